What follows belongs to an exercise in optimizing a design on an open flow for small area; a production flow would make more cautious choices. At most, simulation tests tie the RTL to the original design; equivalence was not proved. The runs stand in the order in which they began. Some may have run side by side, so a run need not build on the results above it, and the first need not be the original design. Some runs may be left out. An edit can pass the tests and still lose a function that they never use. The RTL of run 1 was laid out without a check of its function. Power and IR drop assume default switching activity.

==> flow/design.v <==
module n_shift_register
#(parameter n=1)
(
	out,
	clk,
	rst,
	in
);
output [16:0] out;
input clk;
input rst;
input [16:0] in;
reg [16:0] registers [0:n-1];
assign out = registers[n-1];
integer i;
always@(posedge clk or posedge rst) begin
	if(rst) begin
		for(i=0; i<n; i=i+1) begin
			registers[i] <= 0;
		end
	end
	else begin
		for(i=1; i<n; i=i+1) begin
			registers[i] <= registers[i-1];
		end
		registers[0] <= in;
	end
end
endmodule
module pipeline_unit(
	y_out,
	clk,
	rst,
	x_in,
	y_in,
	w_in
);
output reg [16:0] y_out;
input clk;
input rst;
input [16:0] x_in;
input [16:0] y_in;
input [16:0] w_in;
wire [33:0] x_in_ext;
assign x_in_ext = x_in[16] ? {17'h1ffff, x_in} : x_in;
wire [33:0] y_in_ext;
assign y_in_ext = y_in[16] ? {17'h1ffff, y_in} : y_in;
wire [33:0] w_in_ext;
assign w_in_ext = w_in[16] ? {17'h1ffff, w_in} : w_in;
wire [33:0] y_out_ext;
assign y_out_ext = y_in_ext + x_in_ext*w_in_ext;
always@(posedge clk or posedge rst) begin
	if(rst) begin
		y_out <= 0;
	end
	else begin
		y_out <= $signed(y_out_ext) > $signed(34'h00000ffff) ? 17'h0ffff :
				$signed(y_out_ext) < $signed(34'h3ffff0000) ? 17'h10000 : y_out_ext[16:0];
	end
end
endmodule
module convolution_pipeline(
	y_out,
	y_valid,
	clk,
	rst,
	x_in,
	w0,
	w1,
	w2,
	w3,
	w4,
	w5,
	w6,
	w7,
	w8
);
parameter length = 32;
output [15:0] y_out;
output reg y_valid;
input clk;
input rst;
input [15:0] x_in;
input [16:0] w0;
input [16:0] w1;
input [16:0] w2;
input [16:0] w3;
input [16:0] w4;
input [16:0] w5;
input [16:0] w6;
input [16:0] w7;
input [16:0] w8;
wire [16:0] x_in_ext;
assign x_in_ext = {1'b0, x_in};
wire [16:0] y0_out;
wire [16:0] y1_out;
wire [16:0] y2_out;
wire [16:0] y3_out;
wire [16:0] y4_out;
wire [16:0] y5_out;
wire [16:0] y6_out;
wire [16:0] y7_out;
wire [16:0] y8_out;
assign y_out = $signed(y8_out) < $signed(17'h0) ? 16'h0 : y8_out[15:0];
always@(posedge clk or posedge rst) begin
	if(rst) begin
		y_valid <= 1'b0;
	end
	else begin
		y_valid <= 1'b1;
	end
end
wire [16:0] r0_out;
wire [16:0] r1_out;
pipeline_unit p0(
	.y_out(y0_out),
	.clk(clk),
	.rst(rst),
	.x_in(x_in_ext),
	.y_in(17'h0),
	.w_in(w0)
);
pipeline_unit p1(
	.y_out(y1_out),
	.clk(clk),
	.rst(rst),
	.x_in(x_in_ext),
	.y_in(y0_out),
	.w_in(w1)
);
pipeline_unit p2(
	.y_out(y2_out),
	.clk(clk),
	.rst(rst),
	.x_in(x_in_ext),
	.y_in(y1_out),
	.w_in(w2)
);
n_shift_register #(length-3) r0(
	.out(r0_out),
	.clk(clk),
	.rst(rst),
	.in(y2_out)
);
pipeline_unit p3(
	.y_out(y3_out),
	.clk(clk),
	.rst(rst),
	.x_in(x_in_ext),
	.y_in(r0_out),
	.w_in(w3)
);
pipeline_unit p4(
	.y_out(y4_out),
	.clk(clk),
	.rst(rst),
	.x_in(x_in_ext),
	.y_in(y3_out),
	.w_in(w4)
);
pipeline_unit p5(
	.y_out(y5_out),
	.clk(clk),
	.rst(rst),
	.x_in(x_in_ext),
	.y_in(y4_out),
	.w_in(w5)
);
n_shift_register #(length-3) r1(
	.out(r1_out),
	.clk(clk),
	.rst(rst),
	.in(y5_out)
);
pipeline_unit p6(
	.y_out(y6_out),
	.clk(clk),
	.rst(rst),
	.x_in(x_in_ext),
	.y_in(r1_out),
	.w_in(w6)
);
pipeline_unit p7(
	.y_out(y7_out),
	.clk(clk),
	.rst(rst),
	.x_in(x_in_ext),
	.y_in(y6_out),
	.w_in(w7)
);
pipeline_unit p8(
	.y_out(y8_out),
	.clk(clk),
	.rst(rst),
	.x_in(x_in_ext),
	.y_in(y7_out),
	.w_in(w8)
);
endmodule
==> flow/run.sh <==
#!/bin/bash
# synth_recipe.tcl (not shown) runs the flow's synth.tcl, then flattens the netlist and writes it again
# the make line also repeats each setting of config.mk as NAME=value (left out here)
make -C /OpenROAD-flow-scripts/flow DESIGN_CONFIG=/design/flow/config.mk WORK_HOME=/design/flow/orfs CLKGATE_MAP_FILE= SYNTH_SCRIPT=/design/flow/synth_recipe.tcl finish
==> flow/config.mk <==
export PLATFORM = sky130hd
export DESIGN_NAME = convolution_pipeline
export DESIGN_NICKNAME = convolution_pipeline
export VERILOG_FILES = /design/flow/design.v
export SDC_FILE = /design/flow/constraint.sdc
export NUM_CORES = 4
export LEC_CHECK = 0
export CAP_MARGIN = 20
export CORE_MARGIN = 2
export CORE_UTILIZATION = 40
export SLEW_MARGIN = 20
==> flow/constraint.sdc <==
create_clock -name core_clock -period 8.5 [get_ports {clk}]
set_input_delay 1.7000 -clock core_clock [delete_from_list [all_inputs] [get_ports {clk}]]
set_output_delay 1.7000 -clock core_clock [all_outputs]
set_load 0.01 [all_outputs]
==> results of run 1 <==
## state kept, by name, indices dropped and copies added (netlist names)
signal and cells:
p6.y_out 17, p8.y_out 17, p3.y_out 17, r0.registers 493, p2.y_out 17, y_valid 1
p7.y_out 17, p4.y_out 17, p0.y_out 17, r1.registers 493, p5.y_out 17, p1.y_out 17
## final timing paths
check                               startpoint                  end  slack (ns)
min reg2reg                r1.registers[27][1]  r1.registers[28][1]        0.24
min                        r1.registers[27][1]  r1.registers[28][1]        0.24
max                                    x_in[5]          p6.y_out[5]        0.22
max reg2reg                        p7.y_out[9]          p8.y_out[7]        2.14
min in group asynchronous                  rst   r0.registers[1][0]        1.52
max in group asynchronous                  rst  r0.registers[28][9]        5.15
## cell families (layout without fill, tap and decap cells)
logic type | after synthesis | count (layout) | synth area share (%)
buffers and inverters | 3411 | 4798 | 10.0
adder cells (fa/ha/maj) | 3325 | 3325 | 48.3
AND/OR/NAND/NOR | 3135 | 3135 | 12.2
flip-flops | 1140 | 1140 | 22.3
AO/OA/AOI/OAI | 981 | 982 | 4.97
XOR/XNOR | 316 | 316 | 2.16
multiplexers | 10 | 10 | 0.0781
other | 1 | 14 | 0.00293
## layout make-up
cell class / count / area, µm²
fill: 29500 / 168000
multi-input combinational: 7769 / 87000
sequential: 1140 / 28500
timing repair buffer: 1673 / 15100
inverter: 2915 / 10900
tap: 4180 / 5230
clock buffer: 149 / 3110
clock inverter: 61 / 823
antenna: 13 / 32.5
## repair_timing
item / 4_1_cts / 5_1_grt
setup buffers: 0 / 3
setup endpoints to repair: 3 / 141
pin swaps: 0 / 9
resized for setup: 1 / 67
gates cloned: 0 / 3
## per-stage QoR
stage,cells,TNS [ns]
6_report,17900,0
4_1_cts,17900,0
5_1_grt,17900,-0.0133
2_1_floorplan,12300,-
3_3_place_gp,17700,-57.09
3_5_place_dp,17700,-60.79
## synthesized netlist by cell type, types with 142 or more instances
cell type	n	area, µm²
ha_1	627	7850
a21oi_1	272	1360
clkbuf_1	474	1780
nor2_1	142	533
dfrtp_1	1140	28500
a21o_1	147	1100
xnor2_1	205	1800
nand2_1	1445	5420
and2_1	1190	7440
fa_1	2698	54000
inv_1	2915	10900
o21ai_0	222	1110
## metal layers
metal	share of wire (%)	routed length, µm
met3	4.0	12500
met2	49	154000
met4	2.6	8130
met1	44	139000
met5	0	0
==> metrics.csv, run 1 <==
stage,metric,value,unit
run_status,status,timing/DRC/antenna clean,
logic_synthesis,synth_cell_types,96,
setup_path,start_kind,primary input,
logic_synthesis,synthCells,12300,
global_route,antenna_found_initial,22,
finish,fin_nets,17100,
drt,drtIter0Drc,4814,
clock_network,cts_sinks,1140,
placement,place_ws,-0.704,ns
timing,finClkSkew,0.135,ns
drt,vias_per_cell,4.71,
logic_synthesis,async_flop_share,100,%
die,die_h,570,µm
logic_synthesis,synth-edff-count,0,
global_route,use_met2,34.6,%
drt,routed_wl,314000,µm
timing,whs,0.243,ns
global_route,met3_usage,1.80,%
timing,min_period_over_period,97.5,%
global_route,grt_pass1_wl,522000,µm
setup_path,critPathRequiredTime,9.03,ns
timing,worst_slack,0.216,ns
timing,fin_crit,8.28,ns
drt,detail_route.first_pass.iterations,6,
timing,fmax,121,MHz
setup_path,cp-end-kind,flop,
die,core-area,0.318,mm²
logic_synthesis,syn_avg_cell_area,10.4,µm²
finish,synthToLayoutAreaGrowth,17.6,%
die,die_w,570,µm
timing,finalHoldViolations,0,
setup_path,crit_path_frequent_cell,fa_1,
setup_path,reg2regPathDepth,23,
drt,avgRoutedWirePerCell,17.5,µm
global_route,globalRouteTotalUtil,20.3,%
logic_synthesis,synth_flop_cell,dfrtp_1,
placement,dpl.hpwl,259000,µm
job,cap_violations,0,
global_route,grt_use_met1,28.1,%
placement,port_buffers,187,
drt,ant_nets,0,
clock_network,cts-root-buf,clkbuf_16,
clock_network,cts_hold_buf,0,
setup_path,cp_top_family,adder cells,
global_route,grt.busiest_layer,met2,
timing,tightestPinTransition,0.872,ns
finish,drive_gt1_share,13.0,%
timing,slew_viol_final,0,
clock_network,insertion_delay,0.78,ns
clock_network,clockBufferDepth,3,
logic_synthesis,yosysSeqAreaShare,22.3,%
die,dieArea,0.325,mm²
finish,final_common_cell,inv_1,
global_route,gr-total-overflow,0,
setup_path,slowest_stage,fa_1,
finish,stdcell_area,0.151,mm²
finish,fin_util,47.4,%
clock_network,numCtsBuffers,112,
die,rows,207,
clock_network,htreeDepth,3,
placement,place.gp.congestion,0.872,
placement,place_area,0.146,mm²
logic_synthesis,ys_warn_count,4,
finish,final_cell_mix,"inv_1 (2909), fa_1 (2698), nand2_1 (1443), buf_4 (1328), and2_1 (1190)",
global_route,grt_pass1_vias,94400,
die,ios,188,
min_path,whs_path_depth,0,
logic_synthesis,synth-seq-cells,1140,
logic_synthesis,syn_area,0.128,mm²
setup_path,crit_cells,28,
drt,via_count,84400,
min_path,hp-class,flop to flop,
die,initial_core_util,40.3,%
setup_path,cpPeakStageDelay,0.54,ns
timing,slew_headroom,41.8,%
setup_path,path_buf_inv,9,
drt,drc,0,
timing,finalSetupViolCount,0,
setup_path,path_max_fanout,17,
global_route,grt_max_degree,195,
clock_network,cts_tree,yes,
clock_network,clk_pin_slew_worst_paths,0.06,ns
setup_path,crit_arrival,8.82,ns
setup_path,critical_path_class,primary input to flop,
Power of run 1 is not shown: default switching activity piles up to over one toggle a cycle in this logic, so the estimate is an artifact.
--- run 2: outline of the changes from run 1 ---
flow/design.v: 199 -> 2257 lines; modules unchanged: 0
  fa_bit: new, 4 lines
  ha_bit: new, 4 lines
  pp_seln: new, 3 lines
  pp_sel13n: new, 3 lines
  pp_sel23n: new, 3 lines
  pp_sel: new, 3 lines
  pp_sel13: new, 3 lines
  pp_sel23: new, 3 lines
  mac_first: new, 421 lines, not shown
  mac_mid: new, 463 lines, shown in part
  mac_mid_u: new, 462 lines, not shown
  mac_last_u: new, 462 lines, not shown
  mac_row_first: new, 116 lines
  mac_row_mid: new, 117 lines
  mac_row_last: new, 116 lines
  convolution_pipeline: edited, 138 -> 74 lines
  removed: n_shift_register, pipeline_unit
==> module fa_bit as of run 2 <==
module fa_bit(input a, input b, input c, output s, output co);
assign s = a ^ b ^ c;
assign co = (a & b) | (a & c) | (b & c);
endmodule
==> module ha_bit as of run 2 <==
module ha_bit(input a, input b, output s, output co);
assign s = a ^ b;
assign co = a & b;
endmodule
==> module pp_seln as of run 2 <==
module pp_seln(input one, input two, input three, input a, input b, input c, output p);
assign p = ~((one & a) | (two & b) | (three & c));
endmodule
==> module pp_sel13n as of run 2 <==
module pp_sel13n(input one, input three, input a, input c, output p);
assign p = ~((one & a) | (three & c));
endmodule
==> module pp_sel23n as of run 2 <==
module pp_sel23n(input two, input three, input b, input c, output p);
assign p = ~((two & b) | (three & c));
endmodule
==> module pp_sel as of run 2 <==
module pp_sel(input one, input two, input three, input a, input b, input c, output p);
assign p = (one & a) | (two & b) | (three & c);
endmodule
==> module pp_sel13 as of run 2 <==
module pp_sel13(input one, input three, input a, input c, output p);
assign p = (one & a) | (three & c);
endmodule
==> module pp_sel23 as of run 2 <==
module pp_sel23(input two, input three, input b, input c, output p);
assign p = (two & b) | (three & c);
endmodule
==> module mac_mid as of run 2, first 45 of 463 lines <==
module mac_mid(
	input clk,
	input rst,
	input v,
	input [15:0] x,
	input [17:0] x3,
	input [15:0] xp,
	input [16:0] y_in,
	input [16:0] w_in,
	output reg [16:0] y_out
);
wire s = w_in[16];
wire [17:0] wx = {s, w_in};
wire [8:0] one, two, three;
genvar g;
generate for(g=0; g<9; g=g+1) begin : dig
	assign one[g] = v & (wx[2*g +: 2] == 2'd1);
	assign two[g] = v & (wx[2*g +: 2] == 2'd2);
	assign three[g] = v & (wx[2*g +: 2] == 2'd3);
end endgenerate
wire pp1;
pp_sel13 u_pp2(.one(one[0]), .three(three[0]), .a(x[0]), .c(x3[0]), .p(pp1));
wire pp3;
pp_sel u_pp4(.one(one[0]), .two(two[0]), .three(three[0]), .a(x[1]), .b(x[0]), .c(x3[1]), .p(pp3));
wire pp5;
pp_sel u_pp6(.one(one[0]), .two(two[0]), .three(three[0]), .a(x[2]), .b(x[1]), .c(x3[2]), .p(pp5));
wire pp7;
pp_sel u_pp8(.one(one[0]), .two(two[0]), .three(three[0]), .a(x[3]), .b(x[2]), .c(x3[3]), .p(pp7));
wire pp9;
pp_sel u_pp10(.one(one[0]), .two(two[0]), .three(three[0]), .a(x[4]), .b(x[3]), .c(x3[4]), .p(pp9));
wire pp11;
pp_sel u_pp12(.one(one[0]), .two(two[0]), .three(three[0]), .a(x[5]), .b(x[4]), .c(x3[5]), .p(pp11));
wire pp13;
pp_sel u_pp14(.one(one[0]), .two(two[0]), .three(three[0]), .a(x[6]), .b(x[5]), .c(x3[6]), .p(pp13));
wire pp15;
pp_sel u_pp16(.one(one[0]), .two(two[0]), .three(three[0]), .a(x[7]), .b(x[6]), .c(x3[7]), .p(pp15));
wire pp17;
pp_sel u_pp18(.one(one[0]), .two(two[0]), .three(three[0]), .a(x[8]), .b(x[7]), .c(x3[8]), .p(pp17));
wire pp19;
pp_sel u_pp20(.one(one[0]), .two(two[0]), .three(three[0]), .a(x[9]), .b(x[8]), .c(x3[9]), .p(pp19));
wire pp21;
pp_sel u_pp22(.one(one[0]), .two(two[0]), .three(three[0]), .a(x[10]), .b(x[9]), .c(x3[10]), .p(pp21));
wire pp23;
pp_sel u_pp24(.one(one[0]), .two(two[0]), .three(three[0]), .a(x[11]), .b(x[10]), .c(x3[11]), .p(pp23));
wire pp25;
==> module mac_row_first as of run 2 <==
module mac_row_first(
	input clk,
	input rst,
	input v,
	input [15:0] x,
	input [16:0] wa,
	input [16:0] wb,
	input [16:0] wc,
	output [16:0] y_out
);
wire [17:0] x3;
wire s1, c2;
ha_bit u_ha3(.a(x[1]), .b(x[0]), .s(s1), .co(c2));
wire s4, c5;
ha_bit u_ha6(.a(x[2]), .b(x[1]), .s(s4), .co(c5));
wire s7, c8;
ha_bit u_ha9(.a(x[3]), .b(x[2]), .s(s7), .co(c8));
wire s10, c11;
ha_bit u_ha12(.a(x[4]), .b(x[3]), .s(s10), .co(c11));
wire s13, c14;
ha_bit u_ha15(.a(x[5]), .b(x[4]), .s(s13), .co(c14));
wire s16, c17;
ha_bit u_ha18(.a(x[6]), .b(x[5]), .s(s16), .co(c17));
wire s19, c20;
ha_bit u_ha21(.a(x[7]), .b(x[6]), .s(s19), .co(c20));
wire s22, c23;
ha_bit u_ha24(.a(x[8]), .b(x[7]), .s(s22), .co(c23));
wire s25, c26;
ha_bit u_ha27(.a(x[9]), .b(x[8]), .s(s25), .co(c26));
wire s28, c29;
ha_bit u_ha30(.a(x[10]), .b(x[9]), .s(s28), .co(c29));
wire s31, c32;
ha_bit u_ha33(.a(x[11]), .b(x[10]), .s(s31), .co(c32));
wire s34, c35;
ha_bit u_ha36(.a(x[12]), .b(x[11]), .s(s34), .co(c35));
wire s37, c38;
ha_bit u_ha39(.a(x[13]), .b(x[12]), .s(s37), .co(c38));
wire s40, c41;
ha_bit u_ha42(.a(x[14]), .b(x[13]), .s(s40), .co(c41));
wire s43, c44;
ha_bit u_ha45(.a(x[15]), .b(x[14]), .s(s43), .co(c44));
wire g46 = c5 | (s4 & c2);
wire g47 = c11 | (s10 & c8);
wire p48 = s10 & s7;
wire g49 = c17 | (s16 & c14);
wire p50 = s16 & s13;
wire g51 = c23 | (s22 & c20);
wire p52 = s22 & s19;
wire g53 = c29 | (s28 & c26);
wire p54 = s28 & s25;
wire g55 = c35 | (s34 & c32);
wire p56 = s34 & s31;
wire g57 = c41 | (s40 & c38);
wire p58 = s40 & s37;
wire g59 = x[15] & c44;
wire p60 = x[15] & s43;
wire g61 = c8 | (s7 & g46);
wire g62 = g47 | (p48 & g46);
wire g63 = c20 | (s19 & g49);
wire p64 = s19 & p50;
wire g65 = g51 | (p52 & g49);
wire p66 = p52 & p50;
wire g67 = c32 | (s31 & g53);
wire p68 = s31 & p54;
wire g69 = g55 | (p56 & g53);
wire p70 = p56 & p54;
wire g71 = c44 | (s43 & g57);
wire p72 = s43 & p58;
wire g73 = g59 | (p60 & g57);
wire p74 = p60 & p58;
wire g75 = c14 | (s13 & g62);
wire g76 = g49 | (p50 & g62);
wire g77 = g63 | (p64 & g62);
wire g78 = g65 | (p66 & g62);
wire g79 = c38 | (s37 & g69);
wire p80 = s37 & p70;
wire g81 = g57 | (p58 & g69);
wire p82 = p58 & p70;
wire g83 = g71 | (p72 & g69);
wire p84 = p72 & p70;
wire g85 = g73 | (p74 & g69);
wire p86 = p74 & p70;
wire g87 = c26 | (s25 & g78);
wire g88 = g53 | (p54 & g78);
wire g89 = g67 | (p68 & g78);
wire g90 = g69 | (p70 & g78);
wire g91 = g79 | (p80 & g78);
wire g92 = g81 | (p82 & g78);
wire g93 = g83 | (p84 & g78);
wire g94 = g85 | (p86 & g78);
wire s95 = s4 ^ c2;
wire s96 = s7 ^ g46;
wire s97 = s10 ^ g61;
wire s98 = s13 ^ g62;
wire s99 = s16 ^ g75;
wire s100 = s19 ^ g76;
wire s101 = s22 ^ g77;
wire s102 = s25 ^ g78;
wire s103 = s28 ^ g87;
wire s104 = s31 ^ g88;
wire s105 = s34 ^ g89;
wire s106 = s37 ^ g90;
wire s107 = s40 ^ g91;
wire s108 = s43 ^ g92;
wire s109 = x[15] ^ g93;
assign x3 = {g94, s109, s108, s107, s106, s105, s104, s103, s102, s101, s100, s99, s98, s97, s96, s95, s1, x[0]};
wire [15:0] xp;
genvar g;
generate for(g=0; g<16; g=g+1) begin : pre
	assign xp[g] = |x[15:g];
end endgenerate
wire [16:0] ya, yb;
mac_first sa(.clk(clk), .rst(rst), .v(v), .x(x), .x3(x3), .xp(xp), .w_in(wa), .y_out(ya));
mac_mid sb(.clk(clk), .rst(rst), .v(v), .x(x), .x3(x3), .xp(xp), .y_in(ya), .w_in(wb), .y_out(yb));
mac_mid sc(.clk(clk), .rst(rst), .v(v), .x(x), .x3(x3), .xp(xp), .y_in(yb), .w_in(wc), .y_out(y_out));
endmodule
==> module mac_row_mid as of run 2 <==
module mac_row_mid(
	input clk,
	input rst,
	input v,
	input [15:0] x,
	input [16:0] y_in,
	input [16:0] wa,
	input [16:0] wb,
	input [16:0] wc,
	output [16:0] y_out
);
wire [17:0] x3;
wire s1, c2;
ha_bit u_ha3(.a(x[1]), .b(x[0]), .s(s1), .co(c2));
wire s4, c5;
ha_bit u_ha6(.a(x[2]), .b(x[1]), .s(s4), .co(c5));
wire s7, c8;
ha_bit u_ha9(.a(x[3]), .b(x[2]), .s(s7), .co(c8));
wire s10, c11;
ha_bit u_ha12(.a(x[4]), .b(x[3]), .s(s10), .co(c11));
wire s13, c14;
ha_bit u_ha15(.a(x[5]), .b(x[4]), .s(s13), .co(c14));
wire s16, c17;
ha_bit u_ha18(.a(x[6]), .b(x[5]), .s(s16), .co(c17));
wire s19, c20;
ha_bit u_ha21(.a(x[7]), .b(x[6]), .s(s19), .co(c20));
wire s22, c23;
ha_bit u_ha24(.a(x[8]), .b(x[7]), .s(s22), .co(c23));
wire s25, c26;
ha_bit u_ha27(.a(x[9]), .b(x[8]), .s(s25), .co(c26));
wire s28, c29;
ha_bit u_ha30(.a(x[10]), .b(x[9]), .s(s28), .co(c29));
wire s31, c32;
ha_bit u_ha33(.a(x[11]), .b(x[10]), .s(s31), .co(c32));
wire s34, c35;
ha_bit u_ha36(.a(x[12]), .b(x[11]), .s(s34), .co(c35));
wire s37, c38;
ha_bit u_ha39(.a(x[13]), .b(x[12]), .s(s37), .co(c38));
wire s40, c41;
ha_bit u_ha42(.a(x[14]), .b(x[13]), .s(s40), .co(c41));
wire s43, c44;
ha_bit u_ha45(.a(x[15]), .b(x[14]), .s(s43), .co(c44));
wire g46 = c5 | (s4 & c2);
wire g47 = c11 | (s10 & c8);
wire p48 = s10 & s7;
wire g49 = c17 | (s16 & c14);
wire p50 = s16 & s13;
wire g51 = c23 | (s22 & c20);
wire p52 = s22 & s19;
wire g53 = c29 | (s28 & c26);
wire p54 = s28 & s25;
wire g55 = c35 | (s34 & c32);
wire p56 = s34 & s31;
wire g57 = c41 | (s40 & c38);
wire p58 = s40 & s37;
wire g59 = x[15] & c44;
wire p60 = x[15] & s43;
wire g61 = c8 | (s7 & g46);
wire g62 = g47 | (p48 & g46);
wire g63 = c20 | (s19 & g49);
wire p64 = s19 & p50;
wire g65 = g51 | (p52 & g49);
wire p66 = p52 & p50;
wire g67 = c32 | (s31 & g53);
wire p68 = s31 & p54;
wire g69 = g55 | (p56 & g53);
wire p70 = p56 & p54;
wire g71 = c44 | (s43 & g57);
wire p72 = s43 & p58;
wire g73 = g59 | (p60 & g57);
wire p74 = p60 & p58;
wire g75 = c14 | (s13 & g62);
wire g76 = g49 | (p50 & g62);
wire g77 = g63 | (p64 & g62);
wire g78 = g65 | (p66 & g62);
wire g79 = c38 | (s37 & g69);
wire p80 = s37 & p70;
wire g81 = g57 | (p58 & g69);
wire p82 = p58 & p70;
wire g83 = g71 | (p72 & g69);
wire p84 = p72 & p70;
wire g85 = g73 | (p74 & g69);
wire p86 = p74 & p70;
wire g87 = c26 | (s25 & g78);
wire g88 = g53 | (p54 & g78);
wire g89 = g67 | (p68 & g78);
wire g90 = g69 | (p70 & g78);
wire g91 = g79 | (p80 & g78);
wire g92 = g81 | (p82 & g78);
wire g93 = g83 | (p84 & g78);
wire g94 = g85 | (p86 & g78);
wire s95 = s4 ^ c2;
wire s96 = s7 ^ g46;
wire s97 = s10 ^ g61;
wire s98 = s13 ^ g62;
wire s99 = s16 ^ g75;
wire s100 = s19 ^ g76;
wire s101 = s22 ^ g77;
wire s102 = s25 ^ g78;
wire s103 = s28 ^ g87;
wire s104 = s31 ^ g88;
wire s105 = s34 ^ g89;
wire s106 = s37 ^ g90;
wire s107 = s40 ^ g91;
wire s108 = s43 ^ g92;
wire s109 = x[15] ^ g93;
assign x3 = {g94, s109, s108, s107, s106, s105, s104, s103, s102, s101, s100, s99, s98, s97, s96, s95, s1, x[0]};
wire [15:0] xp;
genvar g;
generate for(g=0; g<16; g=g+1) begin : pre
	assign xp[g] = |x[15:g];
end endgenerate
wire [16:0] ya, yb;
mac_mid sa(.clk(clk), .rst(rst), .v(v), .x(x), .x3(x3), .xp(xp), .y_in(y_in), .w_in(wa), .y_out(ya));
mac_mid sb(.clk(clk), .rst(rst), .v(v), .x(x), .x3(x3), .xp(xp), .y_in(ya), .w_in(wb), .y_out(yb));
mac_mid sc(.clk(clk), .rst(rst), .v(v), .x(x), .x3(x3), .xp(xp), .y_in(yb), .w_in(wc), .y_out(y_out));
endmodule
==> module mac_row_last as of run 2 <==
module mac_row_last(
	input clk,
	input rst,
	input [15:0] x,
	input [16:0] y_in,
	input [16:0] wa,
	input [16:0] wb,
	input [16:0] wc,
	output [15:0] y_out
);
wire [17:0] x3;
wire s1, c2;
ha_bit u_ha3(.a(x[1]), .b(x[0]), .s(s1), .co(c2));
wire s4, c5;
ha_bit u_ha6(.a(x[2]), .b(x[1]), .s(s4), .co(c5));
wire s7, c8;
ha_bit u_ha9(.a(x[3]), .b(x[2]), .s(s7), .co(c8));
wire s10, c11;
ha_bit u_ha12(.a(x[4]), .b(x[3]), .s(s10), .co(c11));
wire s13, c14;
ha_bit u_ha15(.a(x[5]), .b(x[4]), .s(s13), .co(c14));
wire s16, c17;
ha_bit u_ha18(.a(x[6]), .b(x[5]), .s(s16), .co(c17));
wire s19, c20;
ha_bit u_ha21(.a(x[7]), .b(x[6]), .s(s19), .co(c20));
wire s22, c23;
ha_bit u_ha24(.a(x[8]), .b(x[7]), .s(s22), .co(c23));
wire s25, c26;
ha_bit u_ha27(.a(x[9]), .b(x[8]), .s(s25), .co(c26));
wire s28, c29;
ha_bit u_ha30(.a(x[10]), .b(x[9]), .s(s28), .co(c29));
wire s31, c32;
ha_bit u_ha33(.a(x[11]), .b(x[10]), .s(s31), .co(c32));
wire s34, c35;
ha_bit u_ha36(.a(x[12]), .b(x[11]), .s(s34), .co(c35));
wire s37, c38;
ha_bit u_ha39(.a(x[13]), .b(x[12]), .s(s37), .co(c38));
wire s40, c41;
ha_bit u_ha42(.a(x[14]), .b(x[13]), .s(s40), .co(c41));
wire s43, c44;
ha_bit u_ha45(.a(x[15]), .b(x[14]), .s(s43), .co(c44));
wire g46 = c5 | (s4 & c2);
wire g47 = c11 | (s10 & c8);
wire p48 = s10 & s7;
wire g49 = c17 | (s16 & c14);
wire p50 = s16 & s13;
wire g51 = c23 | (s22 & c20);
wire p52 = s22 & s19;
wire g53 = c29 | (s28 & c26);
wire p54 = s28 & s25;
wire g55 = c35 | (s34 & c32);
wire p56 = s34 & s31;
wire g57 = c41 | (s40 & c38);
wire p58 = s40 & s37;
wire g59 = x[15] & c44;
wire p60 = x[15] & s43;
wire g61 = c8 | (s7 & g46);
wire g62 = g47 | (p48 & g46);
wire g63 = c20 | (s19 & g49);
wire p64 = s19 & p50;
wire g65 = g51 | (p52 & g49);
wire p66 = p52 & p50;
wire g67 = c32 | (s31 & g53);
wire p68 = s31 & p54;
wire g69 = g55 | (p56 & g53);
wire p70 = p56 & p54;
wire g71 = c44 | (s43 & g57);
wire p72 = s43 & p58;
wire g73 = g59 | (p60 & g57);
wire p74 = p60 & p58;
wire g75 = c14 | (s13 & g62);
wire g76 = g49 | (p50 & g62);
wire g77 = g63 | (p64 & g62);
wire g78 = g65 | (p66 & g62);
wire g79 = c38 | (s37 & g69);
wire p80 = s37 & p70;
wire g81 = g57 | (p58 & g69);
wire p82 = p58 & p70;
wire g83 = g71 | (p72 & g69);
wire p84 = p72 & p70;
wire g85 = g73 | (p74 & g69);
wire p86 = p74 & p70;
wire g87 = c26 | (s25 & g78);
wire g88 = g53 | (p54 & g78);
wire g89 = g67 | (p68 & g78);
wire g90 = g69 | (p70 & g78);
wire g91 = g79 | (p80 & g78);
wire g92 = g81 | (p82 & g78);
wire g93 = g83 | (p84 & g78);
wire g94 = g85 | (p86 & g78);
wire s95 = s4 ^ c2;
wire s96 = s7 ^ g46;
wire s97 = s10 ^ g61;
wire s98 = s13 ^ g62;
wire s99 = s16 ^ g75;
wire s100 = s19 ^ g76;
wire s101 = s22 ^ g77;
wire s102 = s25 ^ g78;
wire s103 = s28 ^ g87;
wire s104 = s31 ^ g88;
wire s105 = s34 ^ g89;
wire s106 = s37 ^ g90;
wire s107 = s40 ^ g91;
wire s108 = s43 ^ g92;
wire s109 = x[15] ^ g93;
assign x3 = {g94, s109, s108, s107, s106, s105, s104, s103, s102, s101, s100, s99, s98, s97, s96, s95, s1, x[0]};
wire [15:0] xp;
genvar g;
generate for(g=0; g<16; g=g+1) begin : pre
	assign xp[g] = |x[15:g];
end endgenerate
wire [16:0] ya, yb;
mac_mid_u sa(.clk(clk), .rst(rst), .x(x), .x3(x3), .xp(xp), .y_in(y_in), .w_in(wa), .y_out(ya));
mac_mid_u sb(.clk(clk), .rst(rst), .x(x), .x3(x3), .xp(xp), .y_in(ya), .w_in(wb), .y_out(yb));
mac_last_u sc(.clk(clk), .rst(rst), .x(x), .x3(x3), .xp(xp), .y_in(yb), .w_in(wc), .y_out(y_out));
endmodule
==> module convolution_pipeline as of run 2 <==
module convolution_pipeline(
	y_out,
	y_valid,
	clk,
	rst,
	x_in,
	w0,
	w1,
	w2,
	w3,
	w4,
	w5,
	w6,
	w7,
	w8
);
parameter length = 32;
output [15:0] y_out;
output reg y_valid;
input clk;
input rst;
input [15:0] x_in;
input [16:0] w0;
input [16:0] w1;
input [16:0] w2;
input [16:0] w3;
input [16:0] w4;
input [16:0] w5;
input [16:0] w6;
input [16:0] w7;
input [16:0] w8;
localparam DL = length - 3;
reg [15:0] line0;
reg [15:0] line [1:2*DL];
integer i;
always @(posedge clk or posedge rst) begin
	if(rst)
		line0 <= 16'h0;
	else
		line0 <= x_in;
end
always @(posedge clk) begin
	line[1] <= line0;
	for(i=2; i<=2*DL; i=i+1)
		line[i] <= line[i-1];
end
reg [5:0] fill;
reg v0, v1;
always @(posedge clk or posedge rst) begin
	if(rst) begin
		fill <= 0;
		v0 <= 1'b0;
		v1 <= 1'b0;
	end
	else begin
		if(!v0)
			fill <= fill + 1'b1;
		if(fill == DL)
			v1 <= 1'b1;
		if(fill == 2*DL)
			v0 <= 1'b1;
	end
end
always @(posedge clk or posedge rst) begin
	if(rst)
		y_valid <= 1'b0;
	else
		y_valid <= fill != 0;
end
wire [16:0] a2, a5;
mac_row_first r0(.clk(clk), .rst(rst), .v(v0), .x(line[2*DL]), .wa(w0), .wb(w1), .wc(w2), .y_out(a2));
mac_row_mid r1(.clk(clk), .rst(rst), .v(v1), .x(line[DL]), .y_in(a2), .wa(w3), .wb(w4), .wc(w5), .y_out(a5));
mac_row_last r2(.clk(clk), .rst(rst), .x(line0), .y_in(a5), .wa(w6), .wb(w7), .wc(w8), .y_out(y_out));
endmodule
--- a/flow/config.mk
+++ b/flow/config.mk
@@ -5,7 +5,11 @@
 export SDC_FILE = /design/flow/constraint.sdc
 export NUM_CORES = 4
 export LEC_CHECK = 0
+export ABC_AREA = 1
 export CAP_MARGIN = 20
 export CORE_MARGIN = 2
-export CORE_UTILIZATION = 40
+export CORE_UTILIZATION = 65
+export CTS_BUF_LIST = sky130_fd_sc_hd__clkbuf_2 sky130_fd_sc_hd__clkbuf_4 sky130_fd_sc_hd__clkbuf_8
+export CTS_CLUSTER_SIZE = 30
 export SLEW_MARGIN = 20
+export SYNTH_HIERARCHICAL = 1
==> run 2 against run 1 <==
  * Die area shrank 68%
  * Hold slack is essentially flat
  * Non-clock buffer count shrank 1233
  * Critical path depth is the same
  * Via count shrank 30%
  * Cell count shrank 44%
  * Register-to-register slack lost 1.3 ns
  * First-iteration DRC count grew 58%
  * Sequential share of layout area grew 12 points
  * Flip-flop and latch count shrank 35
  * Synthesized cell count shrank 35%
  * Area after synthesis shrank 49%
  * Largest cell class unchanged
==> metrics.csv, run 2 <==
stage,metric,value,unit
finish,n_fill_cell,7221,
placement,place.gp.congestion,1.01,
pwr,p_total,22.0,mW
timing,rsz0062_at_grt,false,
die,die_w,321,µm
clock_network,cts_resized,0,
die,die_h,321,µm
drt,via_count,59200,
placement,place_ws,0.256,ns
job,cap_violations,0,
clock_network,clockBufferDepth,3,
clock_network,cts_hold_buf,0,
min_path,whs_path_depth,0,
setup_path,worstReg2RegStart,v0,
min_path,hp-class,flop to flop,
logic_synthesis,ys_warn_count,13,
min_path,min_from,line[54][15],
finish,fin_nets,9595,
die,initial_core_util,65.5,%
pwr,ir_drop,0.000877,V
setup_path,crit_arrival,8.36,ns
setup_path,start_kind,flop,
placement,dpl.hpwl,150000,µm
setup_path,reg2regPathDepth,28,
drt,drc,0,
setup_path,cp-end-kind,flop,
setup_path,critical_path_class,flop to flop,
setup_path,reg2reg_slack,0.79,ns
timing,tightestPinTransition,1.22,ns
logic_synthesis,syn_area,0.0654,mm²
timing,finClkSkew,0.111,ns
global_route,grt_pass1_wl,336000,µm
pwr,p_switching,9.85,mW
pwr,clkPwrFrac,21.2,%
finish,regMostFlops,line,
placement,place_inst,9665,
finish,final_common_cell,nand2_1,
setup_path,slowest_stage,nor3_2,
finish,final_cell_count_no_fill,9951,
clock_network,cts_tree,yes,
die,core-area,0.0999,mm²
pwr,p_leak,37.1,nW
clock_network,numCtsBuffers,157,
pwr,p_int,12.1,mW
timing,fmax,130,MHz
pwr,combPwrFrac,53.5,%
timing,fin_crit,7.71,ns
timing,slew_headroom,18.5,%
die,ios,188,
logic_synthesis,synthCells,7946,
setup_path,cpPeakStageDelay,1.04,ns
min_path,hold_path_end,line[55][15],
finish,largest_reg_flops,928,
finish,final_cell_mix,"nand2_1 (3571), dfxtp_1 (918), nand3_1 (897), fa_1 (631), inv_1 (467)",
pwr,switching_share,44.9,%
finish,synthToLayoutAreaGrowth,13.6,%
drt,ant_nets,0,
finish,drive_gt1_share,9.67,%
timing,slew_viol_final,0,
pwr,seq_power_share,25.3,%
drt,routed_wl,219000,µm
setup_path,path_max_fanout,24,
logic_synthesis,syn_avg_cell_area,8.23,µm²
setup_path,critPathRequiredTime,9.15,ns
drt,drtIter0Drc,7587,
drt,detail_route.first_pass.iterations,10,
run_status,status,timing/DRC/antenna clean,
clock_network,insertion_delay,0.88,ns
clock_network,htreeDepth,4,
drt,vias_per_cell,5.95,
global_route,grt_max_degree,56,
timing,finalSetupViolCount,0,
timing,tns,0,ns
global_route,gr-total-overflow,0,
clock_network,cts_sinks,1105,
global_route,globalRouteTotalUtil,42.8,%
timing,worst_slack,0.791,ns
clock_network,cts-root-buf,clkbuf_8,
placement,port_buffers,187,
setup_path,crit_path_frequent_cell,fa_1,
global_route,grt_pass1_vias,59000,
die,rows,116,
clock_network,clk_pin_slew_worst_paths,0.08,ns
timing,min_period_over_period,90.7,%
die,dieArea,0.103,mm²
timing,finalHoldViolations,0,
drt,avgRoutedWirePerCell,22.0,µm
pwr,p_per_area,296,mW/mm²
clock_network,cts_setup_buffers,0,
setup_path,timing.rr.end,r0.sb.y_out[7],
global_route,antenna_found_initial,8,
[run 2: metrics by stage]
stage / instance area, µm² / hold WS [ns] / utilization (%)
2_1_floorplan: 65500 / 0.310 / -
3_3_place_gp: 70600 / 0.310 / 70.7
3_5_place_dp: 70600 / 0.312 / 70.7
4_1_cts: 74200 / 0.247 / 74.3
5_1_grt: 74200 / 0.246 / 74.3
6_report: 74200 / 0.243 / 74.3
[run 2: area by class of cell]
class,instances,area [µm²],share of cell area (%)
well taps,1298,1620,2.19
inverters,481,1870,2.52
repair buffers,440,3800,5.11
clock inverters,38,598,0.806
diodes,6,15.0,0.0202
multi-input cells,6341,40300,54.3
flip-flops and latches,1105,23000,31.0
clock buffers,242,3030,4.08
[run 2: worst max path at each step]
stage | from | slack [ns] | endpoint | depth (start not counted)
2_1_floorplan | line[29][0] | 0.90 | r1.sa.y_out[10] | 33
3_5_place_dp | w2[0] | 0.26 | r0.sc.y_out[13] | 29
6_report | v0 | 0.79 | r0.sb.y_out[7] | 28
3_3_place_gp | w1[0] | 0.41 | r0.sb.y_out[4] | 29
4_1_cts | v0 | 0.95 | r0.sb.y_out[7] | 28
5_1_grt | v0 | 0.41 | r0.sc.y_out[14] | 28
[run 2: critical path: cells and delay by family (launching register included)]
kind / cells / cell delay, ns
xor+xnor: 1 / 0.13
buf+inv: 4 / 0.77
simple gates: 14 / 2.50
flops: 1 / 0.87
fa+ha+maj: 9 / 3.23
[run 2: power by group through the flow]
| stage | sequential, mW | clock, mW | combinational [mW] |
|---|---|---|---|
| finish | 5.56 | 4.66 | 11.7 |
| global route | 5.58 | 4.93 | 13.0 |
| CTS | 5.56 | 4.72 | 11.4 |
| detailed placement | 5.66 | 0 | 11.3 |
| global placement | 5.65 | 0 | 11.0 |
| floorplan | 5.65 | 0 | 8.67 |
[run 2: routing by layer]
metal | share of wire [%] | track usage (%) | vias to the layer above
li1 | - | - | 26200
met1 | 35 | 52.5 | 27400
met2 | 44 | 64.9 | 4316
met3 | 13 | 13.2 | 1229
met4 | 8.1 | 29.6 | 4
met5 | 0.016 | 0 | -
==> run 3: changes to the inputs <==
--- a/flow/config.mk
+++ b/flow/config.mk
@@ -9,7 +9,5 @@
 export CAP_MARGIN = 20
 export CORE_MARGIN = 2
 export CORE_UTILIZATION = 65
-export CTS_BUF_LIST = sky130_fd_sc_hd__clkbuf_2 sky130_fd_sc_hd__clkbuf_4 sky130_fd_sc_hd__clkbuf_8
-export CTS_CLUSTER_SIZE = 30
 export SLEW_MARGIN = 20
 export SYNTH_HIERARCHICAL = 1
==> run 3 against run 2 <==
  * Worst setup slack lost 0.054 ns
  * Hold slack gained 0.058 ns
  * Cell count shrank 1.0%
  * Flip-flop and latch count is the same
  * Critical path depth grew 1
  * Area after synthesis is the same
  * First-iteration DRC count grew 6.5%
  * Largest cell class unchanged
  * Highest routed layer unchanged
==> metrics.csv, run 3 <==
stage,metric,value,unit
run_status,status,timing/DRC/antenna clean,
drt,avgRoutedWirePerCell,22.6,µm
setup_path,crit_path_frequent_cell,fa_1,
clock_network,numCtsBuffers,97,
logic_synthesis,syn_area,0.0654,mm²
clock_network,cts_setup_buffers,0,
timing,min_period_over_period,91.3,%
die,die_w,321,µm
clock_network,htreeDepth,3,
die,dieArea,0.103,mm²
finish,fin_util,74.0,%
finish,final_common_cell,nand2_1,
finish,final_cell_count_no_fill,9851,
logic_synthesis,syn_avg_cell_area,8.23,µm²
setup_path,critPathRequiredTime,9.03,ns
setup_path,reg2reg_slack,0.85,ns
finish,drive_gt1_share,8.34,%
timing,rsz0062_at_grt,false,
setup_path,reg2regPathDepth,28,
setup_path,critical_path_class,primary input to flop,
setup_path,cp-end-kind,flop,
timing,finalSetupViolCount,0,
clock_network,clockBufferDepth,3,
timing,tns,0,ns
setup_path,cpPeakStageDelay,0.85,ns
setup_path,crit_start,w2[0],
placement,port_buffers,187,
timing,tightestPinTransition,1.28,ns
timing,slew_viol_final,0,
min_path,hold_path_end,line[55][1],
clock_network,cts_tree,yes,
clock_network,cts_resized,0,
global_route,grt_pass1_wl,340000,µm
logic_synthesis,synthCells,7946,
die,initial_core_util,65.5,%
setup_path,worstReg2RegStart,v0,
timing,fmax,129,MHz
job,cap_violations,0,
drt,vias_per_cell,6.00,
setup_path,start_kind,primary input,
setup_path,slowest_stage,nor3_2,
placement,place_area,0.0706,mm²
pwr,p_leak,36.8,nW
finish,fin_nets,9535,
clock_network,insertion_delay,0.71,ns
drt,ant_nets,0,
pwr,p_total,21.9,mW
drt,drc,0,
min_path,whs_path_depth,0,
global_route,grt_max_degree,56,
finish,regMostFlops,line,
clock_network,cts_hold_buf,0,
global_route,globalRouteTotalUtil,43.4,%
die,ios,188,
min_path,min_from,line[54][1],
die,core-area,0.0999,mm²
clock_network,cts-root-buf,clkbuf_16,
clock_network,cts_sinks,1105,
timing,whs,0.301,ns
timing,worst_slack,0.738,ns
global_route,grt_pass1_vias,59000,
finish,final_cell_mix,"nand2_1 (3571), dfxtp_1 (918), nand3_1 (897), fa_1 (631), inv_1 (467)",
global_route,gr-total-overflow,0,
die,die_h,321,µm
die,rows,116,
placement,dpl.hpwl,150000,µm
drt,via_count,59100,
drt,drtIter0Drc,8077,
clock_network,clk_pin_slew_worst_paths,0.06,ns
timing,slew_headroom,14.6,%
timing,finClkSkew,0.0662,ns
finish,stdcell_area,0.0739,mm²
logic_synthesis,ys_warn_count,13,
placement,place.gp.congestion,1.01,
pwr,p_per_area,296,mW/mm²
drt,routed_wl,222000,µm
setup_path,timing.rr.end,r0.sb.y_out[1],
setup_path,path_max_fanout,18,
finish,largest_reg_flops,928,
timing,fin_crit,7.76,ns
pwr,ir_drop,0.000886,V
timing,finalHoldViolations,0,
placement,place_ws,0.256,ns
min_path,hp-class,flop to flop,
global_route,antenna_found_initial,7,
setup_path,crit_arrival,8.29,ns
finish,synthToLayoutAreaGrowth,13.0,%
drt,detail_route.first_pass.iterations,7,
placement,place_inst,9665,
-- run 3: worst max-delay path by stage --
stage                     slack [ns]               to
after detailed placement        0.26  r0.sc.y_out[13]
after global routing            0.32   r0.sc.y_out[7]
final                           0.74   r0.sc.y_out[7]
after CTS                       0.87   r0.sc.y_out[7]
after global placement          0.41   r0.sb.y_out[4]
after floorplan                 0.90  r1.sa.y_out[10]
-- run 3: cell type report --
| cell class | instances | area [µm²] |
|---|---|---|
| tap | 1298 | 1620 |
| antenna | 6 | 15.0 |
| multi-input combinational | 6341 | 40300 |
| clock inverter | 45 | 557 |
| inverter | 481 | 1870 |
| timing repair buffer | 440 | 3800 |
| fill | 7252 | 26000 |
| sequential | 1105 | 23000 |
| clock buffer | 135 | 2720 |
-- run 3: layer usage --
metal  track usage, %  part of all wire (%)  vias up
met5                0                0.0072        -
met4             29.8                   8.4        2
met3             13.7                    13     1313
met2             66.5                    44     4424
met1             52.5                    35    27200
li1                 -                     -    26100
-- run 3: critical path, delay by kind of cell --
kind          cells  cell delay (ns)
xor+xnor          1             0.15
fa+ha+maj         9             3.23
buf+inv           5             0.91
simple gates     14             2.28
-- run 3: where the power goes --
group	total, mW	internal, mW	switching (mW)
combinational	11.8	4.22	7.62
clock	4.48	2.42	2.06
sequential	5.57	5.43	0.138
==> run 4: too many edits to list; what changed since run 3 <==
flow/design.v: 2257 -> 2429 lines; modules unchanged: 9
  mac_first: edited, 421 -> 467 lines
  mac_mid: edited, 463 -> 505 lines, shown in part
  mac_mid_u: edited, 462 -> 504 lines, not shown
  mac_last_u: edited, 462 -> 504 lines, not shown
  mac_row_first: edited, 116 -> 116 lines
  mac_row_mid: edited, 117 -> 117 lines
  mac_row_last: edited, 116 -> 116 lines
==> module mac_first as of run 4 <==
module mac_first #(parameter RST = 1) (
	input clk,
	input rst,
	input v,
	input [15:0] x,
	input [17:0] x3,
	input [15:0] xp,
	input [16:0] w_in,
	output reg [16:0] y_out
);
wire s = w_in[16];
wire [17:0] wx = {s, w_in};
wire [8:0] one, two, three;
genvar g;
generate for(g=0; g<9; g=g+1) begin : dig
	assign one[g] = v & (wx[2*g +: 2] == 2'd1);
	assign two[g] = v & (wx[2*g +: 2] == 2'd2);
	assign three[g] = v & (wx[2*g +: 2] == 2'd3);
end endgenerate
wire pp1;
pp_sel13n u_pp2(.one(one[0]), .three(three[0]), .a(x[0]), .c(x3[0]), .p(pp1));
wire pp3;
pp_seln u_pp4(.one(one[0]), .two(two[0]), .three(three[0]), .a(x[1]), .b(x[0]), .c(x3[1]), .p(pp3));
wire pp5;
pp_seln u_pp6(.one(one[0]), .two(two[0]), .three(three[0]), .a(x[2]), .b(x[1]), .c(x3[2]), .p(pp5));
wire pp7;
pp_seln u_pp8(.one(one[0]), .two(two[0]), .three(three[0]), .a(x[3]), .b(x[2]), .c(x3[3]), .p(pp7));
wire pp9;
pp_seln u_pp10(.one(one[0]), .two(two[0]), .three(three[0]), .a(x[4]), .b(x[3]), .c(x3[4]), .p(pp9));
wire pp11;
pp_seln u_pp12(.one(one[0]), .two(two[0]), .three(three[0]), .a(x[5]), .b(x[4]), .c(x3[5]), .p(pp11));
wire pp13;
pp_seln u_pp14(.one(one[0]), .two(two[0]), .three(three[0]), .a(x[6]), .b(x[5]), .c(x3[6]), .p(pp13));
wire pp15;
pp_seln u_pp16(.one(one[0]), .two(two[0]), .three(three[0]), .a(x[7]), .b(x[6]), .c(x3[7]), .p(pp15));
wire pp17;
pp_seln u_pp18(.one(one[0]), .two(two[0]), .three(three[0]), .a(x[8]), .b(x[7]), .c(x3[8]), .p(pp17));
wire pp19;
pp_seln u_pp20(.one(one[0]), .two(two[0]), .three(three[0]), .a(x[9]), .b(x[8]), .c(x3[9]), .p(pp19));
wire pp21;
pp_seln u_pp22(.one(one[0]), .two(two[0]), .three(three[0]), .a(x[10]), .b(x[9]), .c(x3[10]), .p(pp21));
wire pp23;
pp_seln u_pp24(.one(one[0]), .two(two[0]), .three(three[0]), .a(x[11]), .b(x[10]), .c(x3[11]), .p(pp23));
wire pp25;
pp_seln u_pp26(.one(one[0]), .two(two[0]), .three(three[0]), .a(x[12]), .b(x[11]), .c(x3[12]), .p(pp25));
wire pp27;
pp_seln u_pp28(.one(one[0]), .two(two[0]), .three(three[0]), .a(x[13]), .b(x[12]), .c(x3[13]), .p(pp27));
wire pp29;
pp_seln u_pp30(.one(one[0]), .two(two[0]), .three(three[0]), .a(x[14]), .b(x[13]), .c(x3[14]), .p(pp29));
wire pp31;
pp_seln u_pp32(.one(one[0]), .two(two[0]), .three(three[0]), .a(x[15]), .b(x[14]), .c(x3[15]), .p(pp31));
wire pp33;
pp_sel23n u_pp34(.two(two[0]), .three(three[0]), .b(x[15]), .c(x3[16]), .p(pp33));
wire pp35;
assign pp35 = ~(three[0] & x3[17]);
wire pp37;
pp_sel13n u_pp38(.one(one[1]), .three(three[1]), .a(x[0]), .c(x3[0]), .p(pp37));
wire pp39;
pp_seln u_pp40(.one(one[1]), .two(two[1]), .three(three[1]), .a(x[1]), .b(x[0]), .c(x3[1]), .p(pp39));
wire pp41;
pp_seln u_pp42(.one(one[1]), .two(two[1]), .three(three[1]), .a(x[2]), .b(x[1]), .c(x3[2]), .p(pp41));
wire pp43;
pp_seln u_pp44(.one(one[1]), .two(two[1]), .three(three[1]), .a(x[3]), .b(x[2]), .c(x3[3]), .p(pp43));
wire pp45;
pp_seln u_pp46(.one(one[1]), .two(two[1]), .three(three[1]), .a(x[4]), .b(x[3]), .c(x3[4]), .p(pp45));
wire pp47;
pp_seln u_pp48(.one(one[1]), .two(two[1]), .three(three[1]), .a(x[5]), .b(x[4]), .c(x3[5]), .p(pp47));
wire pp49;
pp_seln u_pp50(.one(one[1]), .two(two[1]), .three(three[1]), .a(x[6]), .b(x[5]), .c(x3[6]), .p(pp49));
wire pp51;
pp_seln u_pp52(.one(one[1]), .two(two[1]), .three(three[1]), .a(x[7]), .b(x[6]), .c(x3[7]), .p(pp51));
wire pp53;
pp_seln u_pp54(.one(one[1]), .two(two[1]), .three(three[1]), .a(x[8]), .b(x[7]), .c(x3[8]), .p(pp53));
wire pp55;
pp_seln u_pp56(.one(one[1]), .two(two[1]), .three(three[1]), .a(x[9]), .b(x[8]), .c(x3[9]), .p(pp55));
wire pp57;
pp_seln u_pp58(.one(one[1]), .two(two[1]), .three(three[1]), .a(x[10]), .b(x[9]), .c(x3[10]), .p(pp57));
wire pp59;
pp_seln u_pp60(.one(one[1]), .two(two[1]), .three(three[1]), .a(x[11]), .b(x[10]), .c(x3[11]), .p(pp59));
wire pp61;
pp_seln u_pp62(.one(one[1]), .two(two[1]), .three(three[1]), .a(x[12]), .b(x[11]), .c(x3[12]), .p(pp61));
wire pp63;
pp_seln u_pp64(.one(one[1]), .two(two[1]), .three(three[1]), .a(x[13]), .b(x[12]), .c(x3[13]), .p(pp63));
wire pp65;
pp_seln u_pp66(.one(one[1]), .two(two[1]), .three(three[1]), .a(x[14]), .b(x[13]), .c(x3[14]), .p(pp65));
wire pp67;
pp_seln u_pp68(.one(one[1]), .two(two[1]), .three(three[1]), .a(x[15]), .b(x[14]), .c(x3[15]), .p(pp67));
wire pp69;
pp_sel23n u_pp70(.two(two[1]), .three(three[1]), .b(x[15]), .c(x3[16]), .p(pp69));
wire pp71;
pp_sel13n u_pp72(.one(one[2]), .three(three[2]), .a(x[0]), .c(x3[0]), .p(pp71));
wire pp73;
pp_seln u_pp74(.one(one[2]), .two(two[2]), .three(three[2]), .a(x[1]), .b(x[0]), .c(x3[1]), .p(pp73));
wire pp75;
pp_seln u_pp76(.one(one[2]), .two(two[2]), .three(three[2]), .a(x[2]), .b(x[1]), .c(x3[2]), .p(pp75));
wire pp77;
pp_seln u_pp78(.one(one[2]), .two(two[2]), .three(three[2]), .a(x[3]), .b(x[2]), .c(x3[3]), .p(pp77));
wire pp79;
pp_seln u_pp80(.one(one[2]), .two(two[2]), .three(three[2]), .a(x[4]), .b(x[3]), .c(x3[4]), .p(pp79));
wire pp81;
pp_seln u_pp82(.one(one[2]), .two(two[2]), .three(three[2]), .a(x[5]), .b(x[4]), .c(x3[5]), .p(pp81));
wire pp83;
pp_seln u_pp84(.one(one[2]), .two(two[2]), .three(three[2]), .a(x[6]), .b(x[5]), .c(x3[6]), .p(pp83));
wire pp85;
pp_seln u_pp86(.one(one[2]), .two(two[2]), .three(three[2]), .a(x[7]), .b(x[6]), .c(x3[7]), .p(pp85));
wire pp87;
pp_seln u_pp88(.one(one[2]), .two(two[2]), .three(three[2]), .a(x[8]), .b(x[7]), .c(x3[8]), .p(pp87));
wire pp89;
pp_seln u_pp90(.one(one[2]), .two(two[2]), .three(three[2]), .a(x[9]), .b(x[8]), .c(x3[9]), .p(pp89));
wire pp91;
pp_seln u_pp92(.one(one[2]), .two(two[2]), .three(three[2]), .a(x[10]), .b(x[9]), .c(x3[10]), .p(pp91));
wire pp93;
pp_seln u_pp94(.one(one[2]), .two(two[2]), .three(three[2]), .a(x[11]), .b(x[10]), .c(x3[11]), .p(pp93));
wire pp95;
pp_seln u_pp96(.one(one[2]), .two(two[2]), .three(three[2]), .a(x[12]), .b(x[11]), .c(x3[12]), .p(pp95));
wire pp97;
pp_seln u_pp98(.one(one[2]), .two(two[2]), .three(three[2]), .a(x[13]), .b(x[12]), .c(x3[13]), .p(pp97));
wire pp99;
pp_seln u_pp100(.one(one[2]), .two(two[2]), .three(three[2]), .a(x[14]), .b(x[13]), .c(x3[14]), .p(pp99));
wire pp101;
pp_sel13n u_pp102(.one(one[3]), .three(three[3]), .a(x[0]), .c(x3[0]), .p(pp101));
wire pp103;
pp_seln u_pp104(.one(one[3]), .two(two[3]), .three(three[3]), .a(x[1]), .b(x[0]), .c(x3[1]), .p(pp103));
wire pp105;
pp_seln u_pp106(.one(one[3]), .two(two[3]), .three(three[3]), .a(x[2]), .b(x[1]), .c(x3[2]), .p(pp105));
wire pp107;
pp_seln u_pp108(.one(one[3]), .two(two[3]), .three(three[3]), .a(x[3]), .b(x[2]), .c(x3[3]), .p(pp107));
wire pp109;
pp_seln u_pp110(.one(one[3]), .two(two[3]), .three(three[3]), .a(x[4]), .b(x[3]), .c(x3[4]), .p(pp109));
wire pp111;
pp_seln u_pp112(.one(one[3]), .two(two[3]), .three(three[3]), .a(x[5]), .b(x[4]), .c(x3[5]), .p(pp111));
wire pp113;
pp_seln u_pp114(.one(one[3]), .two(two[3]), .three(three[3]), .a(x[6]), .b(x[5]), .c(x3[6]), .p(pp113));
wire pp115;
pp_seln u_pp116(.one(one[3]), .two(two[3]), .three(three[3]), .a(x[7]), .b(x[6]), .c(x3[7]), .p(pp115));
wire pp117;
pp_seln u_pp118(.one(one[3]), .two(two[3]), .three(three[3]), .a(x[8]), .b(x[7]), .c(x3[8]), .p(pp117));
wire pp119;
pp_seln u_pp120(.one(one[3]), .two(two[3]), .three(three[3]), .a(x[9]), .b(x[8]), .c(x3[9]), .p(pp119));
wire pp121;
pp_seln u_pp122(.one(one[3]), .two(two[3]), .three(three[3]), .a(x[10]), .b(x[9]), .c(x3[10]), .p(pp121));
wire pp123;
pp_seln u_pp124(.one(one[3]), .two(two[3]), .three(three[3]), .a(x[11]), .b(x[10]), .c(x3[11]), .p(pp123));
wire pp125;
pp_seln u_pp126(.one(one[3]), .two(two[3]), .three(three[3]), .a(x[12]), .b(x[11]), .c(x3[12]), .p(pp125));
wire pp127;
pp_sel13n u_pp128(.one(one[4]), .three(three[4]), .a(x[0]), .c(x3[0]), .p(pp127));
wire pp129;
pp_seln u_pp130(.one(one[4]), .two(two[4]), .three(three[4]), .a(x[1]), .b(x[0]), .c(x3[1]), .p(pp129));
wire pp131;
pp_seln u_pp132(.one(one[4]), .two(two[4]), .three(three[4]), .a(x[2]), .b(x[1]), .c(x3[2]), .p(pp131));
wire pp133;
pp_seln u_pp134(.one(one[4]), .two(two[4]), .three(three[4]), .a(x[3]), .b(x[2]), .c(x3[3]), .p(pp133));
wire pp135;
pp_seln u_pp136(.one(one[4]), .two(two[4]), .three(three[4]), .a(x[4]), .b(x[3]), .c(x3[4]), .p(pp135));
wire pp137;
pp_seln u_pp138(.one(one[4]), .two(two[4]), .three(three[4]), .a(x[5]), .b(x[4]), .c(x3[5]), .p(pp137));
wire pp139;
pp_seln u_pp140(.one(one[4]), .two(two[4]), .three(three[4]), .a(x[6]), .b(x[5]), .c(x3[6]), .p(pp139));
wire pp141;
pp_seln u_pp142(.one(one[4]), .two(two[4]), .three(three[4]), .a(x[7]), .b(x[6]), .c(x3[7]), .p(pp141));
wire pp143;
pp_seln u_pp144(.one(one[4]), .two(two[4]), .three(three[4]), .a(x[8]), .b(x[7]), .c(x3[8]), .p(pp143));
wire pp145;
pp_seln u_pp146(.one(one[4]), .two(two[4]), .three(three[4]), .a(x[9]), .b(x[8]), .c(x3[9]), .p(pp145));
wire pp147;
pp_seln u_pp148(.one(one[4]), .two(two[4]), .three(three[4]), .a(x[10]), .b(x[9]), .c(x3[10]), .p(pp147));
wire pp149;
pp_sel13n u_pp150(.one(one[5]), .three(three[5]), .a(x[0]), .c(x3[0]), .p(pp149));
wire pp151;
pp_seln u_pp152(.one(one[5]), .two(two[5]), .three(three[5]), .a(x[1]), .b(x[0]), .c(x3[1]), .p(pp151));
wire pp153;
pp_seln u_pp154(.one(one[5]), .two(two[5]), .three(three[5]), .a(x[2]), .b(x[1]), .c(x3[2]), .p(pp153));
wire pp155;
pp_seln u_pp156(.one(one[5]), .two(two[5]), .three(three[5]), .a(x[3]), .b(x[2]), .c(x3[3]), .p(pp155));
wire pp157;
pp_seln u_pp158(.one(one[5]), .two(two[5]), .three(three[5]), .a(x[4]), .b(x[3]), .c(x3[4]), .p(pp157));
wire pp159;
pp_seln u_pp160(.one(one[5]), .two(two[5]), .three(three[5]), .a(x[5]), .b(x[4]), .c(x3[5]), .p(pp159));
wire pp161;
pp_seln u_pp162(.one(one[5]), .two(two[5]), .three(three[5]), .a(x[6]), .b(x[5]), .c(x3[6]), .p(pp161));
wire pp163;
pp_seln u_pp164(.one(one[5]), .two(two[5]), .three(three[5]), .a(x[7]), .b(x[6]), .c(x3[7]), .p(pp163));
wire pp165;
pp_seln u_pp166(.one(one[5]), .two(two[5]), .three(three[5]), .a(x[8]), .b(x[7]), .c(x3[8]), .p(pp165));
wire pp167;
pp_sel13n u_pp168(.one(one[6]), .three(three[6]), .a(x[0]), .c(x3[0]), .p(pp167));
wire pp169;
pp_seln u_pp170(.one(one[6]), .two(two[6]), .three(three[6]), .a(x[1]), .b(x[0]), .c(x3[1]), .p(pp169));
wire pp171;
pp_seln u_pp172(.one(one[6]), .two(two[6]), .three(three[6]), .a(x[2]), .b(x[1]), .c(x3[2]), .p(pp171));
wire pp173;
pp_seln u_pp174(.one(one[6]), .two(two[6]), .three(three[6]), .a(x[3]), .b(x[2]), .c(x3[3]), .p(pp173));
wire pp175;
pp_seln u_pp176(.one(one[6]), .two(two[6]), .three(three[6]), .a(x[4]), .b(x[3]), .c(x3[4]), .p(pp175));
wire pp177;
pp_seln u_pp178(.one(one[6]), .two(two[6]), .three(three[6]), .a(x[5]), .b(x[4]), .c(x3[5]), .p(pp177));
wire pp179;
pp_seln u_pp180(.one(one[6]), .two(two[6]), .three(three[6]), .a(x[6]), .b(x[5]), .c(x3[6]), .p(pp179));
wire pp181;
pp_sel13n u_pp182(.one(one[7]), .three(three[7]), .a(x[0]), .c(x3[0]), .p(pp181));
wire pp183;
pp_seln u_pp184(.one(one[7]), .two(two[7]), .three(three[7]), .a(x[1]), .b(x[0]), .c(x3[1]), .p(pp183));
wire pp185;
pp_seln u_pp186(.one(one[7]), .two(two[7]), .three(three[7]), .a(x[2]), .b(x[1]), .c(x3[2]), .p(pp185));
wire pp187;
pp_seln u_pp188(.one(one[7]), .two(two[7]), .three(three[7]), .a(x[3]), .b(x[2]), .c(x3[3]), .p(pp187));
wire pp189;
pp_seln u_pp190(.one(one[7]), .two(two[7]), .three(three[7]), .a(x[4]), .b(x[3]), .c(x3[4]), .p(pp189));
wire pp191;
pp_sel13n u_pp192(.one(one[8]), .three(three[8]), .a(x[0]), .c(x3[0]), .p(pp191));
wire pp193;
pp_seln u_pp194(.one(one[8]), .two(two[8]), .three(three[8]), .a(x[1]), .b(x[0]), .c(x3[1]), .p(pp193));
wire pp195;
pp_seln u_pp196(.one(one[8]), .two(two[8]), .three(three[8]), .a(x[2]), .b(x[1]), .c(x3[2]), .p(pp195));
wire pp197 = ~(s & x[0] & v);
wire i198 = ~pp37;
wire i199 = ~pp71;
wire i200 = ~pp101;
wire i201 = ~pp127;
wire i202 = ~pp149;
wire i203 = ~pp167;
wire i204 = ~pp181;
wire i205 = ~pp191;
wire s206, c207;
ha_bit u_ha208(.a(pp191), .b(pp193), .s(s206), .co(c207));
wire s209 = pp197 ^ pp195;
wire s210, c211;
ha_bit u_ha212(.a(pp149), .b(pp151), .s(s210), .co(c211));
wire s213, c214;
fa_bit u_fa215(.a(i203), .b(pp153), .c(pp135), .s(s213), .co(c214));
wire s216, c217;
fa_bit u_fa218(.a(pp167), .b(pp169), .c(pp155), .s(s216), .co(c217));
wire s219, c220;
ha_bit u_ha221(.a(pp137), .b(pp115), .s(s219), .co(c220));
wire s222, c223;
fa_bit u_fa224(.a(i204), .b(pp171), .c(pp157), .s(s222), .co(c223));
wire s225, c226;
fa_bit u_fa227(.a(pp139), .b(pp117), .c(pp91), .s(s225), .co(c226));
wire s228, c229;
fa_bit u_fa230(.a(pp181), .b(pp183), .c(pp173), .s(s228), .co(c229));
wire s231, c232;
fa_bit u_fa233(.a(pp159), .b(pp141), .c(pp119), .s(s231), .co(c232));
wire s234, c235;
ha_bit u_ha236(.a(pp93), .b(pp63), .s(s234), .co(c235));
wire s237, c238;
fa_bit u_fa239(.a(i205), .b(pp185), .c(pp175), .s(s237), .co(c238));
wire s240, c241;
fa_bit u_fa242(.a(pp161), .b(pp143), .c(pp121), .s(s240), .co(c241));
wire s243, c244;
fa_bit u_fa245(.a(pp95), .b(pp65), .c(pp33), .s(s243), .co(c244));
wire s246, c247;
fa_bit u_fa248(.a(pp187), .b(s206), .c(pp177), .s(s246), .co(c247));
wire s249, c250;
fa_bit u_fa251(.a(pp163), .b(pp145), .c(pp123), .s(s249), .co(c250));
wire s252, c253;
fa_bit u_fa254(.a(pp97), .b(pp67), .c(pp35), .s(s252), .co(c253));
wire s255 = c207 ^ pp189 ^ s209;
wire s256 = pp179 ^ pp165 ^ pp147;
wire s257 = pp125 ^ pp99 ^ pp69;
wire s258, c259;
ha_bit u_ha260(.a(pp101), .b(pp103), .s(s258), .co(c259));
wire s261, c262;
fa_bit u_fa263(.a(i201), .b(pp105), .c(pp79), .s(s261), .co(c262));
wire s264, c265;
fa_bit u_fa266(.a(pp127), .b(pp129), .c(pp107), .s(s264), .co(c265));
wire s267, c268;
ha_bit u_ha269(.a(pp81), .b(pp51), .s(s267), .co(c268));
wire s270, c271;
fa_bit u_fa272(.a(i202), .b(pp131), .c(pp109), .s(s270), .co(c271));
wire s273, c274;
fa_bit u_fa275(.a(pp83), .b(pp53), .c(pp21), .s(s273), .co(c274));
wire s276, c277;
fa_bit u_fa278(.a(pp133), .b(s210), .c(pp111), .s(s276), .co(c277));
wire s279, c280;
fa_bit u_fa281(.a(pp85), .b(pp55), .c(pp23), .s(s279), .co(c280));
wire s282, c283;
fa_bit u_fa284(.a(c211), .b(pp113), .c(pp87), .s(s282), .co(c283));
wire s285, c286;
fa_bit u_fa287(.a(s213), .b(pp57), .c(pp25), .s(s285), .co(c286));
wire s288, c289;
fa_bit u_fa290(.a(c214), .b(s216), .c(pp89), .s(s288), .co(c289));
wire s291, c292;
fa_bit u_fa293(.a(s219), .b(pp59), .c(pp27), .s(s291), .co(c292));
wire s294, c295;
fa_bit u_fa296(.a(c217), .b(s222), .c(c220), .s(s294), .co(c295));
wire s297, c298;
fa_bit u_fa299(.a(pp61), .b(pp29), .c(s225), .s(s297), .co(c298));
wire s300, c301;
fa_bit u_fa302(.a(c223), .b(s228), .c(c226), .s(s300), .co(c301));
wire s303, c304;
fa_bit u_fa305(.a(s231), .b(pp31), .c(s234), .s(s303), .co(c304));
wire s306, c307;
fa_bit u_fa308(.a(c229), .b(s237), .c(c232), .s(s306), .co(c307));
wire s309, c310;
fa_bit u_fa311(.a(s240), .b(c235), .c(s243), .s(s309), .co(c310));
wire s312, c313;
fa_bit u_fa314(.a(c238), .b(s246), .c(c241), .s(s312), .co(c313));
wire s315, c316;
fa_bit u_fa317(.a(s249), .b(c244), .c(s252), .s(s315), .co(c316));
wire s318 = c247 ^ s255 ^ c250;
wire s319 = s256 ^ c253 ^ s257;
wire s320, c321;
ha_bit u_ha322(.a(pp71), .b(pp73), .s(s320), .co(c321));
wire s323, c324;
fa_bit u_fa325(.a(i200), .b(pp75), .c(pp45), .s(s323), .co(c324));
wire s326, c327;
fa_bit u_fa328(.a(pp77), .b(s258), .c(pp47), .s(s326), .co(c327));
wire s329, c330;
fa_bit u_fa331(.a(c259), .b(pp49), .c(pp17), .s(s329), .co(c330));
wire s332, c333;
fa_bit u_fa334(.a(c262), .b(s264), .c(pp19), .s(s332), .co(c333));
wire s335, c336;
fa_bit u_fa337(.a(c265), .b(s270), .c(c268), .s(s335), .co(c336));
wire s338, c339;
fa_bit u_fa340(.a(c271), .b(s276), .c(c274), .s(s338), .co(c339));
wire s341, c342;
fa_bit u_fa343(.a(c277), .b(s282), .c(c280), .s(s341), .co(c342));
wire s344, c345;
fa_bit u_fa346(.a(c283), .b(s288), .c(c286), .s(s344), .co(c345));
wire s347, c348;
fa_bit u_fa349(.a(c289), .b(s294), .c(c292), .s(s347), .co(c348));
wire s350, c351;
fa_bit u_fa352(.a(c295), .b(c298), .c(s300), .s(s350), .co(c351));
wire s353, c354;
fa_bit u_fa355(.a(c301), .b(s306), .c(c304), .s(s353), .co(c354));
wire s356, c357;
fa_bit u_fa358(.a(c307), .b(s312), .c(c310), .s(s356), .co(c357));
wire s359 = c313 ^ s318 ^ c316;
wire s360, c361;
ha_bit u_ha362(.a(pp37), .b(pp39), .s(s360), .co(c361));
wire s363, c364;
fa_bit u_fa365(.a(i199), .b(pp41), .c(pp9), .s(s363), .co(c364));
wire s366, c367;
fa_bit u_fa368(.a(pp43), .b(s320), .c(pp11), .s(s366), .co(c367));
wire s369, c370;
fa_bit u_fa371(.a(c321), .b(pp13), .c(s323), .s(s369), .co(c370));
wire s372, c373;
fa_bit u_fa374(.a(pp15), .b(c324), .c(s326), .s(s372), .co(c373));
wire s375, c376;
fa_bit u_fa377(.a(s261), .b(c327), .c(s329), .s(s375), .co(c376));
wire s378, c379;
fa_bit u_fa380(.a(s267), .b(c330), .c(s332), .s(s378), .co(c379));
wire s381, c382;
fa_bit u_fa383(.a(c333), .b(s335), .c(s273), .s(s381), .co(c382));
wire s384, c385;
fa_bit u_fa386(.a(c336), .b(s279), .c(s338), .s(s384), .co(c385));
wire s387, c388;
fa_bit u_fa389(.a(s285), .b(c339), .c(s341), .s(s387), .co(c388));
wire s390, c391;
fa_bit u_fa392(.a(s291), .b(c342), .c(s344), .s(s390), .co(c391));
wire s393, c394;
fa_bit u_fa395(.a(s297), .b(c345), .c(s347), .s(s393), .co(c394));
wire s396, c397;
fa_bit u_fa398(.a(s303), .b(c348), .c(s350), .s(s396), .co(c397));
wire s399, c400;
fa_bit u_fa401(.a(c351), .b(s353), .c(s309), .s(s399), .co(c400));
wire s402, c403;
fa_bit u_fa404(.a(c354), .b(s315), .c(s356), .s(s402), .co(c403));
wire s405 = s319 ^ c357 ^ s359;
wire s406, c407;
ha_bit u_ha408(.a(i198), .b(pp5), .s(s406), .co(c407));
wire s409, c410;
fa_bit u_fa411(.a(pp7), .b(s360), .c(c407), .s(s409), .co(c410));
wire s412, c413;
fa_bit u_fa414(.a(c361), .b(s363), .c(c410), .s(s412), .co(c413));
wire s415, c416;
fa_bit u_fa417(.a(c364), .b(s366), .c(c413), .s(s415), .co(c416));
wire s418, c419;
ha_bit u_ha420(.a(c367), .b(s369), .s(s418), .co(c419));
wire s421, c422;
ha_bit u_ha423(.a(c370), .b(s372), .s(s421), .co(c422));
wire s424, c425;
ha_bit u_ha426(.a(c373), .b(s375), .s(s424), .co(c425));
wire s427, c428;
ha_bit u_ha429(.a(c376), .b(s378), .s(s427), .co(c428));
wire s430, c431;
ha_bit u_ha432(.a(c379), .b(s381), .s(s430), .co(c431));
wire s433, c434;
ha_bit u_ha435(.a(c382), .b(s384), .s(s433), .co(c434));
wire s436, c437;
ha_bit u_ha438(.a(c385), .b(s387), .s(s436), .co(c437));
wire s439, c440;
ha_bit u_ha441(.a(c388), .b(s390), .s(s439), .co(c440));
wire s442, c443;
ha_bit u_ha444(.a(c391), .b(s393), .s(s442), .co(c443));
wire s445, c446;
ha_bit u_ha447(.a(c394), .b(s396), .s(s445), .co(c446));
wire s448, c449;
ha_bit u_ha450(.a(c397), .b(s399), .s(s448), .co(c449));
wire s451, c452;
ha_bit u_ha453(.a(c400), .b(s402), .s(s451), .co(c452));
wire s454, c455;
ha_bit u_ha456(.a(c403), .b(s405), .s(s454), .co(c455));
wire g457 = c419 | (s418 & c416);
wire g458 = c425 | (s424 & c422);
wire p459 = s424 & s421;
wire g460 = c431 | (s430 & c428);
wire p461 = s430 & s427;
wire g462 = c437 | (s436 & c434);
wire p463 = s436 & s433;
wire g464 = c443 | (s442 & c440);
wire p465 = s442 & s439;
wire g466 = c449 | (s448 & c446);
wire p467 = s448 & s445;
wire g468 = c455 | (s454 & c452);
wire p469 = s454 & s451;
wire g470 = c422 | (s421 & g457);
wire g471 = g458 | (p459 & g457);
wire g472 = c434 | (s433 & g460);
wire p473 = s433 & p461;
wire g474 = g462 | (p463 & g460);
wire p475 = p463 & p461;
wire g476 = c446 | (s445 & g464);
wire p477 = s445 & p465;
wire g478 = g466 | (p467 & g464);
wire p479 = p467 & p465;
wire g480 = c428 | (s427 & g471);
wire g481 = g460 | (p461 & g471);
wire g482 = g472 | (p473 & g471);
wire g483 = g474 | (p475 & g471);
wire g484 = c452 | (s451 & g478);
wire p485 = s451 & p479;
wire g486 = g468 | (p469 & g478);
wire p487 = p469 & p479;
wire g488 = c440 | (s439 & g483);
wire g489 = g464 | (p465 & g483);
wire g490 = g476 | (p477 & g483);
wire g491 = g478 | (p479 & g483);
wire g492 = g484 | (p485 & g483);
wire g493 = g486 | (p487 & g483);
wire s494 = s418 ^ c416;
wire s495 = s421 ^ g457;
wire s496 = s424 ^ g470;
wire s497 = s427 ^ g471;
wire s498 = s430 ^ g480;
wire s499 = s433 ^ g481;
wire s500 = s436 ^ g482;
wire s501 = s439 ^ g483;
wire s502 = s442 ^ g488;
wire s503 = s445 ^ g489;
wire s504 = s448 ^ g490;
wire s505 = s451 ^ g491;
wire s506 = s454 ^ g492;
wire [18:0] sum = {s506, s505, s504, s503, s502, s501, s500, s499, s498, s497, s496, s495, s494, s415, s412, s409, s406, pp3, pp1};
wire [15:0] wm = w_in[15:0] ^ {16{s}};
reg big;
integer j;
always @(*) begin
	big = 1'b0;
	for(j=2; j<16; j=j+1)
		big = big | (wm[j] & xp[17-j]);
end
wire sat = (v & big) | ((sum[18:16] != 3'b000) & (sum[18:16] != 3'b111));
wire [16:0] res = sat ? (s ? 17'h0ffff : 17'h10000) : sum[16:0];
generate if(RST) begin : rreg
	always @(posedge clk or posedge rst) begin
		if(rst)
			y_out <= 17'h1ffff;
		else
			y_out <= res;
	end
end else begin : nreg
	always @(posedge clk)
		y_out <= res;
end endgenerate
endmodule
==> module mac_mid, changes in run 4, first 32 of 818 lines <==
@@ -1,4 +1,4 @@
-module mac_mid(
+module mac_mid #(parameter RST = 1) (
 	input clk,
 	input rst,
 	input v,
@@ -19,431 +19,468 @@
 	assign three[g] = v & (wx[2*g +: 2] == 2'd3);
 end endgenerate
 wire pp1;
-pp_sel13 u_pp2(.one(one[0]), .three(three[0]), .a(x[0]), .c(x3[0]), .p(pp1));
+pp_sel13n u_pp2(.one(one[0]), .three(three[0]), .a(x[0]), .c(x3[0]), .p(pp1));
 wire pp3;
-pp_sel u_pp4(.one(one[0]), .two(two[0]), .three(three[0]), .a(x[1]), .b(x[0]), .c(x3[1]), .p(pp3));
+pp_seln u_pp4(.one(one[0]), .two(two[0]), .three(three[0]), .a(x[1]), .b(x[0]), .c(x3[1]), .p(pp3));
 wire pp5;
-pp_sel u_pp6(.one(one[0]), .two(two[0]), .three(three[0]), .a(x[2]), .b(x[1]), .c(x3[2]), .p(pp5));
+pp_seln u_pp6(.one(one[0]), .two(two[0]), .three(three[0]), .a(x[2]), .b(x[1]), .c(x3[2]), .p(pp5));
 wire pp7;
-pp_sel u_pp8(.one(one[0]), .two(two[0]), .three(three[0]), .a(x[3]), .b(x[2]), .c(x3[3]), .p(pp7));
+pp_seln u_pp8(.one(one[0]), .two(two[0]), .three(three[0]), .a(x[3]), .b(x[2]), .c(x3[3]), .p(pp7));
 wire pp9;
-pp_sel u_pp10(.one(one[0]), .two(two[0]), .three(three[0]), .a(x[4]), .b(x[3]), .c(x3[4]), .p(pp9));
+pp_seln u_pp10(.one(one[0]), .two(two[0]), .three(three[0]), .a(x[4]), .b(x[3]), .c(x3[4]), .p(pp9));
 wire pp11;
-pp_sel u_pp12(.one(one[0]), .two(two[0]), .three(three[0]), .a(x[5]), .b(x[4]), .c(x3[5]), .p(pp11));
+pp_seln u_pp12(.one(one[0]), .two(two[0]), .three(three[0]), .a(x[5]), .b(x[4]), .c(x3[5]), .p(pp11));
 wire pp13;
-pp_sel u_pp14(.one(one[0]), .two(two[0]), .three(three[0]), .a(x[6]), .b(x[5]), .c(x3[6]), .p(pp13));
+pp_seln u_pp14(.one(one[0]), .two(two[0]), .three(three[0]), .a(x[6]), .b(x[5]), .c(x3[6]), .p(pp13));
 wire pp15;
-pp_sel u_pp16(.one(one[0]), .two(two[0]), .three(three[0]), .a(x[7]), .b(x[6]), .c(x3[7]), .p(pp15));
==> module mac_row_first, changes in run 4 <==
@@ -110,7 +110,7 @@
 	assign xp[g] = |x[15:g];
 end endgenerate
 wire [16:0] ya, yb;
-mac_first sa(.clk(clk), .rst(rst), .v(v), .x(x), .x3(x3), .xp(xp), .w_in(wa), .y_out(ya));
-mac_mid sb(.clk(clk), .rst(rst), .v(v), .x(x), .x3(x3), .xp(xp), .y_in(ya), .w_in(wb), .y_out(yb));
-mac_mid sc(.clk(clk), .rst(rst), .v(v), .x(x), .x3(x3), .xp(xp), .y_in(yb), .w_in(wc), .y_out(y_out));
+mac_first #(0) sa(.clk(clk), .rst(rst), .v(v), .x(x), .x3(x3), .xp(xp), .w_in(wa), .y_out(ya));
+mac_mid #(1) sb(.clk(clk), .rst(rst), .v(v), .x(x), .x3(x3), .xp(xp), .y_in(ya), .w_in(wb), .y_out(yb));
+mac_mid #(0) sc(.clk(clk), .rst(rst), .v(v), .x(x), .x3(x3), .xp(xp), .y_in(yb), .w_in(wc), .y_out(y_out));
 endmodule
==> module mac_row_mid, changes in run 4 <==
@@ -111,7 +111,7 @@
 	assign xp[g] = |x[15:g];
 end endgenerate
 wire [16:0] ya, yb;
-mac_mid sa(.clk(clk), .rst(rst), .v(v), .x(x), .x3(x3), .xp(xp), .y_in(y_in), .w_in(wa), .y_out(ya));
-mac_mid sb(.clk(clk), .rst(rst), .v(v), .x(x), .x3(x3), .xp(xp), .y_in(ya), .w_in(wb), .y_out(yb));
-mac_mid sc(.clk(clk), .rst(rst), .v(v), .x(x), .x3(x3), .xp(xp), .y_in(yb), .w_in(wc), .y_out(y_out));
+mac_mid #(1) sa(.clk(clk), .rst(rst), .v(v), .x(x), .x3(x3), .xp(xp), .y_in(y_in), .w_in(wa), .y_out(ya));
+mac_mid #(0) sb(.clk(clk), .rst(rst), .v(v), .x(x), .x3(x3), .xp(xp), .y_in(ya), .w_in(wb), .y_out(yb));
+mac_mid #(1) sc(.clk(clk), .rst(rst), .v(v), .x(x), .x3(x3), .xp(xp), .y_in(yb), .w_in(wc), .y_out(y_out));
 endmodule
==> module mac_row_last, changes in run 4 <==
@@ -110,7 +110,7 @@
 	assign xp[g] = |x[15:g];
 end endgenerate
 wire [16:0] ya, yb;
-mac_mid_u sa(.clk(clk), .rst(rst), .x(x), .x3(x3), .xp(xp), .y_in(y_in), .w_in(wa), .y_out(ya));
-mac_mid_u sb(.clk(clk), .rst(rst), .x(x), .x3(x3), .xp(xp), .y_in(ya), .w_in(wb), .y_out(yb));
-mac_last_u sc(.clk(clk), .rst(rst), .x(x), .x3(x3), .xp(xp), .y_in(yb), .w_in(wc), .y_out(y_out));
+mac_mid_u #(0) sa(.clk(clk), .rst(rst), .x(x), .x3(x3), .xp(xp), .y_in(y_in), .w_in(wa), .y_out(ya));
+mac_mid_u #(0) sb(.clk(clk), .rst(rst), .x(x), .x3(x3), .xp(xp), .y_in(ya), .w_in(wb), .y_out(yb));
+mac_last_u #(0) sc(.clk(clk), .rst(rst), .x(x), .x3(x3), .xp(xp), .y_in(yb), .w_in(wc), .y_out(y_out));
 endmodule
--- a/flow/config.mk
+++ b/flow/config.mk
@@ -5,9 +5,8 @@
 export SDC_FILE = /design/flow/constraint.sdc
 export NUM_CORES = 4
 export LEC_CHECK = 0
-export ABC_AREA = 1
 export CAP_MARGIN = 20
 export CORE_MARGIN = 2
-export CORE_UTILIZATION = 65
+export CORE_UTILIZATION = 50
 export SLEW_MARGIN = 20
 export SYNTH_HIERARCHICAL = 1
==> run 4 against run 3 <==
  * Core utilization down 16 points
  * Total power up 17%
  * Via count down 21%
  * Largest cell class unchanged
==> metrics.csv, run 4 <==
stage,metric,value,unit
finish,fin_nets,6428,
clock_network,clockBufferDepth,3,
logic_synthesis,syn_avg_cell_area,12.7,µm²
global_route,grt_pass1_vias,47400,
drt,via_count,46800,
pwr,p_leak,26.7,nW
finish,largest_reg_flops,928,
finish,multi_input_area,0.0369,mm²
drt,drc,0,
pwr,p_total,25.5,mW
clock_network,numCtsBuffers,104,
die,rows,127,
timing,slew_headroom,23.3,%
drt,detail_route.first_pass.iterations,17,
finish,final_common_cell,dfxtp_1,
setup_path,path_max_fanout,17,
global_route,globalRouteTotalUtil,29.5,%
finish,seqCellArea,0.0226,mm²
setup_path,path_buf_inv,2,
die,die_h,351,µm
clock_network,cts_sinks,1105,
timing,fin_crit,7.43,ns
finish,synthToLayoutAreaGrowth,15.8,%
timing,finalHoldViolations,0,
setup_path,cpPeakStageDelay,0.70,ns
job,cap_violations,0,
setup_path,cp-end-kind,flop,
clock_network,htreeDepth,3,
drt,routed_wl,184000,µm
finish,drive_gt1_share,13.3,%
setup_path,crit_path_frequent_cell,xnor2_1,
drt,ant_nets,0,
setup_path,crit_arrival,8.00,ns
drt,vias_per_cell,6.69,
clock_network,cts_hold_buf,0,
die,initial_core_util,50.4,%
timing,fmax,135,MHz
clock_network,cts_tree,yes,
logic_synthesis,syn_area,0.0604,mm²
setup_path,start_kind,flop,
min_path,hp-class,flop to flop,
pwr,p_int,14.6,mW
setup_path,critPathRequiredTime,9.07,ns
pwr,combPwrFrac,58.9,%
pwr,ir_drop,0.000833,V
clock_network,cts_resized,0,
timing,slew_viol_final,0,
finish,n_fill_cell,9970,
clock_network,cts-root-buf,clkbuf_16,
global_route,gr-total-overflow,0,
pwr,p_per_area,365,mW/mm²
die,ios,188,
placement,dpl.hpwl,130000,µm
die,dieArea,0.124,mm²
run_status,status,timing/DRC/antenna clean,
finish,final_cell_mix,"dfxtp_1 (1019), a222oi_1 (786), fa_1 (667), ha_1 (302), buf_4 (243)",
placement,port_buffers,187,
timing,tns,0,ns
global_route,grt_pass1_wl,282000,µm
clock_network,insertion_delay,0.74,ns
setup_path,slowest_stage,dfxtp_1,
logic_synthesis,ys_warn_count,14,
global_route,antenna_found_initial,4,
pwr,p_switching,10.9,mW
timing,min_period_over_period,87.4,%
timing,tightestPinTransition,1.15,ns
timing,rsz0062_at_grt,false,
pwr,seq_power_share,21.9,%
global_route,grt_max_degree,86,
pwr,switching_share,42.7,%
placement,place.gp.congestion,0.936,
drt,avgRoutedWirePerCell,26.3,µm
logic_synthesis,synthCells,4755,
timing,finalSetupViolCount,0,
drt,drtIter0Drc,9566,
setup_path,critical_path_class,flop to flop,
clock_network,clk_pin_slew_worst_paths,0.06,ns
timing,finClkSkew,0.0798,ns
clock_network,cts_setup_buffers,0,
pwr,clkPwrFrac,19.2,%
finish,regMostFlops,line,
timing,whs,0.256,ns
die,core-area,0.120,mm²
setup_path,cp_top_family,adder cells,
die,die_w,351,µm
## run 4: final timing paths
check | startpoint | endpoint | slack, ns | cells after the start
setup / recovery | line[58][3] | r0.sa.y_out[1] | 1.07 | 28
hold / removal | line[15][1] | line[16][1] | 0.26 | 0
setup reg to reg | line[58][3] | r0.sa.y_out[1] | 1.07 | 28
hold reg to reg | line[15][1] | line[16][1] | 0.26 | 0
max in group asynchronous | rst | line0[0] | 5.89 | 3
min in group asynchronous | rst | fill[0] | 1.86 | 2
## run 4: through the flow
stage / area, µm² / worst slack (ns) / std cells / utilization [%]
final: 69900 / 1.07 / 6990 / 58.3
after global placement: 66100 / 0.808 / 6792 / 55.2
after floorplan: 60500 / 0.0408 / 4791 / -
after CTS: 69900 / 1.10 / 6988 / 58.3
after detailed placement: 66100 / 0.874 / 6792 / 55.2
after global routing: 69900 / 0.554 / 6990 / 58.3
## run 4: layer usage
metal / up-vias / GRT usage [%] / share of wire [%]
li1: 20000 / - / -
met1: 22900 / 38.3 / 38
met2: 3243 / 46.7 / 46
met3: 593 / 6.37 / 11
met4: 6 / 14.8 / 5.0
met5: - / 0.157 / 0.025
## run 4: power by group through the flow
stage / Sequential (mW) / Combinational, mW / Clock (mW)
after floorplan: 5.72 / 11.4 / 0
after global placement: 5.70 / 14.7 / 0
after detailed placement: 5.69 / 14.7 / 0
after CTS: 5.59 / 14.9 / 5.04
after global routing: 5.61 / 16.6 / 5.24
final: 5.59 / 15.0 / 4.90
## run 4: area by class of cell
cell class | count | area share [%]
inverters | 225 | 1.21
flip-flops and latches | 1105 | 32.3
repair buffers | 432 | 5.32
clock inverters | 57 | 1.27
clock buffers | 139 | 4.16
diodes | 1 | 0.00358
multi-input cells | 3419 | 52.8
well taps | 1612 | 2.89
## run 4: worst register-to-register path: cells and delay by family, from the launching register on
kind	cells	cell delay, ns
AOI/OAI and AO/OA	7	1.30
xor gates and xnor gates	7	1.38
adders and majority gates	6	2.27
buffers and inverters	2	0.64
DFF	1	0.70
muxes	1	0.40
and+or+nand+nor	5	0.66

==> separate check: timing with driven ports <==
In the flow no input, the clock included, has a driving cell. The finished layouts below were timed again as built, in two steps.
Step 1 assumes that a clkbuf_16 drives the clock port and a buf_2 every other input.
Step 2, shift: input delay + t, output delay - t, t = (earliest + latest rising clock arrival at the registers) / 2. This alone moves slack from input paths to output paths.
Three values: ideal, step 1, step 2; two values: the first two.
run | t, ns | setup WS [ns] | worst hold slack (ns) | worst setup path after step 2 | worst slew at a driven data input, ns
run 1 | 0.811 | 0.216 / 0.250 / -0.561 | 0.243 / 0.243 / 0.243 | input to register | 0.24
run 2 | 0.894 | 0.791 / 0.791 / 0.090 | 0.243 / 0.243 / 0.243 | input to register | 0.11
run 3 | 0.746 | 0.738 / 0.780 / 0.034 | 0.301 / 0.301 / 0.301 | input to register | 0.10
run 4 | 0.773 | 1.068 / 1.068 / 0.689 | 0.256 / 0.256 / 0.256 | input to register | 0.09
With both steps, setup timing fails in run 1, where it was met with ideal ports. For run 1, which loses most, drivers alone change the setup slack by +0.034 ns; drivers and shift together by -0.777 ns.
